Context: an optimization exercise on an open-source flow, tuned for a short achievable clock period and few clock cycles. The choices shown serve that exercise and are no tape-out recipe. The RTL was checked by simulation tests, not by an equivalence proof against the original design. Order is by start time. A run may have started before the one above it ended, and the first run may already hold edits. Some runs may be left out. An edit can pass the tests and still lose a function that they never use. No driver is modelled on the clock port, so clocking that relies on it looks cheaper here than on a real chip.

$ cat flow/design.v
`timescale 1ns / 1ps
module adder(input [31:0] a, b,
             output [31:0] y);
  assign y = a + b;
endmodule
module alu(
input [31:0] a, b, 
input [4:0] shamt,
input [3:0] alu_control, 
output reg [31:0] result, wd0, wd1,
output zero
);
wire [31:0] b2, sum, slt, sra_sign, sra_aux;
wire [63:0] product, quotient, remainder;
assign b2 = alu_control[2] ? ~b:b; 
assign sum = a + b2 + alu_control[2];
assign slt = sum[31];
assign sra_sign = ~(32'hffff_ffff >> shamt) & {32{b[31]}};
assign sra_aux = b >> shamt;
assign product = a * b;
assign quotient = {32'd0, (b == 32'd0) ? 32'hffff_ffff : a / b};
assign remainder = {32'd0, (b == 32'd0) ? a : a % b};
always@(*)
  begin
    result = 32'd0;
    wd0 = 32'd0;
    wd1 = 32'd0;
    case(alu_control[3:0])
      4'b0000: result = a & b;
      4'b0001: result = a | b;
      4'b0010: result = sum;
      4'b0011: result = b << shamt;
      4'b1011: result = b << a;
      4'b0100: result = b >> shamt;
      4'b1100: result = b >> a;
      4'b0101: result = sra_sign | sra_aux;
      4'b0110: result = sum;
      4'b0111: result = slt;
      4'b1010: 
        begin
          result = product[31:0]; 
          wd0 = product[31:0];
          wd1 = product[63:32];
        end
      4'b1110: 
        begin
          result = quotient[31:0]; 
          wd0 = quotient[31:0];
          wd1 = remainder[31:0];
        end
      4'b1000: result = b << 5'd16;
      default: result = 32'd0;
    endcase
  end
  assign zero = (result == 32'd0);
endmodule
`timescale 1ns / 1ps
module aludec(
input [5:0] funct,
input [4:0] shamt,
input [3:0] aluop,
output reg [3:0] alucontrol,
output jumpreg
);
  always @(*)
    case(aluop)
      4'b0000: alucontrol <= 4'b0010; 
      4'b0001: alucontrol <= 4'b0110; 
      4'b0100: alucontrol <= 4'b0000; 
      4'b0101: alucontrol <= 4'b0001; 
      4'b0111: alucontrol <= 4'b0111; 
      4'b1000: alucontrol <= 4'b1000; 
      default: case(funct) 
          6'b100000: alucontrol <= 4'b0010; 
          6'b100010: alucontrol <= 4'b0110; 
          6'b100100: alucontrol <= 4'b0000; 
          6'b100101: alucontrol <= 4'b0001; 
          6'b101010: alucontrol <= 4'b0111; 
          6'b000000: alucontrol <= 4'b0011; 
          6'b000010: alucontrol <= 4'b0100; 
          6'b000011: alucontrol <= 4'b0101; 
          6'b000100: alucontrol <= 4'b1011; 
          6'b000110: alucontrol <= 4'b1100; 
          6'b011000: alucontrol <= 4'b1010; 
          6'b011010: alucontrol <= 4'b1110; 
          default:   alucontrol <= 4'b0000; 
        endcase
    endcase
assign jumpreg = (funct == 6'b001000) ? 1 : 0;
endmodule
`timescale 1ns / 1ps
module controller(
input [5:0] op, funct,
input [4:0] shamt,
input zero,
output memwrite,
output pcsrc, alusrc,
output regwrite, spregwrite,
output [1:0] regdst, 
output memtoreg,
output jump, jal, jumpreg,
output [3:0] alucontrol,
output spra, readhilo
);
wire [3:0] aluop;
wire branch;
maindec main_decoder(op, funct, memwrite, branch, alusrc, regwrite, spregwrite, regdst, memtoreg, jump, jal, aluop, spra, readhilo);
aludec alu_decoder(funct, shamt, aluop, alucontrol, jumpreg);
assign pcsrc = branch & zero;
endmodule
`timescale 1ns / 1ps
module datapath(
input clk, reset,
input memtoreg, 
input pcsrc,
input alusrc, 
input [1:0] regdst,
input regwrite, spregwrite, jump, jal, jumpreg,
input [4:0] shamt,
input [3:0] alucontrol,
output zero,
output [31:0] pc,
input [31:0] instr,
output [31:0] aluout, writedata,
input [31:0] readdata,
input spra, readhilo
);
wire [4:0]  writereg;
wire [31:0] pcnextjr, pcnext, pcnextbr, pcplus4, pcbranch;
wire [31:0] signimm, signimmsh;
wire [31:0] srca, srcb, wd0, wd1, sprd;
wire [31:0] result, resultjal, resulthilo;
flopr #(32) pcreg(clk, reset, pcnext, pc);  
adder pcadd1(pc, 32'b100, pcplus4);
sl2  immsh(signimm, signimmsh);
adder pcadd2(pcplus4, signimmsh, pcbranch);
mux2 #(32)pcbrmux(pcplus4, pcbranch, pcsrc, pcnextbr);
mux2 #(32)pcmux(pcnextbr, {pcplus4[31:28], instr[25:0], 2'b00}, jump, pcnext);
mux2 #(32)pcmuxjr(pcnext, srca, jumpreg, pcnextjr);
regfile reg_file(clk, regwrite, instr[25:21], instr[20:16], writereg, resulthilo, srca, writedata);  
mux3 #(5) wrmux(instr[20:16], instr[15:11], 5'b11111, regdst, writereg);
mux2 #(32)resmux(aluout, readdata, memtoreg, result);
mux2 #(32)wrmuxjal(result, pcplus4, jal, resultjal);
mux2 #(32)wrmuxhilo(resultjal, sprd, readhilo, resulthilo);
signext se(instr[15:0], signimm);
mux2 #(32)srcbmux(writedata, signimm, alusrc, srcb);  
alu alu(srca, srcb, shamt, alucontrol, aluout, wd0, wd1, zero);
spregfile sprf(clk, spregwrite, spra, wd0, wd1, sprd);  
endmodule
`timescale 1ns / 1ps
module flopr #(parameter WIDTH = 8)
              (
input clk, reset,
input [WIDTH-1:0] d, 
output reg [WIDTH-1:0] q
);
always @(posedge clk, posedge reset)
    if(reset)
        q <= 0;
    else
        q <= d;
endmodule
`timescale 1ns / 1ps
module maindec(
input [5:0] op, funct,
output memwrite,
output branch, alusrc,
output regwrite, spregwrite,
output [1:0] regdst, 
output memtoreg,
output jump, jal,
output [3:0] aluop,
output reg spra,
output readhilo
);
reg [14:0] controls;
assign {regwrite, regdst, alusrc,branch, memwrite, memtoreg, jump, jal, aluop, spregwrite, readhilo} = controls;
always @(*)
 begin
   spra <= (funct == 6'b010000);
   case(op)
      6'b000000: 
      	begin
      		case(funct)
      			6'b011000: controls <= 15'b101000000001010;  
      			6'b011010: controls <= 15'b101000000001010;  
      			default:   
      			  begin
      			    case(funct)
      			      6'b010000: 
      			        begin
      			          spra <= 1'b1;
      			          controls <= 15'b101000000001001;
      			        end
      			      6'b010010: 
      			        begin
      			          spra <= 1'b0;
      			          controls <= 15'b101000000001001;
      			        end
      			      default: controls <= 15'b101000000001000;  
      			    endcase
      			  end
      		endcase
      	end
      6'b100011: controls <= 15'b100100100000000;  
      6'b101011: controls <= 15'b000101000000000;  
      6'b000100: controls <= 15'b000010000000100;  
      6'b001000: controls <= 15'b100100000000000;  
      6'b000010: controls <= 15'b000000010000000;  
      6'b000011: controls <= 15'b111000011000000;  
      6'b001100: controls <= 15'b100100000010000;  
      6'b001101: controls <= 15'b100100000010100;  
      6'b001010: controls <= 15'b100100000011100;  
      6'b001111: controls <= 15'b100100000100000;  
      default:   controls <= 15'b000000000000000;  
    endcase
 end
endmodule
`timescale 1ns / 1ps
module mux2 #(parameter WIDTH = 8)
             (input  [WIDTH-1:0] d0, d1, 
              input              s, 
              output [WIDTH-1:0] y);
  assign y = s ? d1 : d0; 
endmodule
`timescale 1ns / 1ps
module mux3 #(parameter WIDTH = 8)
             (input [WIDTH-1:0] d0, d1, d2,
              input [1:0] s, 
              output [WIDTH-1:0] y);
  assign y = (s == 2'b00) ? d0 : ((s == 2'b01) ? d1 : d2); 
endmodule
`timescale 1ns / 1ps
module regfile(
input clk, 
input we3, 
input [4:0] ra1, ra2, wa3, 
input [31:0] wd3, 
output [31:0] rd1, rd2
);
reg [31:0] rf[31:0];
always@(posedge clk)
    if (we3) rf[wa3] <= wd3;	
assign rd1 = (ra1 != 0) ? rf[ra1] : 0;
assign rd2 = (ra2 != 0) ? rf[ra2] : 0;
endmodule
`timescale 1ns / 1ps
module signext(input  [15:0] a,
               output [31:0] y);
       assign y = {{16{a[15]}}, a};
endmodule
`timescale 1ns / 1ps
module sl2(input  [31:0] a,
           output [31:0] y);
  assign y = {a[29:0], 2'b00};
endmodule
`timescale 1ns / 1ps
module spregfile(
input clk, 
input we, 
input ra, 
input  [31:0] wd0, wd1, 
output [31:0] rd
);
reg [31:0] rf[1:0];
always @(posedge clk)
    if (we == 1'b1)
      begin
        rf[1'b0] <= wd0;
        rf[1'b1] <= wd1;
      end
   assign rd = (ra != 1'b0) ? rf[1'b1] : rf[1'b0];
endmodule
`timescale 1ns / 1ps
module single_cycle(
input clk, reset,
output [31:0] pc,
input [31:0] instr,
output memwrite,
output [31:0] aluout, writedata,
input [31:0] readdata
);
  localparam DSTEP = 4;               
  localparam DCYC  = (32 + DSTEP - 1) / DSTEP;    
  localparam QW    = DCYC * DSTEP;                
  localparam BI    = 5;               
  localparam BN    = 1 << BI;
  localparam TB    = 12;              
  reg  [31:0] pc_q;
  reg  [31:0] ir_q, irpc_q;
  reg         irv_q;
  reg  [31:0] aluout_q, wdata_q;
  reg         memwrite_q;
  reg         ldm_v;                  
  reg  [4:0]  ldm_rd;
  reg         ldw_v;                  
  reg  [4:0]  ldw_rd;
  reg  [31:0] ldr_q;
  reg  [31:0] hi_q, lo_q;
  reg         dv_busy, dv_pend;     
  reg  [4:0]  dv_rd;
  reg  [5:0]  dv_cnt;                 
  reg  [31:0] dv_rem, dv_d;
  reg  [QW-1:0] dv_q;
  assign pc        = pc_q;
  assign memwrite  = memwrite_q;
  assign aluout    = aluout_q;
  assign writedata = wdata_q;
  wire        weA;                    
  wire [4:0]  waA;
  wire [31:0] wdA;
  wire        weB = ldw_v;            
  wire [4:0]  waB = ldw_rd;
  wire [31:0] wdB = ldr_q;
  wire        weC = dv_pend & ~dv_busy;    
  wire [4:0]  waC = dv_rd;
  wire [31:0] wdC = lo_q;
  wire [1023:0] rff;
  assign rff[31:0] = 32'd0;
  genvar gi;
  generate for (gi = 1; gi < 32; gi = gi + 1) begin : R
    reg [31:0] q;
    always @(posedge clk)
      if (weA && waA == gi) q <= wdA;
      else if (weC && waC == gi) q <= wdC;
      else if (weB && waB == gi) q <= wdB;
    assign rff[gi*32 +: 32] = q;
  end endgenerate
  wire [5:0]  op    = ir_q[31:26];
  wire [5:0]  fn    = ir_q[5:0];
  wire [4:0]  rs    = ir_q[25:21];
  wire [4:0]  rt    = ir_q[20:16];
  wire [4:0]  rd    = ir_q[15:11];
  wire [4:0]  sh    = ir_q[10:6];
  wire [31:0] simm  = {{16{ir_q[15]}}, ir_q[15:0]};
  wire rtype  = op == 6'b000000;
  wire f_add  = rtype && fn == 6'b100000;
  wire f_sub  = rtype && fn == 6'b100010;
  wire f_and  = rtype && fn == 6'b100100;
  wire f_or   = rtype && fn == 6'b100101;
  wire f_slt  = rtype && fn == 6'b101010;
  wire f_sll  = rtype && fn == 6'b000000;
  wire f_srl  = rtype && fn == 6'b000010;
  wire f_sra  = rtype && fn == 6'b000011;
  wire f_sllv = rtype && fn == 6'b000100;
  wire f_srlv = rtype && fn == 6'b000110;
  wire f_mult = rtype && fn == 6'b011000;
  wire f_div  = rtype && fn == 6'b011010;
  wire f_mfhi = rtype && fn == 6'b010000;
  wire f_mflo = rtype && fn == 6'b010010;
  wire o_lw   = op == 6'b100011;
  wire o_sw   = op == 6'b101011;
  wire o_beq  = op == 6'b000100;
  wire o_addi = op == 6'b001000;
  wire o_j    = op == 6'b000010;
  wire o_jal  = op == 6'b000011;
  wire o_andi = op == 6'b001100;
  wire o_ori  = op == 6'b001101;
  wire o_slti = op == 6'b001010;
  wire o_lui  = op == 6'b001111;
  wire f_shi  = f_sll | f_srl | f_sra;
  wire f_mhl  = f_mfhi | f_mflo;
  wire uses_rs = (rtype & ~f_shi & ~f_mhl) | o_lw | o_sw | o_beq | o_addi | o_andi | o_ori | o_slti;
  wire uses_rt = (rtype & ~f_mhl) | o_sw | o_beq;
  wire muldiv  = f_mult | f_div | f_mhl;
  wire [31:0] rf_rs = rff[rs*32 +: 32];
  wire [31:0] rf_rt = rff[rt*32 +: 32];
  wire [31:0] a = (ldw_v && ldw_rd == rs && rs != 5'd0) ? ldr_q : rf_rs;
  wire [31:0] b = (ldw_v && ldw_rd == rt && rt != 5'd0) ? ldr_q : rf_rt;
  wire ld_haz = ldm_v && ldm_rd != 5'd0 &&
                ((uses_rs && rs == ldm_rd) || (uses_rt && rt == ldm_rd));
  wire [32*(DSTEP+1)-1:0] drem_c;
  wire [QW*(DSTEP+1)-1:0] dq_c;
  assign drem_c[31:0] = dv_rem;
  assign dq_c[QW-1:0]  = dv_q;
  generate for (gi = 0; gi < DSTEP; gi = gi + 1) begin : DS
    wire [31:0] r0 = drem_c[gi*32 +: 32];
    wire [QW-1:0] q0 = dq_c[gi*QW +: QW];
    wire [32:0] r1 = {r0, q0[QW-1]};
    wire [33:0] df = {1'b0, r1} - {2'b00, dv_d};
    wire        ge = ~df[33];
    assign drem_c[(gi+1)*32 +: 32] = ge ? df[31:0] : r1[31:0];
    assign dq_c[(gi+1)*QW +: QW]   = {q0[QW-2:0], ge};
  end endgenerate
  wire [31:0] dv_rem_n = drem_c[DSTEP*32 +: 32];
  wire [QW-1:0] dv_q_n = dq_c[DSTEP*QW +: QW];
  wire        dv_last  = dv_busy && dv_cnt == 6'd0;
  function [5:0] blen(input [31:0] x);
    integer i;
    begin
      blen = 6'd0;
      for (i = 0; i < 32; i = i + 1)
        if (x[i]) blen = i + 1;
    end
  endfunction
  wire [5:0] la = blen(a);
  wire [5:0] lb = blen(b);
  wire        dz    = b == 32'd0;
  wire        altb  = a < b;
  wire        p2    = (b & (b - 32'd1)) == 32'd0;
  wire        dfast = dz | altb | p2;
  wire [4:0]  p2k   = lb[4:0] - 5'd1;
  wire [31:0] fq    = dz ? 32'hffff_ffff : altb ? 32'd0 : a >> p2k;
  wire [31:0] fr    = (dz | altb) ? a : a & (b - 32'd1);
  wire [6:0] nq = {1'b0, la} - {1'b0, lb} + 7'd1;    
  reg  [5:0] dn;                                     
  always @(*) begin
    if (b == 32'd0 || nq > QW - DSTEP) dn = QW;
    else if (la < lb) dn = DSTEP;
    else dn = ((nq[5:0] + DSTEP - 1) / DSTEP) * DSTEP;
  end
  wire [31:0] bsrc  = rtype ? b : simm;
  wire [31:0] sum   = a + bsrc;
  wire [31:0] diff  = a - bsrc;
  wire [63:0] prod  = a * b;
  wire [31:0] sra_v = (b >> sh) | (~(32'hffff_ffff >> sh) & {32{b[31]}});
  reg  [31:0] res;
  always @(*) begin
    res = 32'd0;
    if (f_add | o_addi | o_lw | o_sw) res = sum;
    else if (f_sub)           res = diff;
    else if (f_and | o_andi)  res = a & bsrc;
    else if (f_or | o_ori)    res = a | bsrc;
    else if (f_slt | o_slti)  res = {31'd0, diff[31]};
    else if (f_sll)           res = b << sh;
    else if (f_srl)           res = b >> sh;
    else if (f_sra)           res = sra_v;
    else if (f_sllv)          res = b << a;
    else if (f_srlv)          res = b >> a;
    else if (f_mult)          res = prod[31:0];
    else if (f_div)           res = fq;
    else if (f_mfhi)          res = hi_q;
    else if (f_mflo)          res = lo_q;
    else if (o_lui)           res = {ir_q[15:0], 16'd0};
    else if (o_jal)           res = irpc_q + 32'd4;
  end
  wire e_wr;
  wire [4:0] e_wa = o_jal ? 5'd31 : rtype ? rd : rt;
  wire dv_haz = dv_pend && ((uses_rs && rs == dv_rd) || (uses_rt && rt == dv_rd) ||
                            ((e_wr || o_lw) && e_wa == dv_rd));
  wire div_stall = (muldiv & dv_busy) | (f_div & dv_pend) | dv_haz;
  wire stallE  = irv_q & (ld_haz | div_stall);
  wire doE     = irv_q & ~stallE;
  wire div_start = doE & f_div & ~dfast;
  wire [31:0] pc4E  = irpc_q + 32'd4;
  wire [31:0] brtgt = pc4E + {simm[29:0], 2'b00};
  wire        eq    = a == b;
  wire [31:0] npcE  = (o_j | o_jal) ? {pc4E[31:28], ir_q[25:0], 2'b00} :
                      (o_beq & eq) ? brtgt : pc4E;
  wire redirect = doE && npcE != pc_q;
  assign e_wr = (rtype & (f_add | f_sub | f_and | f_or | f_slt | f_shi | f_sllv | f_srlv |
                          f_mult | f_mhl | (f_div & dfast))) |
                o_addi | o_andi | o_ori | o_slti | o_lui | o_jal;
  assign weA = doE & e_wr;
  assign waA = e_wa;
  assign wdA = res;
  reg  [BN-1:0]     bt_v;
  reg  [TB-1:BI+2]  bt_tag [0:BN-1];
  reg  [4:0]        bt_rs  [0:BN-1];
  reg  [4:0]        bt_rt  [0:BN-1];
  reg  [TB-1:2]     bt_tgt [0:BN-1];
  wire [BI-1:0] fidx = pc_q[BI+1:2];
  wire [BI-1:0] eidx = irpc_q[BI+1:2];
  wire          bt_hit = bt_v[fidx] && bt_tag[fidx] == pc_q[TB-1:BI+2];
  wire [4:0]    prs = bt_rs[fidx];
  wire [4:0]    prt = bt_rt[fidx];
  wire [31:0]   prf_rs = rff[prs*32 +: 32];
  wire [31:0]   prf_rt = rff[prt*32 +: 32];
  wire fwdA_s = weA && waA == prs;
  wire fwdA_t = weA && waA == prt;
  wire fwdB_s = ldw_v && ldw_rd == prs;
  wire fwdB_t = ldw_v && ldw_rd == prt;
  wire [31:0] pa = (prs == 5'd0) ? 32'd0 : fwdA_s ? wdA : fwdB_s ? ldr_q : prf_rs;
  wire [31:0] pb = (prt == 5'd0) ? 32'd0 : fwdA_t ? wdA : fwdB_t ? ldr_q : prf_rt;
  wire pend_s = prs != 5'd0 && !fwdA_s &&
                ((ldm_v && ldm_rd == prs) || (irv_q && o_lw && rt == prs) ||
                 (dv_pend && dv_rd == prs) || (irv_q && f_div && rd == prs));
  wire pend_t = prt != 5'd0 && !fwdA_t &&
                ((ldm_v && ldm_rd == prt) || (irv_q && o_lw && rt == prt) ||
                 (dv_pend && dv_rd == prt) || (irv_q && f_div && rd == prt));
  wire p_taken = bt_hit && !pend_s && !pend_t && pa == pb;
  wire [31:0] pc4F = pc_q + 32'd4;
  wire [31:0] pred = p_taken ? {pc_q[31:TB], bt_tgt[fidx], 2'b00} : pc4F;
  wire bt_wr = doE && o_beq && rs != rt;
  always @(posedge clk or posedge reset)
    if (reset) bt_v <= {BN{1'b0}};
    else if (bt_wr) bt_v[eidx] <= 1'b1;
  always @(posedge clk)
    if (bt_wr) begin
      bt_tag[eidx] <= irpc_q[TB-1:BI+2];
      bt_rs[eidx]  <= rs;
      bt_rt[eidx]  <= rt;
      bt_tgt[eidx] <= brtgt[TB-1:2];
    end
  wire [13:0] php = pc4F[31:18] + 14'd1;
  wire [13:0] phm = pc4F[31:18] - 14'd1;
  wire        use_base = redirect | stallE;
  wire [31:0] base = redirect ? npcE : stallE ? pc_q : pred;
  wire [31:0] pc_next;
  fetchsel fsel(.instr(instr), .pc4(pc4F), .php(php), .phm(phm), .base(base),
                .use_base(use_base), .pc_next(pc_next));
  always @(posedge clk or posedge reset)
    if (reset) begin
      pc_q  <= 32'd0;
      irv_q <= 1'b0;
    end else begin
      pc_q  <= pc_next;
      if (redirect) irv_q <= 1'b0;
      else if (!stallE) irv_q <= 1'b1;
    end
  always @(posedge clk)
    if (!stallE) begin
      ir_q   <= instr;
      irpc_q <= pc_q;
    end
  always @(posedge clk or posedge reset)
    if (reset) begin
      memwrite_q <= 1'b0;
      ldm_v      <= 1'b0;
      ldw_v      <= 1'b0;
    end else begin
      memwrite_q <= doE & o_sw;
      ldm_v      <= doE & o_lw;
      ldw_v      <= ldm_v && ldm_rd != 5'd0 && !(weA && waA == ldm_rd);
    end
  always @(posedge clk) begin
    if (doE) begin
      aluout_q <= res;
      wdata_q  <= b;
      ldm_rd   <= rt;
    end
    ldw_rd <= ldm_rd;
    ldr_q  <= readdata;
  end
  always @(posedge clk or posedge reset)
    if (reset) begin
      dv_busy <= 1'b0;
      dv_pend <= 1'b0;
      dv_cnt  <= 6'd0;
    end else begin
      if (div_start) begin
        dv_busy <= 1'b1;
        dv_cnt  <= dn - DSTEP;
        dv_pend <= rd != 5'd0;
      end else if (dv_busy) begin
        dv_cnt <= dv_cnt - DSTEP;
        if (dv_last) dv_busy <= 1'b0;
      end else if (weC)
        dv_pend <= 1'b0;
    end
  always @(posedge clk) begin
    if (div_start) begin
      dv_rd  <= rd;
      dv_rem <= (dn >= 6'd32) ? 32'd0 : a >> dn;
      dv_q   <= {{(QW-32){1'b0}}, a} << (QW - dn);
      dv_d   <= b;
    end else if (dv_busy) begin
      dv_rem <= dv_rem_n;
      dv_q   <= dv_q_n;
    end
    if (dv_last) begin
      hi_q <= dv_rem_n;
      lo_q <= dv_q_n[31:0];
    end else if (doE && f_div && dfast) begin
      hi_q <= fr;
      lo_q <= fq;
    end else if (doE && f_mult) begin
      hi_q <= prod[63:32];
      lo_q <= prod[31:0];
    end
  end
endmodule
module fetchsel(
input  [31:0] instr,
input  [31:0] pc4,
input  [13:0] php, phm,      
input  [31:0] base,
input         use_base,
output [31:0] pc_next
);
  wire fj  = instr[31:27] == 5'b00001;
  wire fbs = instr[31:26] == 6'b000100 && instr[25:21] == instr[20:16];
  wire [31:0] fjt = {pc4[31:28], instr[25:0], 2'b00};
  wire [16:0] fbl = {1'b0, pc4[17:2]} + {1'b0, instr[15:0]};
  wire [13:0] fbh = (fbl[16] & ~instr[15]) ? php : (~fbl[16] & instr[15]) ? phm : pc4[31:18];
  wire [31:0] fbt = {fbh, fbl[15:0], 2'b00};
  assign pc_next = (use_base | ~(fj | fbs)) ? base : fj ? fjt : fbt;
endmodule
$ cat flow/flow/run.sh
#!/bin/bash
# Standard ORFS layout, with timing repair aimed at 26.5 ns paths (slack margin
# 98.5 ns against the 125 ns clock) so the I/O and register paths get sized.
set -euo pipefail
bash standard.sh SETUP_SLACK_MARGIN=98.5 finish > standard_make.log 2>&1
$ cat flow/standard.sh
#!/bin/bash
# synth_recipe.tcl (not shown) runs the flow's synth.tcl, then flattens the netlist and writes it again
# the make line also repeats each setting of config.mk as NAME=value (left out here)
make -C /OpenROAD-flow-scripts/flow DESIGN_CONFIG=/design/flow/config.mk WORK_HOME=/design/flow/orfs CLKGATE_MAP_FILE= SYNTH_SCRIPT=/design/flow/synth_recipe.tcl "${@:-finish}"
$ cat flow/config.mk
export PLATFORM = sky130hd
export DESIGN_NAME = single_cycle
export DESIGN_NICKNAME = single_cycle
export VERILOG_FILES = /design/flow/design.v
export SDC_FILE = /design/flow/constraint.sdc
export NUM_CORES = 4
export LEC_CHECK = 0
export CAP_MARGIN = 20
export CORE_MARGIN = 2
export CORE_UTILIZATION = 30
export PLACE_DENSITY = 0.38
export SLEW_MARGIN = 20
export SYNTH_HIERARCHICAL = 1
export SYNTH_MINIMUM_KEEP_SIZE = 0
$ cat flow/constraint.sdc
create_clock -name core_clock -period 125.0 [get_ports {clk}]
set_input_delay 25.0000 -clock core_clock [delete_from_list [all_inputs] [get_ports {clk}]]
set_output_delay 25.0000 -clock core_clock [all_outputs]
set_load 0.01 [all_outputs]
==> summary.md, run 1 <==
| Metric | Value |
|---|---|
| Fmax achieved | `0.0375 GHz` |
| Die Y | `829 um` |
| Largest net degree at the start of global routing | `121` |
| Hold Path Class | `register to register` |
| Crit path arrival time | `1.68 ns` |
| Total clock sinks | `2,201` |
| Clock buffer depth | `4` |
| Critical-path cell list | `buf_6` |
| Placed insts | `29,700` |
| H-tree Lvls | `5` |
| Reg-to-reg slack, setup | `104.64 ns` |
| # rows | `303` |
| Largest family of logic cells by synthesized area | `multiplexers` |
| Rel. slew slack | `11.8%` |
| Remaining DRCs | `0` |
| Ys flop type | `edfxtp_1` |
| Final setup fails | `0` |
| Slew Limit Fails | `0` |
| Worst Hold Path Cells | `1` |
| Iter 0 DRT Violations | `30,200` |
| Outcome | `finished clean` |
| Crit Reg-Reg Endpoint | `dv_rem[16]` |
| DIE AREA | `688,000 sq um` |
| Pre-CTS WS | `96.86 ns` |
| Startpoint Class | `register` |
| DR pass1 iterations | `9` |
| Initial antenna violation count | `176` |
| Via count | `192,000` |
| Worst hold start | `bt_v[31]` |
| Synth Area in XOR/XNOR | `1.82%` |
| Post-Syn Area | `204,000 sq um` |
| Min Tclk post-route | `26.68 ns` |
| Fin. Hold Viols | `0` |
| Worst path buffer plus inverter count | `1` |
| Root Driver | `clkbuf_16` |
| Multiplexer share of the synthesized area | `18.2%` |
| Post-Syn Instances | `21,600` |
| Total GRT Usage | `35.9%` |
| Synth warn | `7` |
| Starting Density | `30.1%` |
| FF+latch count, synth | `2,201` |
| Adder-cell share of the synthesized area | `12.9%` |
| Core Region | `680,000 sq um` |
| Die Wd | `829 um` |
| RSZ-0062 raised after global routing | `true` |
| Vias in the first global route | `178,000` |
| Area delta synth->final | `12.1%` |
| Syn Nets | `23,300` |
| Global route total overflow | `0` |
| TritonCTS buffer count | `305` |
| Setup Total Neg Slack | `0 ns` |
| ANT nets after route | `0` |
| Sequential share of the synthesized area | `32.0%` |
| Hold_buf cts | `0` |
| Fin cells | `30,500` |
| Fraction of layout cells with a size suffix above 1 | `14.8%` |
| RR Startpoint | `dv_d[1]` |
| Max cap viols | `0` |
| Worst-path clk slew | `0.06 ns` |
| Global-route wire length before repair | `1,690,000 um` |
| EDFF count, synth | `2,090` |
| Min-Delay Endpoint | `bt_v[31]` |
| Drt wl/cell | `42.2 um` |
| Max Clock Skew | `0.106 ns` |
| Synth Area per Inst | `9.44 sq um` |
| Yosys cell types | `121` |
| CP max stage delay | `0.57 ns` |
| Crit-path max FO | `3` |
| Commonest cells after routing, fill and taps aside | `nand2_1, edfxtp_1, mux2i_1` |
| Placer Congestion | `1.02` |
| CP delay by family, top | `flip-flops` |
| Detailed placer's ending HPWL | `872,000 um` |
| Final worst slack | `98.32 ns` |
| Top Ports | `163` |
| CP Capture Type | `output port` |
| Clock latency (worst-skew pair) | `1.04 ns` |
| Async set-reset flop share out of synthesis | `3.36%` |
| Vias/cell | `6.29` |
| R2R cell count | `77` |
| Fin crit share | `21.3%` |
| Actual slew at the worst max-slew pin | `1.31 ns` |
| Required @ worst endpoint | `100.00 ns` |
| I/O Buffers | `162` |
| Setup CP Type | `register to output port` |
| CTS tree | `done` |
| Compound-Gate Fraction of Synth Area | `15.0%` |
| Nets | `22,700` |
| Most common cell after layout, fill and taps aside | `nand2_1` |
| Post-Route WL | `1,280,000 um` |
| CP max-delay cell | `dfrtp_4` |
| Simple-gate share of the synthesized area | `13.6%` |
## through the flow
stage	instance area [sq um]	utilization [%]	hold slack [ns]
2_1_floorplan	204000	-	0.346
3_3_place_gp	219000	32.1	0.434
3_5_place_dp	219000	32.2	0.439
4_1_cts	228000	33.6	0.451
5_1_grt	229000	33.6	0.461
6_report	229000	33.7	0.450
## metal layers
layer  GRT usage (%)  wire, um  part of all wire [%]  up-vias
met5           0.200       466                 0.036        -
met4            22.5     96000                   7.5       42
met3            10.1    141000                    11     3113
met2            50.9    525000                    41    13000
met1            48.0    523000                    41    98400
li1                -         -                     -    77000
## how the worst max path moves through the flow
stage	from	to	cells after the start	slack [ns]
detailed placement	instr[31]	pc_q[29]	7	96.86
global placement	instr[31]	pc_q[29]	7	96.72
finish	pc_q[5]	pc[5]	1	98.32
floorplan	instr[0]	pc_q[21]	8	98.15
CTS	pc_q[2]	pc[2]	1	98.21
global route	pc_q[5]	pc[5]	1	98.26
## timing repair
item / in CTS / in global routing
buffers inserted: 50 / 6
gates cloned: 0 / 1
setup endpoints to repair: 128 / 108
endpoints found under the hold margin: 0 / 0
pin swaps: 9 / 9
gates resized for setup: 473 / 34
## per-module statistics from Yosys (local to each module, per instance)
module        area (sq um)  flops+latches  copies in the design
fetchsel              2190              0                     1
single_cycle        202000           2201                     1
## worst register-to-register path: cells and delay by family, from the launching register on
kind                     cells  cell delay (ns)
AO/OA/AOI/OAI               57            14.35
buffers and inverters        5             1.91
adder cells (fa/ha/maj)      4             1.24
flip-flops                   1             0.42
AND/OR/NAND/NOR              9             1.21
multiplexers                 2             0.92
## cells in the mapped netlist (192+ instances only)
library cell	n	area [sq um]
nand2_1	3358	12600
edfxtp_1	2090	62800
mux2i_1	1646	16500
nor2_1	1639	6150
inv_1	1318	4950
o21ai_0	1281	6410
clkbuf_1	1264	4740
a21oi_1	1206	6040
fa_1	907	18200
mux4_2	686	15400
ha_1	651	8150
mux2_2	464	5230
nand3_1	416	2080
o211ai_1	364	2730
buf_2	354	1770
a211oi_1	319	2390
buf_1	289	1080
xnor2_1	274	2400
a31oi_1	242	1510
nor3_1	202	1010
a22oi_1	192	1440
## final cells by class
type / instances / area, sq um
Timing Repair Buffer: 1136 / 9150
Clock inverter: 160 / 1340
Fill cell: 69900 / 451000
Inverter: 1364 / 5140
Antenna cell: 131 / 328
Sequential cell: 2201 / 65400
Clock buffer: 379 / 8040
Tap cell: 8997 / 11300
Multi-Input combinational cell: 16100 / 128000
## cells by family (layout without fill, tap and decap cells)
family	Yosys count	in the layout
fa+ha+maj	1558	1558
compound gates	4809	4809
buf+inv	3341	3039
simple gates	6512	6512
xor+xnor	425	425
flops	2201	2201
other cells	0	131
mux	2801	2801
## sequential cells by signal (all words and copies together) (netlist names), 32 cells and up
| signal | count |
|---|---|
| R.q | 992 |
| aluout_q | 32 |
| bt_rs | 160 |
| bt_rt | 160 |
| bt_tag | 160 |
| bt_tgt | 320 |
| bt_v | 32 |
| dv_d | 32 |
| dv_q | 32 |
| dv_rem | 32 |
| hi_q | 32 |
| ir_q | 32 |
| irpc_q | 32 |
| ldr_q | 32 |
| lo_q | 32 |
| pc_q | 32 |
| wdata_q | 32 |
Testbench counts, summed over its fixed seeds: cycles 16,382.
Power of run 1 is not shown: default switching activity piles up to over one toggle a cycle in this logic, so the estimate is an artifact.
==> inputs of run 2 (changes only) <==
--- a/flow/design.v
+++ b/flow/design.v
@@ -303,5 +303,6 @@
   reg  [31:0] dv_rem, dv_d;
   reg  [QW-1:0] dv_q;
-  assign pc        = pc_q;
+  reg  [31:0] pc_o;                   
+  assign pc        = pc_o;
   assign memwrite  = memwrite_q;
   assign aluout    = aluout_q;
@@ -510,4 +511,6 @@
     end
   always @(posedge clk)
+    pc_o <= reset ? 32'd0 : pc_next;
+  always @(posedge clk)
     if (!stallE) begin
       ir_q   <= instr;
==> flow/flow/run.sh (replaced) <==
#!/bin/bash
# Standard ORFS layout. Timing repair aims at 26.2 ns paths (slack margin
# 98.8 ns against the 125 ns clock) so the I/O and register paths get sized;
# sizing may change a cell's footprint (detailed placement follows each
# repair), and the port buffers start as buf_8.
set -euo pipefail
bash standard.sh SETUP_SLACK_MARGIN=98.8 MATCH_CELL_FOOTPRINT=0 \
  "BUFFER_PORTS_ARGS=-buffer_cell sky130_fd_sc_hd__buf_8" finish > standard_make.log 2>&1
==> summary.md, run 2 <==
| Metric | Value |
|---|---|
| Outcome | `finished clean` |
| Yosys cell types | `122 (+0.83%)` |
| Nets | `23,100 (+1.5%)` |
| Fmax achieved | `0.0376 GHz (+0.24%)` |
| Vias in the first global route | `181,000 (+1.8%)` |
| Drt wl/cell | `42.8 um (+1.5%)` |
| CP max stage delay | `0.41 ns (-0.16 ns)` |
| Hold_buf cts | `0 (unchanged)` |
| Reg with most FFs | `R.q` |
| Critical-path cell list | `buf_8` |
| Post-Route WL | `1,320,000 um (+2.7%)` |
| Placer Congestion | `1.04 (+1.6%)` |
| Post-Syn Instances | `22,000 (+1.5%)` |
| Max cap viols | `0 (unchanged)` |
| H-tree Lvls | `5 (unchanged)` |
| Placed insts | `30,100 (+1.3%)` |
| Largest register FFs | `992 (unchanged)` |
| Synth warn | `7 (unchanged)` |
| Worst path buffer plus inverter count | `1 (unchanged)` |
| Rel. slew slack | `8.15% (-3.7 points)` |
| # rows | `304 (+0.33%)` |
| Startpoint Class | `register` |
| Iter 0 DRT Violations | `31,200 (+3.3%)` |
| Via count | `195,000 (+2.0%)` |
| Required @ worst endpoint | `100.00 ns (about the same)` |
| Clock buffer depth | `4 (unchanged)` |
| Largest net degree at the start of global routing | `112 (-7.4%)` |
| Total clock sinks | `2,233 (+1.5%)` |
| Area delta synth->final | `12.9%` |
| Root Driver | `clkbuf_16` |
| Worst-path clk slew | `0.06 ns (about the same)` |
| Fraction of layout cells with a size suffix above 1 | `14.1% (-0.73 points)` |
| Remaining DRCs | `0 (unchanged)` |
| Detailed placer's ending HPWL | `919,000 um (+5.4%)` |
| Cell area after layout | `232,000 sq um (+1.4%)` |
| CP delay by family, top | `flip-flops` |
| Syn Nets | `23,600 (+1.4%)` |
| Sequential share of the synthesized area | `32.1% (+0.12 points)` |
| Most common cell after layout, fill and taps aside | `nand2_1` |
| Vias/cell | `6.34 (+0.81%)` |
| Biggest regs | `R.q (992), bt_tgt (320)` |
| Final setup fails | `0 (unchanged)` |
| EDFF count, synth | `2,090 (unchanged)` |
| Slew Limit Fails | `0 (unchanged)` |
| Top post-synthesis cells by count | `nand2_1, edfxtp_1, mux2i_1, nor2_1, clkbuf_1` |
| Async set-reset flop share out of synthesis | `3.31% (-0.048 points)` |
| Final Util | `33.9% (+0.26 points)` |
| RSZ-0062 raised after global routing | `true` |
| Post-Syn Area | `206,000 sq um (+0.60%)` |
| Setup Total Neg Slack | `0 ns (unchanged)` |
| Min Tclk post-route | `26.62 ns (-0.0648 ns)` |
| Starting Density | `30.1% (about the same)` |
| Total GRT Usage | `36.7% (+0.79 points)` |
| Initial antenna violation count | `204 (+16%)` |
| Largest cells by area after synthesis | `edfxtp_1, mux2i_1, fa_1` |
| Fin. Hold Viols | `0 (unchanged)` |
| Top Ports | `163 (unchanged)` |
| Fin cells | `30,800 (+1.2%)` |
| I/O Buffers | `162 (unchanged)` |
| Die Wd | `832 um (+0.30%)` |
| DR pass1 iterations | `10 (+1)` |
| ANT nets after route | `0 (unchanged)` |
| Clock latency (worst-skew pair) | `1.07 ns (+0.03 ns)` |
| CTS tree | `done` |
| Crit-path max FO | `1 (-2)` |
| CP Capture Type | `output port` |
| Max Clock Skew | `0.128 ns (+0.0218 ns)` |
| Synth Area per Inst | `9.35 sq um (-0.93%)` |
| Fin crit share | `21.3% (-0.052 points)` |
| Share of the synthesized area in the top cell type | `30.5% (-0.18 points)` |
| Core Region | `684,000 sq um (+0.61%)` |
| Die Y | `832 um (+0.30%)` |
| Ys flop type | `edfxtp_1` |
| Count leader, synth | `nand2_1` |
| DIE AREA | `692,000 sq um (+0.60%)` |
| Global-route wire length before repair | `1,730,000 um (+2.4%)` |
| CP max-delay cell | `edfxtp_1` |
| Hold Path Class | `register to register` |
| Global route total overflow | `0 (unchanged)` |
| Commonest cells after routing, fill and taps aside | `nand2_1, edfxtp_1, mux2i_1` |
| TritonCTS buffer count | `305 (unchanged)` |
| Cell accounting for the most synthesized area | `edfxtp_1` |
| FF+latch count, synth | `2,233 (+1.5%)` |
| Setup CP Type | `register to output port` |
| Dpl cell area | `221,000 sq um (+1.2%)` |
| Actual slew at the worst max-slew pin | `1.37 ns (+0.0593 ns)` |
| Crit path arrival time | `1.62 ns (-0.06 ns)` |
==> run 2: cell count changes after synthesis, sizes merged, moves of 57 or more <==
cell / previous run / this run
a21oi: 1207 / 1333
buf: 712 / 596
mux2: 468 / 316
mux2i: 1647 / 1917
a311oi: 85 / 237
nor2: 1643 / 1700
o211ai: 368 / 189
and3: 93 / 187
mux4: 686 / 609
nand3: 419 / 573
a211oi: 320 / 256
clkbuf: 1265 / 1405
a31oi: 246 / 175
o21ai: 1319 / 1199
==> run 2: cell families (layout without fill, tap and decap cells) <==
kind of cell | after synthesis | count (layout) | share of synthesized area, %
flops | 2233 | 2233 | 32.1
xor+xnor | 430 | 430 | 1.84
fa+ha+maj | 1558 | 1558 | 12.8
mux | 2842 | 2842 | 17.7
compound gates | 4738 | 4738 | 14.7
simple gates | 6798 | 6798 | 14.3
other cells | 0 | 119 | 0
buf+inv | 3383 | 3090 | 6.53
==> run 2: final cells by class <==
cell class	instances	area, sq um
antenna	119	298
clock buffer	390	8230
clock inverter	157	1640
fill	70000	452000
inverter	1381	5200
multi-input combinational	16400	129000
sequential	2233	66100
tap	9027	11300
timing repair buffer	1162	10400
==> run 2: modules after synthesis (local to each module, per instance) <==
module | copies in the design | flops+latches | cells inside
fetchsel | 1 | 0 | 337
single_cycle | 1 | 2233 | 21600
==> run 2: metal layers <==
layer  vias up  global-route usage, %  part of all wire [%]
met1    100000                   49.7                    41
met5         -                  0.372                 0.054
met3      3043                   12.0                    12
li1      78200                      -                     -
met4        78                   20.3                   6.6
met2     13700                   51.2                    40
==> run 2: stage by stage <==
step | worst slack, ns | hold slack, ns
CTS | 98.31 | 0.474
global placement | 96.74 | 0.454
detailed placement | 96.82 | 0.457
floorplan | 98.02 | 0.346
global route | 98.34 | 0.479
finish | 98.38 | 0.471
==> run 2: worst paths after layout <==
check / start / slack (ns) / end / cells after the start
setup / recovery: aluout_q[20] / 98.38 / aluout[20] / 1
hold / removal: bt_v[6] / 0.47 / bt_v[6] / 1
setup reg to reg: dv_d[1] / 103.07 / dv_rem[25] / 76
hold reg to reg: bt_v[6] / 0.47 / bt_v[6] / 1
max in group asynchronous: reset / 99.40 / pc_q[5] / 3
min in group asynchronous: reset / 24.29 / pc_q[29] / 2
==> run 2: worst register-to-register path, delay by kind of cell, from the launching register on <==
kind | cells | cell delay [ns]
fa+ha+maj | 4 | 1.18
flops | 1 | 0.42
mux | 2 | 1.15
buf+inv | 4 | 1.41
simple gates | 15 | 2.31
compound gates | 51 | 15.15
==> run 2: repair_timing <==
item / 4_1_cts / 5_1_grt
endpoints found under the setup margin: 161 / 130
pin swaps: 17 / 18
resized for setup: 51 / 30
endpoints found under the hold margin: 0 / 0
buffers inserted: 9 / 13
Testbench counts for the RTL of run 2, summed over its fixed seeds: cycles 16,382.
Power of run 2 is left out for the same reason.
==> inputs of run 3 (changes only) <==
--- a/flow/config.mk
+++ b/flow/config.mk
@@ -9,4 +9,5 @@
 export CORE_MARGIN = 2
 export CORE_UTILIZATION = 30
+export MIN_ROUTING_LAYER = met2
 export PLACE_DENSITY = 0.38
 export SLEW_MARGIN = 20
==> summary.md, run 3 <==
| Metric | Value |
|---|---|
| Top Ports | `163 (unchanged)` |
| EDFF count, synth | `2,090 (unchanged)` |
| Hold_buf cts | `0 (unchanged)` |
| Cell accounting for the most synthesized area | `edfxtp_1` |
| Stop Error | `[ERROR GRT-0116] Global routing finished with congestion. Check the congestion regions in the DRC Viewer.` |
| I/O Buffers | `162 (unchanged)` |
| Failing step | `5_1_grt` |
| Vias in the first global route | `295,000` |
| Total clock sinks | `2,233 (unchanged)` |
| Outcome | `did not finish` |
| Yosys cell types | `122 (unchanged)` |
| Count leader, synth | `nand2_1` |
| Root Driver | `clkbuf_16` |
| Clock buffer depth | `4 (unchanged)` |
| Share of the synthesized area in the top cell type | `30.5% (unchanged)` |
| Synth warn | `7 (unchanged)` |
| Global-route wire length before repair | `2,120,000 um` |
| FF+latch count, synth | `2,233 (unchanged)` |
| Total GRT Usage | `67.4%` |
| Placer Congestion | `1.14 (+9.5%)` |
| Global route total overflow | `604` |
| Top post-synthesis cells by count | `nand2_1, edfxtp_1, mux2i_1, nor2_1, clkbuf_1` |
| Detailed placer's ending HPWL | `1,030,000 um (+12%)` |
| Die Wd | `832 um (unchanged)` |
| Async set-reset flop share out of synthesis | `3.31% (unchanged)` |
| # rows | `304 (unchanged)` |
| Die Y | `832 um (unchanged)` |
| TritonCTS buffer count | `304 (-0.33%)` |
| Largest cells by area after synthesis | `edfxtp_1, mux2i_1, fa_1` |
| Post-Syn Area | `206,000 sq um (unchanged)` |
| Largest net degree at the start of global routing | `115` |
| Synth Area per Inst | `9.35 sq um (unchanged)` |
| Syn Nets | `23,600 (unchanged)` |
| Sequential share of the synthesized area | `32.1% (unchanged)` |
| Post-Syn Instances | `22,000 (unchanged)` |
| H-tree Lvls | `5 (unchanged)` |
| Ys flop type | `edfxtp_1` |
| Starting Density | `30.1% (unchanged)` |
==> run 3: cell counts after synthesis <==
No cell type changed its count.
==> run 3: cells by family after synthesis <==
family | Yosys count | synth area share, %
DFF | 2233 | 32.1
adders and majority gates | 1558 | 12.8
buffers and inverters | 3383 | 6.53
AOI/OAI and AO/OA | 4738 | 14.7
and+or+nand+nor | 6798 | 14.3
muxes | 2842 | 17.7
xor gates and xnor gates | 430 | 1.84
==> run 3: metrics by stage <==
| stage | setup WS, ns | cell area, sq um | util [%] | hold slack, ns | std cells |
|---|---|---|---|---|---|
| detailed placement | 96.86 | 223000 | 32.5 | 0.459 | 30300 |
| CTS | 98.31 | 233000 | 34.0 | 0.474 | 30800 |
| floorplan | 98.02 | 206000 | - | 0.346 | 22000 |
| global placement | 96.77 | 222000 | 32.5 | 0.453 | 30300 |
==> run 3: repair_timing <==
action / CTS
buffers inserted: 14
cloned: 1
pin swaps: 18
gates resized for setup: 58
setup endpoints to repair: 161
==> run 3: worst min path at each step <==
stage	slack [ns]	endpoint
after detailed placement	0.46	bt_v[26]
after CTS	0.47	bt_v[15]
after global placement	0.45	bt_v[19]
after floorplan	0.35	ldw_rd[0]
==> run 3: layer usage <==
metal | GRT usage [%] | overflow
met1 | - | -
met2 | 71.3 | 9
met3 | 81.4 | 493
met4 | 38.3 | 29
met5 | 57.2 | 73
==> run 3: Yosys stat by module, one instance, submodules excluded <==
module,cells,flip-flops and latches,area [sq um],times used
single_cycle,21600,2233,203000,1
fetchsel,337,0,2190,1
==> inputs of run 4 (changes only) <==
--- a/flow/design.v
+++ b/flow/design.v
@@ -284,5 +284,5 @@
   localparam DCYC  = (32 + DSTEP - 1) / DSTEP;    
   localparam QW    = DCYC * DSTEP;                
-  localparam BI    = 5;               
+  localparam BI    = 4;               
   localparam BN    = 1 << BI;
   localparam TB    = 12;              
@@ -498,7 +498,9 @@
   wire        use_base = redirect | stallE;
   wire [31:0] base = redirect ? npcE : stallE ? pc_q : pred;
-  wire [31:0] pc_next;
+  wire [31:0] pc_next, pc_next_o;
   fetchsel fsel(.instr(instr), .pc4(pc4F), .php(php), .phm(phm), .base(base),
                 .use_base(use_base), .pc_next(pc_next));
+  fetchsel fselo(.instr(instr), .pc4(pc4F), .php(php), .phm(phm), .base(base),
+                 .use_base(use_base), .pc_next(pc_next_o));
   always @(posedge clk or posedge reset)
     if (reset) begin
@@ -510,6 +512,7 @@
       else if (!stallE) irv_q <= 1'b1;
     end
-  always @(posedge clk)
-    pc_o <= reset ? 32'd0 : pc_next;
+  always @(posedge clk or posedge reset)
+    if (reset) pc_o <= 32'd0;
+    else pc_o <= pc_next_o;
   always @(posedge clk)
     if (!stallE) begin
@@ -528,9 +531,7 @@
     end
   always @(posedge clk) begin
-    if (doE) begin
-      aluout_q <= res;
-      wdata_q  <= b;
-      ldm_rd   <= rt;
-    end
+    aluout_q <= res;
+    wdata_q  <= b;
+    if (doE) ldm_rd <= rt;
     ldw_rd <= ldm_rd;
     ldr_q  <= readdata;
@@ -556,5 +557,5 @@
       dv_rd  <= rd;
       dv_rem <= (dn >= 6'd32) ? 32'd0 : a >> dn;
-      dv_q   <= {{(QW-32){1'b0}}, a} << (QW - dn);
+      dv_q   <= {{QW{1'b0}}, a} << (QW - dn);
       dv_d   <= b;
     end else if (dv_busy) begin
--- a/flow/config.mk
+++ b/flow/config.mk
@@ -6,10 +6,9 @@
 export NUM_CORES = 4
 export LEC_CHECK = 0
-export CAP_MARGIN = 20
+export CAP_MARGIN = 30
 export CORE_MARGIN = 2
 export CORE_UTILIZATION = 30
-export MIN_ROUTING_LAYER = met2
 export PLACE_DENSITY = 0.38
-export SLEW_MARGIN = 20
+export SLEW_MARGIN = 30
 export SYNTH_HIERARCHICAL = 1
 export SYNTH_MINIMUM_KEEP_SIZE = 0
==> summary.md, run 4 <==
| Metric | Value |
|---|---|
| WHS | `0.454 ns` |
| Reg with most FFs | `R.q` |
| Area delta synth->final | `13.0%` |
| Starting Density | `30.1% (about the same)` |
| Async set-reset flop share out of synthesis | `4.91% (+1.6 points)` |
| ANT nets after route | `0` |
| Synth warn | `7 (unchanged)` |
| Total GRT Usage | `35.4%` |
| RR Startpoint | `dv_d[1]` |
| Global route total overflow | `0` |
| Setup Total Neg Slack | `0 ns` |
| Root Driver | `clkbuf_16` |
| DIE AREA | `635,000 sq um` |
| Largest register FFs | `992` |
| Top Ports | `163 (unchanged)` |
| Count leader, synth | `nand2_1` |
| Hold_buf cts | `0 (unchanged)` |
| Fin. Hold Viols | `0` |
| Placer Congestion | `1.02 (-10%)` |
| H-tree Lvls | `5 (unchanged)` |
| I/O Buffers | `162 (unchanged)` |
| Cell accounting for the most synthesized area | `edfxtp_1` |
| Yosys cell types | `123 (+0.82%)` |
| Worst-path clk slew | `0.06 ns` |
| Hold Path Class | `register to register` |
| Remaining DRCs | `0` |
| R2R cell count | `76` |
| Share of the synthesized area in the top cell type | `26.1% (-4.4 points)` |
| Post-Route WL | `1,160,000 um` |
| Slew Limit Fails | `0` |
| Reg-to-reg slack, setup | `104.76 ns` |
| Clock buffer depth | `4 (unchanged)` |
| Global-route wire length before repair | `1,550,000 um` |
| Crit-path max FO | `1` |
| Post-Syn Instances | `20,000 (-8.8%)` |
| Post-Syn Area | `189,000 sq um (-8.2%)` |
| Synth Area per Inst | `9.42 sq um (+0.69%)` |
| Nets | `21,100` |
| CP max stage delay | `0.42 ns` |
| Crit Reg-Reg Endpoint | `hi_q[7]` |
| Cell area after layout | `213,000 sq um` |
| Largest cells by area after synthesis | `edfxtp_1, mux4_2, fa_1` |
| Worst path buffer plus inverter count | `1` |
| Min Tclk post-route | `26.51 ns` |
| Max Clock Skew | `0.113 ns` |
| Detailed placer's ending HPWL | `803,000 um (-22%)` |
| # rows | `291 (-4.3%)` |
| Crit. path cell count | `1` |
| Critical-path cell list | `buf_8` |
| Clock latency (worst-skew pair) | `1.05 ns` |
| Setup CP Type | `register to output port` |
| Die Wd | `797 um (-4.2%)` |
| EDFF count, synth | `1,642 (-21%)` |
| DR pass1 iterations | `8` |
| Sequential share of the synthesized area | `28.4% (-3.7 points)` |
| Total clock sinks | `1,833 (-18%)` |
| Fin crit share | `21.2%` |
| Commonest cells after routing, fill and taps aside | `nand2_1, nor2_1, edfxtp_1` |
| Dpl cell area | `203,000 sq um (-8.7%)` |
| CP delay by family, top | `flip-flops` |
| CP Capture Type | `output port` |
| CP max-delay cell | `dfrtp_1` |
| Crit path arrival time | `1.51 ns` |
| Actual slew at the worst max-slew pin | `1.20 ns` |
| Vias/cell | `6.30` |
| Fmax achieved | `0.0377 GHz` |
| Required @ worst endpoint | `100.00 ns` |
| CTS tree | `done` |
| Iter 0 DRT Violations | `25,700` |
| Initial antenna violation count | `138` |
| Max cap viols | `0` |
| Outcome | `finished clean` |
| Most common cell after layout, fill and taps aside | `nand2_1` |
| Rel. slew slack | `20.3%` |
| Final setup fails | `0` |
| FF+latch count, synth | `1,833 (-18%)` |
| TritonCTS buffer count | `262 (-14%)` |
| Startpoint Class | `register` |
| Drt wl/cell | `41.4 um` |
| End of the critical path | `pc[18]` |
| Biggest regs | `R.q (992), bt_tgt (160), bt_tag (96)` |
| Die Y | `797 um (-4.2%)` |
| RSZ-0062 raised after global routing | `true` |
| Fraction of layout cells with a size suffix above 1 | `17.5%` |
| Largest net degree at the start of global routing | `89` |
| Core Region | `627,000 sq um` |
| Vias in the first global route | `167,000` |
| Syn Nets | `21,700 (-8.1%)` |
| Via count | `177,000` |
| Top post-synthesis cells by count | `nand2_1, nor2_1, edfxtp_1, clkbuf_1, a21oi_1` |
| Crit path from | `pc_o[18]` |
| Ys flop type | `edfxtp_1` |
-- run 4: cells by family (layout without fill, tap and decap cells) --
logic type      after synthesis  count (layout)  share of synthesized area [%]
simple gates               5909            5909                           13.6
compound gates             4605            4606                           15.6
buf+inv                    3254            2859                           6.71
mux                        2439            2439                           19.7
flops                      1833            1833                           28.4
fa+ha+maj                  1578            1578                           14.1
xor+xnor                    424             424                           1.97
other cells                   0             104                              0
-- run 4: how the worst min path moves through the flow --
stage / startpoint / to / slack [ns] / cells after the start
after floorplan: ldm_rd[0] / ldw_rd[0] / 0.35 / 0
after global placement: bt_v[10] / bt_v[10] / 0.44 / 1
after detailed placement: bt_v[2] / bt_v[2] / 0.44 / 1
after CTS: bt_v[2] / bt_v[2] / 0.45 / 1
after global routing: bt_v[14] / bt_v[14] / 0.47 / 1
final: bt_v[2] / bt_v[2] / 0.45 / 1
-- run 4: worst register-to-register path, delay by kind of cell (launching register included) --
kind            cells  cell delay (ns)
compound gates     51            13.46
flops               1             0.42
mux                 2             0.82
fa+ha+maj           4             1.13
buf+inv             7             1.93
simple gates       12             2.18
-- run 4: area by class of cell --
type | count | area [sq um]
clock buffer | 320 | 6960
fill | 64500 | 414000
antenna | 104 | 260
sequential | 1833 | 53700
timing repair buffer | 1021 | 9810
tap | 8350 | 10400
multi-input combinational | 15000 | 125000
inverter | 1360 | 5120
clock inverter | 158 | 1650
-- run 4: per-layer routing --
layer	vias to the layer above	wire [um]	track usage, %
met5	-	278	0.0832
met4	32	88800	22.3
met3	2835	114000	8.39
met2	11400	485000	51.5
met1	91300	475000	47.3
li1	71500	-	-
-- run 4: what timing repair did --
| action | CTS | global route |
|---|---|---|
| resized for setup | 109 | 18 |
| pin swaps | 41 | 29 |
| buffers inserted | 30 | 14 |
| setup endpoints to repair | 150 | 132 |
| gates cloned | 2 | 1 |
-- run 4: through the flow --
| step | setup WS (ns) | instances | utilization [%] |
|---|---|---|---|
| after floorplan | 98.15 | 20000 | - |
| after global placement | 96.99 | 27400 | 32.3 |
| after detailed placement | 97.01 | 27500 | 32.4 |
| after CTS | 98.43 | 28000 | 33.9 |
| after global routing | 98.45 | 28000 | 34.0 |
| final | 98.49 | 28100 | 34.0 |
-- run 4: per-module statistics from Yosys, one instance, submodules excluded --
module / cells inside / times used / flops+latches
single_cycle: 19400 / 1 / 1833
fetchsel: 337 / 2 / 0
Testbench counts for the RTL of run 4, summed over its fixed seeds: cycles 16,382.
Power of run 4 is left out for the same reason.
==> inputs of run 5 (changes only) <==
--- a/flow/design.v
+++ b/flow/design.v
@@ -494,12 +494,10 @@
       bt_tgt[eidx] <= brtgt[TB-1:2];
     end
-  wire [13:0] php = pc4F[31:18] + 14'd1;
-  wire [13:0] phm = pc4F[31:18] - 14'd1;
   wire        use_base = redirect | stallE;
   wire [31:0] base = redirect ? npcE : stallE ? pc_q : pred;
   wire [31:0] pc_next, pc_next_o;
-  fetchsel fsel(.instr(instr), .pc4(pc4F), .php(php), .phm(phm), .base(base),
+  fetchsel fsel(.instr(instr), .pc4(pc4F), .base(base),
                 .use_base(use_base), .pc_next(pc_next));
-  fetchsel fselo(.instr(instr), .pc4(pc4F), .php(php), .phm(phm), .base(base),
+  fetchsel fselo(.instr(instr), .pc4(pc4F), .base(base),
                  .use_base(use_base), .pc_next(pc_next_o));
   always @(posedge clk or posedge reset)
@@ -578,5 +576,4 @@
 input  [31:0] instr,
 input  [31:0] pc4,
-input  [13:0] php, phm,      
 input  [31:0] base,
 input         use_base,
@@ -586,7 +583,6 @@
   wire fbs = instr[31:26] == 6'b000100 && instr[25:21] == instr[20:16];
   wire [31:0] fjt = {pc4[31:28], instr[25:0], 2'b00};
-  wire [16:0] fbl = {1'b0, pc4[17:2]} + {1'b0, instr[15:0]};
-  wire [13:0] fbh = (fbl[16] & ~instr[15]) ? php : (~fbl[16] & instr[15]) ? phm : pc4[31:18];
-  wire [31:0] fbt = {fbh, fbl[15:0], 2'b00};
+  wire [9:0]  fbl = pc4[11:2] + instr[9:0];
+  wire [31:0] fbt = {pc4[31:12], fbl, 2'b00};
   assign pc_next = (use_base | ~(fj | fbs)) ? base : fj ? fjt : fbt;
 endmodule
==> summary.md, run 5 <==
| Metric | Value |
|---|---|
| Total clock sinks | `1,833 (unchanged)` |
| # rows | `289 (-0.69%)` |
| Largest register FFs | `992 (unchanged)` |
| Top Ports | `163 (unchanged)` |
| Fraction of layout cells with a size suffix above 1 | `18.0% (+0.48 points)` |
| Syn Nets | `20,800 (-4.2%)` |
| Fillers | `63,100 (-2.1%)` |
| Post-Syn Area | `186,000 sq um (-1.4%)` |
| Drt wl/cell | `42.9 um (+3.6%)` |
| Share of the synthesized area in the top cell type | `26.5% (+0.37 points)` |
| Remaining DRCs | `0 (unchanged)` |
| Largest cells by area after synthesis | `edfxtp_1, mux4_2, fa_1` |
| Die Y | `792 um (-0.70%)` |
| R2R cell count | `76 (unchanged)` |
| Actual slew at the worst max-slew pin | `1.29 ns (+0.0961 ns)` |
| Vias in the first global route | `163,000 (-2.9%)` |
| Post-Syn Instances | `19,200 (-4.4%)` |
| Fin cells | `27,300 (-3.0%)` |
| Rel. slew slack | `13.3% (-7.0 points)` |
| Required @ worst endpoint | `100.00 ns (about the same)` |
| Largest net degree at the start of global routing | `78 (-12%)` |
| ANT nets after route | `0 (unchanged)` |
| CP max-delay cell | `dfrtp_1` |
| CP max stage delay | `0.42 ns (about the same)` |
| Biggest regs | `R.q (992), bt_tgt (160), bt_tag (96)` |
| Commonest cells after routing, fill and taps aside | `nand2_1, edfxtp_1, nor2_1` |
| Fin. Hold Viols | `0 (unchanged)` |
| Count leader, synth | `nand2_1` |
| EDFF count, synth | `1,642 (unchanged)` |
| Root Driver | `clkbuf_16` |
| Die Wd | `792 um (-0.70%)` |
| Nets | `20,300 (-3.6%)` |
| Final worst slack | `98.37 ns (-0.122 ns)` |
| DIE AREA | `626,000 sq um (-1.4%)` |
| Worst-path clk slew | `0.06 ns (about the same)` |
| Fin crit share | `21.3% (+0.098 points)` |
| Min-Delay Endpoint | `bt_v[2]` |
| Placed insts | `26,700 (-2.8%)` |
| Min Tclk post-route | `26.63 ns (+0.122 ns)` |
| Iter 0 DRT Violations | `26,600 (+3.6%)` |
| Reg-to-reg slack, setup | `105.72 ns (+0.96 ns)` |
| Post-Route WL | `1,170,000 um (+0.51%)` |
| RSZ-0062 raised after global routing | `true` |
| WHS | `0.452 ns (-0.00217 ns)` |
| Detailed placer's ending HPWL | `819,000 um (+2.0%)` |
| Outcome | `finished clean` |
| Total GRT Usage | `36.1% (+0.68 points)` |
| Critical-path cell list | `buf_8` |
| Setup CP Type | `register to output port` |
| Setup Total Neg Slack | `0 ns (unchanged)` |
| Final setup fails | `0 (unchanged)` |
| Synth warn | `7 (unchanged)` |
| Sequential share of the synthesized area | `28.8% (+0.40 points)` |
| Synth Area per Inst | `9.71 sq um (+3.2%)` |
| Worst hold start | `bt_v[2]` |
| Global route total overflow | `0 (unchanged)` |
| Max cap viols | `0 (unchanged)` |
| Slew Limit Fails | `0 (unchanged)` |
| Cell accounting for the most synthesized area | `edfxtp_1` |
| CP delay by family, top | `flip-flops` |
| CTS tree | `done` |
| Vias/cell | `6.33 (+0.48%)` |
| Startpoint Class | `register` |
| Register area | `53,700 sq um (about the same)` |
| Area delta synth->final | `12.9%` |
| DR pass1 iterations | `24 (+16)` |
| FF+latch count, synth | `1,833 (unchanged)` |
| Most common cell after layout, fill and taps aside | `nand2_1` |
| Fmax achieved | `0.0376 GHz (-0.46%)` |
| Reg with most FFs | `R.q` |
| Placer Congestion | `1.04 (+2.4%)` |
| Crit Reg-Reg Endpoint | `dv_rem[2]` |
| I/O Buffers | `162 (unchanged)` |
| Yosys cell types | `131 (+6.5%)` |
| Pre-CTS WS | `97.17 ns (+0.164 ns)` |
| Core Region | `619,000 sq um (-1.4%)` |
| Clock buffer depth | `4 (unchanged)` |
| Worst Hold Path Cells | `1 (unchanged)` |
| CP Capture Type | `output port` |
| Max Clock Skew | `0.149 ns (+0.0361 ns)` |
| Crit path arrival time | `1.63 ns (+0.12 ns)` |
| Async set-reset flop share out of synthesis | `4.91% (unchanged)` |
| Worst path buffer plus inverter count | `1 (unchanged)` |
| Via count | `173,000 (-2.5%)` |
| Clock latency (worst-skew pair) | `1.09 ns (+0.04 ns)` |
| Initial antenna violation count | `150 (+8.7%)` |
| Crit-path max FO | `1 (unchanged)` |
| Hold Path Class | `register to register` |
| Global-route wire length before repair | `1,540,000 um (-0.51%)` |
| Ys flop type | `edfxtp_1` |
| Top post-synthesis cells by count | `nand2_1, edfxtp_1, nor2_1, inv_1, o21ai_0` |
| RR Startpoint | `dv_d[1]` |
| Area of the multi-input gates | `123,000 sq um (-2.1%)` |
| TritonCTS buffer count | `245 (-6.5%)` |
| Starting Density | `30.1% (about the same)` |
| H-tree Lvls | `4 (-1)` |
run 5: cell count changes after synthesis, sizes merged, moves of 78 or more:
cell and change:
mux2 -193, mux2i +275, clkbuf -171, o221ai -78, nor2 -348, o22ai +105, and2 -158, mux4 +117
a211oi -120, o21ai +293, a21oi -373, a31oi -130
run 5: metal layers:
metal / GRT usage [%] / share of wire, % / vias up
met5: 0 / 0.024 / -
met4: 18.7 / 6.4 / 42
met3: 10.2 / 11 / 2387
met2: 51.8 / 41 / 11500
met1: 49.3 / 41 / 89900
li1: - / - / 68700
run 5: logic make-up after synthesis:
logic type | Yosys count | share of synthesized area (%)
compound gates | 4235 | 14.4
xor+xnor | 398 | 1.88
fa+ha+maj | 1557 | 14.1
buf+inv | 3152 | 6.79
flops | 1833 | 28.8
mux | 2638 | 21.7
simple gates | 5339 | 12.3
run 5: worst max-delay path by stage:
stage,startpoint,to,slack (ns),depth (start not counted)
6_report,pc_o[2],pc[2],98.37,1
5_1_grt,pc_o[2],pc[2],98.32,1
4_1_cts,pc_o[2],pc[2],98.28,1
3_5_place_dp,instr[16],pc_o[2],97.17,7
3_3_place_gp,instr[16],pc_o[2],97.10,7
2_1_floorplan,instr[0],pc_o[10],98.34,9
run 5: layout make-up:
type / count / share of cell area (%)
multi-input combinational: 14200 / 58.4
inverter: 1379 / 2.47
tap: 8293 / 4.94
timing repair buffer: 1054 / 4.65
clock inverter: 141 / 0.692
sequential: 1833 / 25.6
antenna: 80 / 0.0953
clock buffer: 314 / 3.16
run 5: worst reg2reg max path, delay by kind of cell, from the launching register on:
family	cells	cell delay (ns)
buffers and inverters	5	1.68
multiplexers	3	1.20
AND/OR/NAND/NOR	15	2.11
flip-flops	1	0.42
AO/OA/AOI/OAI	49	12.55
adder cells (fa/ha/maj)	4	1.01
run 5: through the flow:
step / area [sq um] / utilization (%)
2_1_floorplan: 186000 / -
3_3_place_gp: 201000 / 32.4
3_5_place_dp: 201000 / 32.5
4_1_cts: 209000 / 33.9
5_1_grt: 210000 / 33.9
6_report: 210000 / 33.9
run 5: what timing repair did:
action / CTS / global route
pin swaps: 4 / 5
cloned: 3 / 4
setup buffers: 2 / 8
hold buffers: 0 / 0
setup endpoints to repair: 129 / 120
resized for setup: 70 / 5
run 5: Yosys stat by module (local to each module, per instance):
module | cell area (sq um) | flops+latches | times used
single_cycle | 184000 | 1833 | 1
fetchsel | 1120 | 0 | 2
Testbench counts for the RTL of run 5, summed over its fixed seeds: cycles 16,382.
Power of run 5 is left out for the same reason.
==> inputs of run 6 (changes only) <==
--- a/flow/design.v
+++ b/flow/design.v
@@ -498,7 +498,7 @@
   wire [31:0] pc_next, pc_next_o;
   fetchsel fsel(.instr(instr), .pc4(pc4F), .base(base),
-                .use_base(use_base), .pc_next(pc_next));
+                .use_base(use_base), .clr(1'b0), .pc_next(pc_next));
   fetchsel fselo(.instr(instr), .pc4(pc4F), .base(base),
-                 .use_base(use_base), .pc_next(pc_next_o));
+                 .use_base(use_base), .clr(reset), .pc_next(pc_next_o));
   always @(posedge clk or posedge reset)
     if (reset) begin
@@ -510,7 +510,6 @@
       else if (!stallE) irv_q <= 1'b1;
     end
-  always @(posedge clk or posedge reset)
-    if (reset) pc_o <= 32'd0;
-    else pc_o <= pc_next_o;
+  always @(posedge clk)
+    pc_o <= pc_next_o;
   always @(posedge clk)
     if (!stallE) begin
@@ -518,11 +517,11 @@
       irpc_q <= pc_q;
     end
+  always @(posedge clk)
+    memwrite_q <= doE & o_sw;
   always @(posedge clk or posedge reset)
     if (reset) begin
-      memwrite_q <= 1'b0;
       ldm_v      <= 1'b0;
       ldw_v      <= 1'b0;
     end else begin
-      memwrite_q <= doE & o_sw;
       ldm_v      <= doE & o_lw;
       ldw_v      <= ldm_v && ldm_rd != 5'd0 && !(weA && waA == ldm_rd);
@@ -578,4 +577,5 @@
 input  [31:0] base,
 input         use_base,
+input         clr,           
 output [31:0] pc_next
 );
@@ -585,4 +585,4 @@
   wire [9:0]  fbl = pc4[11:2] + instr[9:0];
   wire [31:0] fbt = {pc4[31:12], fbl, 2'b00};
-  assign pc_next = (use_base | ~(fj | fbs)) ? base : fj ? fjt : fbt;
+  assign pc_next = clr ? 32'd0 : (use_base | ~(fj | fbs)) ? base : fj ? fjt : fbt;
 endmodule
==> flow/flow/run.sh (replaced) <==
#!/bin/bash
# Standard ORFS layout in two parts. Timing repair aims at 26.2 ns paths (slack
# margin 98.8 ns against the 125 ns clock) so the I/O and register paths get
# sized; sizing may change a cell's footprint (detailed placement follows each
# repair), and the port buffers start as buf_8. After clock tree synthesis the
# flip-flops that drive output ports are set to their strongest drive.
set -euo pipefail
ARGS=(SETUP_SLACK_MARGIN=98.8 MATCH_CELL_FOOTPRINT=0 "BUFFER_PORTS_ARGS=-buffer_cell sky130_fd_sc_hd__buf_8")
bash standard.sh "${ARGS[@]}" cts > standard_cts.log 2>&1
ODB=orfs/results/sky130hd/single_cycle/base/4_cts.odb openroad -no_init -exit flow/upsize_io.tcl > upsize_io.log 2>&1
bash standard.sh "${ARGS[@]}" finish > standard_finish.log 2>&1
==> flow/flow/upsize_io.tcl (new file) <==
# Upsize the flip-flops that drive output ports (through their port buffer)
# to the strongest drive of the same cell type, then legalize placement.
read_db $::env(ODB)
set n 0
foreach port [[ord::get_db_block] getBTerms] {
  if {[$port getIoType] ne "OUTPUT"} { continue }
  set net [$port getNet]
  set buf [[$net getFirstOutput] getInst]
  foreach it [$buf getITerms] {
    if {[$it getIoType] ne "INPUT" || [$it getSigType] eq "POWER" || [$it getSigType] eq "GROUND"} { continue }
    if {[$it getNet] eq "NULL"} { continue }
    set drv [[$it getNet] getFirstOutput]
    if {$drv eq "NULL" || $drv eq ""} { continue }
    set ff [$drv getInst]
    set m [[$ff getMaster] getName]
    if {[regexp {^(sky130_fd_sc_hd__df[a-z]+p)_[12]$} $m -> base]} {
      set new [[ord::get_db] findMaster ${base}_4]
      if {$new ne "NULL"} { $ff swapMaster $new; incr n; puts "upsized [$ff getName] $m -> ${base}_4" }
    }
  }
}
puts "upsized $n flip-flops"
detailed_placement
check_placement -verbose
write_db $::env(ODB)
==> summary.md, run 6 <==
| Metric | Value |
|---|---|
| Max Clock Skew | `0.126 ns (-0.0223 ns)` |
| Hold_buf cts | `0 (unchanged)` |
| Multiplexer share of the synthesized area | `21.7% (about the same)` |
| Ys flop type | `edfxtp_1` |
| H-tree Lvls | `5 (+1)` |
| DR pass1 iterations | `9 (-63%)` |
| Detailed placer's ending HPWL | `807,000 um (-1.6%)` |
| Synth warn | `7 (unchanged)` |
| Slew Limit Fails | `0 (unchanged)` |
| Post-Route WL | `1,160,000 um (-1.0%)` |
| Die Wd | `792 um (about the same)` |
| Root Driver | `clkbuf_16` |
| Fmax achieved | `0.0378 GHz (+0.59%)` |
| Startpoint Class | `register` |
| Area delta synth->final | `13.0%` |
| Outcome | `finished clean` |
| Min Tclk post-route | `26.47 ns (-0.156 ns)` |
| Largest register FFs | `992 (unchanged)` |
| Setup CP Type | `register to output port` |
| Fin crit share | `21.2% (-0.12 points)` |
| Drt wl/cell | `42.4 um (-1.0%)` |
| FF+latch count, synth | `1,833 (unchanged)` |
| Largest family of logic cells by synthesized area | `multiplexers` |
| Reg-to-reg slack, setup | `105.18 ns (-0.54 ns)` |
| Commonest cells after routing, fill and taps aside | `nand2_1, edfxtp_1, nor2_1` |
| Compound-Gate Fraction of Synth Area | `14.5% (+0.035 points)` |
| Placed insts | `26,700 (-0.015%)` |
| Count leader, synth | `nand2_1` |
| Global-route wire length before repair | `1,530,000 um (-0.56%)` |
| CP delay by family, top | `flip-flops` |
| Global route total overflow | `0 (unchanged)` |
| Vias in the first global route | `163,000 (+0.28%)` |
| Critical-path cell list | `buf_8` |
| Clock buffer depth | `4 (unchanged)` |
| Post-Syn Instances | `19,200 (+0.12%)` |
| Crit path arrival time | `1.48 ns (-0.15 ns)` |
| Sequential share of the synthesized area | `28.7% (-0.097 points)` |
| DIE AREA | `627,000 sq um (about the same)` |
| Fraction of layout cells with a size suffix above 1 | `18.1% (+0.042 points)` |
| Yosys cell types | `132 (+0.76%)` |
| Core Region | `619,000 sq um (unchanged)` |
| Remaining DRCs | `0 (unchanged)` |
| Largest cells by area after synthesis | `edfxtp_1, mux4_2, fa_1` |
| Syn Nets | `20,800 (+0.11%)` |
| Fin. Hold Viols | `0 (unchanged)` |
| RSZ-0062 raised after global routing | `true` |
| Fin cells | `27,300 (+0.0037%)` |
| Initial antenna violation count | `130 (-13%)` |
| Worst path buffer plus inverter count | `1 (unchanged)` |
| Iter 0 DRT Violations | `26,300 (-1.2%)` |
| Top Ports | `163 (unchanged)` |
| Hold Path Class | `register to register` |
| Total GRT Usage | `35.8% (-0.30 points)` |
| CP max-delay cell | `dfxtp_4` |
| Via count | `172,000 (-0.21%)` |
| TritonCTS buffer count | `262 (+6.9%)` |
| EDFF count, synth | `1,642 (unchanged)` |
| Top post-synthesis cells by count | `nand2_1, edfxtp_1, nor2_1, inv_1, o21ai_0` |
| Starting Density | `30.1% (about the same)` |
| CTS tree | `done` |
| I/O Buffers | `162 (unchanged)` |
| Die Y | `792 um (about the same)` |
| Placer Congestion | `1.08 (+3.5%)` |
| Async set-reset flop share out of synthesis | `3.11% (-1.8 points)` |
| Post-Syn Area | `186,000 sq um (about the same)` |
| Vias/cell | `6.31 (-0.22%)` |
| Max cap viols | `0 (unchanged)` |
| Rel. slew slack | `10.3% (-3.0 points)` |
| Biggest regs | `R.q (992), bt_tgt (160), bt_tag (96)` |
| # rows | `289 (unchanged)` |
| Most common cell after layout, fill and taps aside | `nand2_1` |
| Fillers | `63,100 (+0.046%)` |
| Clock latency (worst-skew pair) | `1.05 ns (-0.04 ns)` |
| Setup Total Neg Slack | `0 ns (unchanged)` |
| Share of the synthesized area in the top cell type | `26.5% (about the same)` |
| Cell accounting for the most synthesized area | `edfxtp_1` |
| Adder-cell share of the synthesized area | `14.1% (about the same)` |
| CP max stage delay | `0.34 ns (-0.08 ns)` |
| ANT nets after route | `0 (unchanged)` |
| CP Capture Type | `output port` |
| Total clock sinks | `1,833 (unchanged)` |
| Simple-gate share of the synthesized area | `12.4% (+0.074 points)` |
| Synth Area in XOR/XNOR | `1.89% (+0.0089 points)` |
| Final setup fails | `0 (unchanged)` |
| Nets | `20,300 (+0.025%)` |
| Worst-path clk slew | `0.05 ns (about the same)` |
| Crit-path max FO | `1 (unchanged)` |
| Required @ worst endpoint | `100.00 ns (about the same)` |
| Actual slew at the worst max-slew pin | `1.34 ns (+0.0452 ns)` |
| Reg with most FFs | `R.q` |
| Largest net degree at the start of global routing | `101 (+29%)` |
| Synth Area per Inst | `9.71 sq um (about the same)` |
-- run 6: modules after synthesis (local to each module, per instance) --
| module | flip-flops and latches | area, sq um |
|---|---|---|
| single_cycle | 1833 | 184000 |
| fetchsel | 0 | 1220 |
-- run 6: kinds of logic after synthesis --
logic type               count (synthesis)
flip-flops                            1833
XOR/XNOR                               400
AND/OR/NAND/NOR                       5371
other                                    1
multiplexers                          2642
buffers and inverters                 3152
AO/OA/AOI/OAI                         4219
adder cells (fa/ha/maj)               1557
-- run 6: per-layer routing --
layer / global-route usage (%) / vias to the layer above / part of all wire, %
met5: 0 / - / 0.029
met2: 50.5 / 11600 / 41
met3: 12.0 / 2541 / 12
met1: 47.9 / 89100 / 40
li1: - / 68800 / -
met4: 20.0 / 42 / 6.8
-- run 6: worst reg2reg max path, delay by kind of cell, from the launching register on --
family | cells | cell delay (ns)
adders and majority gates | 4 | 1.12
AOI/OAI and AO/OA | 49 | 12.65
DFF | 1 | 0.41
muxes | 3 | 1.16
buffers and inverters | 5 | 1.67
and+or+nand+nor | 14 | 2.51
-- run 6: worst paths after layout --
kind	from	to	cells past startpoint
max in group asynchronous	reset	bt_v[3]	4
min	bt_v[3]	bt_v[3]	1
min reg2reg	bt_v[3]	bt_v[3]	1
max	wdata_q[22]	writedata[22]	1
min in group asynchronous	reset	pc_q[8]	3
max reg2reg	dv_d[1]	dv_rem[21]	75
-- run 6: layout make-up --
class,instances,area (sq um),area share (%)
multi-input combinational,14200,123000,58.4
sequential,1833,53800,25.6
tap,8293,10400,4.93
timing repair buffer,1032,9430,4.48
clock buffer,343,7110,3.38
inverter,1371,5160,2.45
clock inverter,124,1330,0.632
antenna,81,203,0.0964
-- run 6: timing repair --
action                     4_1_cts  5_1_grt
gates cloned                     2        0
buffers inserted                 3        0
resized for setup              102        3
setup endpoints to repair      157      117
pin swaps                        3        0
-- run 6: through the flow --
stage	hold WS (ns)	area, sq um	util (%)	worst slack (ns)
finish	0.452	210000	34.0	98.53
global route	0.461	210000	34.0	98.48
CTS	0.452	210000	33.9	98.44
detailed placement	0.439	201000	32.5	96.68
global placement	0.437	200000	32.4	96.23
floorplan	0.346	186000	-	98.55
Testbench counts for the RTL of run 6, summed over its fixed seeds: cycles 16,382.
Power of run 6 is left out for the same reason.

[port drivers added, routing unchanged]
The flow's constraints put no driver on any port. The routed layouts listed below were extracted and timed again, unchanged, in two steps.
Step 1, drivers: a clkbuf_16 drives clk and a buf_2 each remaining input, both assumed.
Step 2 moves the port delays by t, midway between the first and last clock arrival at a register: inputs arrive t later, outputs are due t later. That takes back most of the time a late clock gives input paths.
Three values: ideal ports, drivers, drivers and shift; two values: the first two.
run | shift t [ns] | setup WS [ns] | hold slack, ns | worst data-port slew with drivers (ns)
run 1 | 1.132 | 98.318 / 98.176 / 97.535 | 0.450 / 0.450 / 0.450 | 0.05
run 2 | 1.161 | 98.383 / 98.226 / 97.522 | 0.471 / 0.471 / 0.471 | 0.07
run 4 | 1.129 | 98.491 / 98.351 / 97.635 | 0.454 / 0.454 / 0.454 | 0.07
run 5 | 1.135 | 98.369 / 98.245 / 97.757 | 0.452 / 0.452 / 0.452 | 0.07
run 6 | 1.112 | 98.525 / 98.400 / 97.841 | 0.452 / 0.452 / 0.452 | 0.10
After both steps setup and hold are still met in every run listed. For run 2, which loses most, drivers alone change the setup slack by -0.157 ns; drivers and shift together by -0.861 ns.
